This design comes from an exercise in tuning for small area on the open sky130 flow, not from production work. The RTL was checked by simulation tests, not by an equivalence proof against the original design. Order is by start time. A run may have started before the one above it ended, and the first run may already hold edits. The series may have gaps, and a smaller design here may also do less where the tests do not look. No activity file was given, so power comes from the tool's default toggle rates.

**config.mk**
```make
export PLATFORM = sky130hd
export DESIGN_NAME = M65C02A_Core
export DESIGN_NICKNAME = M65C02A_Core
export VERILOG_FILES = /design/flow/design.v
export SDC_FILE = /design/flow/constraint.sdc
export NUM_CORES = 4
export LEC_CHECK = 0
export CAP_MARGIN = 20
export CORE_MARGIN = 2
export CORE_UTILIZATION = 40
export SLEW_MARGIN = 20
export SYNTH_MEMORY_MAX_BITS = 32768
```
**constraint.sdc**
```tcl
create_clock -name core_clock -period 20.0 [get_ports {Clk}]
set_input_delay 4.0000 -clock core_clock [delete_from_list [all_inputs] [get_ports {Clk}]]
set_output_delay 4.0000 -clock core_clock [all_outputs]
set_load 0.01 [all_outputs]
```
**design.v**
```verilog
`timescale 1ns / 1ps
module M65C02A_Core #(
    parameter pSIZ          = 1'b0,  
    parameter pAddrWidth    = 8'd9,  
    parameter pMPC_Stk      = 8'd0,  
    parameter pRst_Addrs    = 8'd0,  
    parameter pInt_Hndlr    = 9'd9,  
    parameter pM65C02A_uPgm = "M65C02A_uPgm_ROM.mem",
    parameter pM65C02A_IDec = "M65C02A_IDecode_ROM.mem",
    parameter pDef_Page     = 8'h01, 
    parameter pSk_Rst       = 8'h02, 
    parameter pSu_Rst       = 8'hFF  
)(
    input   Rst,             
    input   Clk,             
    output  IRQ_Msk,         
    output  LE_Int,          
    input   xIRQ,            
    input   Int,             
    input   [15:0] Vector,   
    output  reg VP,          
    input   SO,              
    output  Clr_SO,          
    output  Kernel,          
    output  ADJ,             
    output  BRK,             
    output  COP,             
    output  FTH,             
    output  PFX,             
    output  SPC,             
    output  Done,            
    output  SC,              
    output  RMW,             
    input   Wait,            
    output  reg Rdy,         
    output  [ 1:0] IO_Op,    
    output  [15:0] AO,       
    input   [ 7:0] DI,       
    output  [ 7:0] DO,       
    output  reg IND,         
    output  reg SIZ,         
    output  reg OAX,         
    output  reg OAY,         
    output  reg OSX,         
    output  COP_En,          
    input   COP_SIZ,         
    output  [ 2:0] COP_Sel,  
    output  [ 1:0] COP_RA,   
    output  COP_Dir,         
    output  [15:0] COP_DI,   
    input   [15:0] COP_DO,   
    input   COP_Busy,        
    input   COP_Done,        
    output  COP_Start,       
    output  COP_Clear,       
    output  COP_Pulse,       
    output  [15:0] X,        
    output  [15:0] Y,        
    output  [15:0] A,        
    output  [15:0] IP,       
    output  [15:0] W,        
    output  [ 7:0] P,        
    output  [15:0] S,        
    output  [15:0] M,        
    output  [ 7:0] IR        
);
localparam  pROM_AddrWidth = 8'd9;
localparam  pROM_Width     = 8'd36;
localparam  pROM_Depth     = (2**pROM_AddrWidth);
localparam  pDEC_AddrWidth = 8'd8;
localparam  pDEC_Width     = 8'd36;
localparam  pDEC_Depth     = (2**pDEC_AddrWidth);
localparam  pBA_Fill = (pROM_AddrWidth - pDEC_AddrWidth);
localparam  pBRV1    = 2'b01;            
localparam  pBRV2    = 2'b10;            
localparam  pBRV3    = 2'b11;            
localparam  pFTCH    = 4'b0010;          
localparam  pBMW     = 4'b0011;          
localparam  pBMW0    = 4'b1100;          
localparam  pBMW1    = 4'b1101;          
localparam  pBMW2    = 4'b1110;          
localparam  pBMW3    = 4'b1111;          
localparam  pIO_WR   = 2'b01;            
localparam  pIO_RD   = 2'b10;            
localparam  pIO_IF   = 2'b11;            
localparam  pDO_ALU  = 2'b00;            
localparam  pDO_MDH  = 2'b01;            
localparam  pDO_MDL  = 2'b10;            
localparam  pDO_PSW  = 2'b11;            
localparam  pDI_Mem  = 2'b00;            
localparam  pDI_OP2  = 2'b01;            
localparam  pDI_OP1  = 2'b10;            
localparam  pDI_IR   = 2'b11;            
localparam  pNOP     = 8'hEA;            
localparam  pSTP     = 8'hDB;            
localparam  pMode    = 5;                
localparam  pIntMsk  = 2;                
localparam  pMd_WAI  = 7;                
localparam  pMd_PFX  = 6;                
localparam  pMd_SPC1 = 5;                
localparam  pMd_FTH  = 4;                
localparam  pMd_BRK  = 3;                
localparam  pMd_COP  = 2;                
localparam  pMd_SPC2 = 1;                
localparam  pMd_VAL  = 0;                
wire    [2:0] Mode;                      
wire    SPC1;                            
wire    SPC2;                            
wire    PSH;                             
wire    PHR;                             
wire    MOV;                             
wire    RTI;                             
wire    DUP;                             
wire    SWP;                             
wire    ROT;                             
wire    WRD;                             
wire    VEN;                             
wire    CEN;                             
wire    PHI;                             
wire    PLI;                             
wire    RSPX;                            
wire    iOSX;                            
wire    iOAY;                            
wire    iOAX;                            
wire    iSIZ;                            
wire    iIND;                            
wire    BRV1;                            
wire    BRV2;                            
wire    BRV3;                            
reg     [(pROM_Width - 1):0] uP_ROM [(pROM_Depth - 1):0];  
wire    [3:0] I;                         
wire    [3:0] T;                         
reg     [2:0] MW;                        
reg     [(pROM_AddrWidth - 1):0] BA;     
wire    [(pROM_AddrWidth - 1):0] MA;     
wire    [1:0] Via;                       
reg     [(pROM_Width - 1)    :0] uPL;    
wire    [(pROM_AddrWidth - 2):0] uP_BA;  
wire    [3:0] uPCntl;                    
wire    [8:0] NA_Op;                     
wire    [2:0] DI_Op;                     
wire    [3:0] DO_Op;                     
wire    Reg_WE;                          
wire    [2:0] uMCntl;                    
wire    Prv;                             
wire    TSiz;                            
wire    Mod;                             
wire    En;                              
wire    CE_IR, CE_OP2, CE_OP1;           
reg     [7:0] rIR, OP2, OP1;             
wire    [1:0] Stk_Op;                    
reg     [(pDEC_Width - 1):0] ID_ROM [(pDEC_Depth - 1):0];  
reg     [(pDEC_Width - 1):0] IDEC;       
wire    [7:0] IDEC_A;                    
wire    [5:0] FU_Sel;                    
wire    [1:0] Op;                        
wire    [1:0] QSel;                      
wire    [1:0] RSel;                      
wire    [1:0] CSel;                      
wire    [2:0] WSel;                      
wire    [2:0] OSel;                      
wire    [3:0] CCSel;                     
wire    [7:0] Opcode;                    
wire    [15:0] MAR;                      
wire    [15:0] PC;                       
wire    SelS;                            
wire    [15:0] ALU_DO;                   
wire    Valid;                           
wire    CC;                              
wire    ALU_Z;                           
reg     dTSZ;                            
wire    [15:0] VM;                       
wor     [15:0] MuxDat;                   
wor     [ 7:0] OutMux;                   
reg     rBRV2;                           
assign Done = Via[0];            
assign SC   = (&Via);            
always @(*)
begin
    case({Done, (FU_Sel[5] & Reg_WE), Valid, ~Wait})
        4'b0000 : Rdy <= 0;
        4'b0001 : Rdy <= 1;      
        4'b0010 : Rdy <= 0;
        4'b0011 : Rdy <= 1;      
        4'b0100 : Rdy <= 0;
        4'b0101 : Rdy <= 1;      
        4'b0110 : Rdy <= 0;
        4'b0111 : Rdy <= 1;      
        4'b1000 : Rdy <= 0;
        4'b1001 : Rdy <= 1;      
        4'b1010 : Rdy <= 0;
        4'b1011 : Rdy <= 1;      
        4'b1100 : Rdy <= 0;      
        4'b1101 : Rdy <= 0;      
        4'b1110 : Rdy <= 0;      
        4'b1111 : Rdy <= 1;      
    endcase
end
assign BRV1 = (Via == pBRV1);
assign BRV2 = (Via == pBRV2);
assign BRV3 = (Via == pBRV3);
always @(*)
begin
    if(&I[3:2])  
        case(I[1:0])
            2'b00 : MW <= {1'b0,  SIZ, 1'b0};    
            2'b01 : MW <= {1'b0, ~IND, ~SIZ};    
            2'b10 : MW <= {1'b0, ~IND, 1'b0};    
            2'b11 : MW <= {1'b0, 1'b0, ~IND};    
        endcase
    else         
        MW <= {2'b00, Int};
end
always @(*) BA <= ((Done) ? ((Int & SC) ? pInt_Hndlr
                                        : {{pBA_Fill{1'b1}}, DI[3:0], DI[7:4]})
                          : {{pBA_Fill{1'b0}}, uP_BA});
assign T = {xIRQ, Int, ALU_Z, CC};
assign TSZ = SIZ & TSiz;     
M65C02A_MPC     #(
                    .pAddrWidth(pAddrWidth),
                    .pMPC_Stk(pMPC_Stk),
                    .pRst_Addrs(pRst_Addrs)
                ) MPC (
                    .Rst(Rst), 
                    .Clk(Clk),
                    .Rdy(Rdy),               
                    .I(((TSZ & ~PSH) ? pFTCH : I)),  
                    .T(T),                   
                    .MW(MW),                 
                    .BA(BA),                 
                    .Via(Via),               
                    .MA(MA)                  
                );
initial
    $readmemb("M65C02A_uPgm_ROM.mem", uP_ROM, 0, (pROM_Depth - 1));
always @(posedge Clk)
begin
    if(Rdy | Rst)
        uPL <= uP_ROM[MA];
end
assign I      = uPL[35:32];      
assign uP_BA  = uPL[31:24];      
assign uPCntl = uPL[23:20];      
assign NA_Op  = uPL[19:11];      
assign IO_Op  = uPL[10: 9];      
assign DI_Op  = uPL[ 7: 5];      
assign DO_Op  = uPL[ 8: 5];      
assign Reg_WE = uPL[    4];      
assign ISR    = uPL[    3];      
assign uMCntl = uPL[ 2: 0];      
assign Mod    = uPCntl[0];       
assign TSiz   = uPCntl[1];       
assign Prv    = uPCntl[2];       
assign SPR    = uPCntl[3];       
assign Stk_Op = {NA_Op[6] & ~NA_Op[1], NA_Op[0]};    
assign Ld_OP1 = IO_Op[1] & DI_Op[2];
assign Ld_OP2 = IO_Op[1] & DI_Op[1];
assign SignDI = DI_Op[0];
assign CE_OP1 = Ld_OP1 & Rdy & ~CE_IR;
always @(posedge Clk)
begin
    if(Rst | BRV2)
        OP1 <= Vector[7:0];
    else if(CE_OP1)
        OP1 <= DI;      
end
assign CE_OP2 = Ld_OP2 & Rdy & ~CE_IR;
always @(posedge Clk)
begin
    if(Rst | BRV2)
        OP2 <= Vector[15:8];
    else if(CE_OP2)
        OP2 <= ((Ld_OP1) ? ((SignDI) ? {8{DI[7]}} : {8{1'b0}}) : DI);
end
assign CE_IR  = (BRV1 | (BRV3 & ~Int)) & Rdy;
assign IDEC_A = {DI[3:0], DI[7:4]}; 
always @(posedge Clk)
begin
    if(Rst | BRV2)
        rIR <= pNOP;
    else if(CE_IR)    
        rIR <= DI;
end
assign IR = rIR;
initial
    $readmemb("M65C02A_IDecode_ROM.mem", ID_ROM, 0, (pDEC_Depth - 1));
always @(posedge Clk)
begin
    if(Rst)
        IDEC <= 0;
    else if(CE_IR)
        IDEC <= ID_ROM[IDEC_A];  
end
assign  Mode   = IDEC[35:33];        
assign  RMW    = IDEC[32];           
assign  FU_Sel = IDEC[31:26];        
assign  Op     = IDEC[25:24];        
assign  QSel   = IDEC[23:22];        
assign  RSel   = IDEC[21:20];        
assign  CSel   = IDEC[19:18];        
assign  WSel   = IDEC[17:15];        
assign  OSel   = IDEC[14:12];        
assign  CCSel  = IDEC[11: 8];        
assign  Opcode = IDEC[ 7: 0];        
assign PFX  = (Mode == pMd_PFX);     
assign iOSX = (PFX) & Opcode[4];     
assign iOAY = (PFX) & Opcode[3];     
assign iOAX = (PFX) & Opcode[2];     
assign iSIZ = (PFX) & Opcode[1];     
assign iIND = (PFX) & Opcode[0];     
assign SPC1 = (Mode == pMd_SPC1);    
assign PSH  = (SPC1) & Opcode[7];    
assign PHR  = (SPC1) & Opcode[6];    
assign MOV  = (SPC1) & Opcode[5];    
assign RTI  = (SPC1) & Opcode[4];    
assign DUP  = (SPC1) & Opcode[3];    
assign SWP  = (SPC1) & Opcode[2];    
assign ROT  = (SPC1) & Opcode[1];    
assign WRD  = (SPC1) & Opcode[0] | (COP_En & COP_SIZ);   
assign SPC2 = (Mode == pMd_SPC2);    
assign ADJ  = (SPC2) & Opcode[7];                
assign LSCX = (SPC2) & Opcode[6];                
assign VEN  = (SPC2) & Opcode[1] & BRV3 & IND;   
assign CEN  = (SPC2) & Opcode[0] & BRV3 & IND;   
assign SPC  = SPC1 | SPC2;
assign FTH  = (Mode == pMd_FTH);     
assign PHI  = (FTH) & Opcode[5];     
assign PLI  = (FTH) & Opcode[4];     
assign RSPX = (FTH) & Opcode[3];     
assign BRK  = (Mode == pMd_BRK);     
assign COP  = (Mode == pMd_COP);     
always @(posedge Clk)
begin
    if(Rst | BRV1)
        rBRV2 <= 0;
    else if(BRV2)
        rBRV2 <= 1;
end
assign Kernel = (P[pMode] | ((BRV2 | rBRV2 | RTI) & ~Done));
always @(posedge Clk)
begin
    if(Rst) begin
        OSX <= 0;                   
        IND <= 0;
        SIZ <= pSIZ;
        OAX <= 0;
        OAY <= 0;
    end else if(CE_IR) begin
        OSX <= ((PFX) ? iOSX | OSX & ~iOAX         : 0);     
        IND <= ((PFX) ? iIND | IND                 : 0);     
        SIZ <= ((PFX) ? ((pSIZ ^ iSIZ) | SIZ)      : pSIZ);  
        OAX <= ((PFX) ? iOAX | OAX & ~iOSX & ~iOAY : 0);
        OAY <= ((PFX) ? iOAY | OAY &         ~iOAX : 0);
    end
end
M65C02A_AddrGen     #(
                        .pDef_Page(pDef_Page),
                        .pSk_Rst(pSk_Rst),
                        .pSu_Rst(pSu_Rst)
                    ) AddrGen (
                        .Rst(Rst),           
                        .Clk(Clk),           
                        .Kernel(Kernel),     
                        .Vector(Vector),     
                        .NA_Op(NA_Op),       
                        .IND(IND),           
                        .SIZ(SIZ),         
                        .OAX(OAX),
                        .OAY(OAY),
                        .OSX(OSX ^ RSPX),    
                        .SPR(SPR & ~LSCX),   
                        .Mod(Mod),           
                        .Prv(Prv),           
                        .CC(CC),             
                        .BRV3(BRV3),         
                        .Int(Int),           
                        .Rdy(Rdy),           
                        .Valid(Valid),       
                        .M(M),               
                        .IP(VM),             
                        .X(X),               
                        .Y(Y),               
                        .A(A),               
                        .AO(AO),             
                        .SelS(SelS),         
                        .Stk_Op(Stk_Op),     
                        .SDI(ALU_DO),        
                        .SDO(S),             
                        .MAR(MAR),           
                        .PC(PC)              
                    );
always @(posedge Clk)
begin
    if(Rst)
        VP <= 0;
    else if(ISR)
        VP <= Mod;
end
assign COP_En    = COP & Reg_WE;
assign COP_Sel   = COP & OP2[7:5];
assign COP_RA    = COP & OP2[2:1];
assign COP_Dir   = COP & OP2[0];
assign COP_DI    = COP & ALU_DO;
assign COP_Start = COP & (OP2[4:3] == 2'b01) & (OP2[2:1] == 2'b00);
assign COP_Clear = COP & (OP2[4:3] == 2'b10) & (OP2[2:1] == 2'b00);
assign COP_Pulse = COP & (OP2[4:3] == 2'b11) & (OP2[2:1] == 2'b00);
M65C02A_ForthVM FVM (
                    .Rst(Rst), 
                    .Clk(Clk),
                    .En(FTH | NA_Op[5]),
                    .Rdy(Rdy), 
                    .IND(IND), 
                    .PHI(PHI), 
                    .PLI(PLI),
                    .DUP(DUP),
                    .VMCntl(uMCntl), 
                    .A(A),
                    .M(M), 
                    .T(VM), 
                    .IP(IP), 
                    .W(W)
                );
assign En = Reg_WE;
assign M  = ((COP_En) ? COP_DO : {OP2, OP1});
M65C02A_ALUv2   ALUv2 (
                    .Rst(Rst),           
                    .Clk(Clk),           
                    .Rdy(Rdy),           
                    .En(En),             
                    .Reg_WE(Reg_WE),     
                    .ISR(ISR),           
                    .SO(SO),             
                    .Clr_SO(Clr_SO),     
                    .COP_SO(1'b0),       
                    .MOV(MOV),           
                    .uMCntl(uMCntl),     
                    .SrcMode(OP2[1:0]),  
                    .DstMode(OP2[3:2]),  
                    .IND(IND),           
                    .SIZ(SIZ | WRD | FTH | ADJ),     
                    .OAX(OAX),           
                    .OAY(OAY),           
                    .OSX(OSX ^ RSPX),    
                    .DUP(DUP),           
                    .SWP(SWP),           
                    .ROT(ROT),           
                    .SelS(SelS),         
                    .S(S),               
                    .Mod(Mod),           
                    .Stk_Op(Stk_Op),     
                    .ADJ(ADJ),           
                    .VEN(VEN),           
                    .CEN(CEN),           
                    .FU_Sel(FU_Sel[4:0]),    
                    .Op(Op),             
                    .QSel(QSel),         
                    .RSel(RSel),         
                    .CSel(CSel),         
                    .WSel(WSel),         
                    .OSel(OSel),         
                    .CCSel(CCSel),       
                    .K(((SPC2) ? 8'b0 : Opcode)),    
                    .T(VM),              
                    .M(M),               
                    .DO(ALU_DO),         
                    .Val(Valid),         
                    .CC_Out(CC),         
                    .ALU_C(),            
                    .ALU_Z(ALU_Z),       
                    .ALU_V(),            
                    .ALU_N(),            
                    .X(X),               
                    .Y(Y),               
                    .A(A),               
                    .P(P)                
                );
assign IRQ_Msk = P[pIntMsk];             
always @(posedge Clk)
begin
    if(Rst)
        dTSZ <= 0;
    else
        dTSZ <= TSZ;
end
reg     Sel_P, Sel_DL, Sel_DH;
assign HB = ((SIZ) ?  (^{dTSZ, PSH}) : 1'b0);
assign LB = ((SIZ) ? ~(^{dTSZ, PSH}) : 1'b1);
always @(*)
begin
    case(DO_Op)
        4'b0000 : {Sel_P, Sel_DL, Sel_DH} <= {1'b0, 1'b0, 1'b0};     
        4'b0001 : {Sel_P, Sel_DL, Sel_DH} <= {1'b0, LB,   HB  };     
        4'b0010 : {Sel_P, Sel_DL, Sel_DH} <= {1'b0, 1'b0, 1'b1};     
        4'b0011 : {Sel_P, Sel_DL, Sel_DH} <= {1'b0, 1'b0, 1'b1};     
        4'b0100 : {Sel_P, Sel_DL, Sel_DH} <= {1'b0, 1'b1, 1'b0};     
        4'b0101 : {Sel_P, Sel_DL, Sel_DH} <= {1'b0, 1'b1, 1'b0};     
        4'b0110 : {Sel_P, Sel_DL, Sel_DH} <= {1'b0, 1'b0, 1'b0};     
        4'b0111 : {Sel_P, Sel_DL, Sel_DH} <= {1'b0, 1'b0, 1'b0};     
        4'b1000 : {Sel_P, Sel_DL, Sel_DH} <= {1'b1, 1'b0, 1'b0};     
        4'b1001 : {Sel_P, Sel_DL, Sel_DH} <= {1'b0, 1'b0, 1'b0};     
        4'b1010 : {Sel_P, Sel_DL, Sel_DH} <= {1'b0, 1'b0, 1'b0};     
        4'b1011 : {Sel_P, Sel_DL, Sel_DH} <= {1'b0, 1'b0, 1'b0};     
        4'b1100 : {Sel_P, Sel_DL, Sel_DH} <= {1'b0, 1'b0, 1'b0};     
        4'b1101 : {Sel_P, Sel_DL, Sel_DH} <= {1'b0, 1'b0, 1'b0};     
        4'b1110 : {Sel_P, Sel_DL, Sel_DH} <= {1'b0, 1'b0, 1'b0};     
        4'b1111 : {Sel_P, Sel_DL, Sel_DH} <= {1'b0, 1'b0, 1'b0};     
    endcase
end
assign MuxDat = ((DO_Op[0]) ? ALU_DO : ((PHR) ? MAR : PC));
assign OutMux = ((Sel_DH) ? MuxDat[15:8] : 0);
assign OutMux = ((Sel_DL) ? MuxDat[ 7:0] : 0);
assign OutMux = ((Sel_P ) ? P            : 0);
assign DO = OutMux;
assign LE_Int = BRV2;
endmodule
`timescale 1ns / 1ps
module M65C02A_MPC #(
    parameter pAddrWidth = 10,           
    parameter pMPC_Stk   = 1'b0,         
    parameter pRst_Addrs = 0             
)(
    input   Rst,                         
    input   Clk,                         
    input   Rdy,                         
    input   [3:0] I,                     
    input   [3:0] T,                     
    input   [2:0] MW,                    
    input   [(pAddrWidth-1):0] BA,       
    output  [1:0] Via,                   
    output  [(pAddrWidth-1):0] MA        
);
localparam pRTS  =  0;   
localparam pBSR  =  1;   
localparam pFTCH =  2;   
localparam pBMW  =  3;   
localparam pBRV0 =  4;   
localparam pBRV1 =  5;   
localparam pBRV2 =  6;   
localparam pBRV3 =  7;   
localparam pBTH0 =  8;   
localparam pBTH1 =  9;   
localparam pBTH2 = 10;   
localparam pBTH3 = 11;   
localparam pBMW0 = 12;   
localparam pBMW1 = 13;   
localparam pBMW2 = 14;   
localparam pBMW3 = 15;   
reg     dRst;                              
wire    MPC_Rst;                           
wire    [(pAddrWidth - 1):0] Next;         
wire    [(pAddrWidth - 1):0] MWA;          
reg     [(pAddrWidth - 1):0] PC_In;        
reg     [(pAddrWidth - 1):0] PC;           
always @(posedge Clk)
begin
    if(Rst)
        dRst <= 1;
    else
        dRst <= 0;
end
assign MPC_Rst = (Rst | dRst);
reg [(pAddrWidth - 1):0] A;      
generate
    if(pMPC_Stk) begin                           
        reg [(pAddrWidth - 1):0] B, C, D;        
        always @(posedge Clk)
        begin
            if(MPC_Rst)
                {A, B, C, D} <= 0;
            else if(Rdy)
                if(I == pBSR)
                    {A, B, C, D} <= {Next, A, B, C};
                else if(I == pRTS)
                    {A, B, C, D} <= {B, C, D, {pAddrWidth{1'b0}}};
        end
    end else begin                               
        always @(posedge Clk)
        begin
            if(MPC_Rst)
                A <= 0;
            else if(Rdy)
                if(I == pBSR)
                    A <= Next;
                else if(I == pRTS)
                    A <= {pAddrWidth{1'b0}};
        end
    end
endgenerate
assign Next = PC + 1;
assign MWA = BA + MW;
assign Via = ((I[3:2] == 2'b01) ? I[1:0] : 0);
always @(*)
begin
    if(MPC_Rst)
        PC_In <= pRst_Addrs;
    else
        case(I)
            4'b0000 : PC_In <= A;                            
            4'b0001 : PC_In <= BA;                           
            4'b0010 : PC_In <= Next;                         
            4'b0011 : PC_In <= MWA;                          
            4'b0100 : PC_In <= BA;                           
            4'b0101 : PC_In <= BA;                           
            4'b0110 : PC_In <= BA;                           
            4'b0111 : PC_In <= BA;                           
            4'b1000 : PC_In <= (T[0] ? BA : Next);           
            4'b1001 : PC_In <= (T[1] ? BA : Next);           
            4'b1010 : PC_In <= (T[2] ? BA : Next);           
            4'b1011 : PC_In <= (T[3] ? BA : Next);           
            4'b1100 : PC_In <= MWA;                          
            4'b1101 : PC_In <= MWA;                          
            4'b1110 : PC_In <= MWA;                          
            4'b1111 : PC_In <= MWA;                          
        endcase
end
always @(posedge Clk)
begin
    if(MPC_Rst)
        PC <= pRst_Addrs;
    else if(Rdy)
        PC <= PC_In;
end
assign MA = PC_In;
endmodule
`timescale 1ns / 1ps
module M65C02A_AddrGen #(
    parameter pDef_Page = 1,         
    parameter pSk_Rst   = 2,         
    parameter pSu_Rst   = 255        
)(
    input   Rst,                     
    input   Clk,                     
    input   Kernel,                  
    input   [15:0] Vector,           
    input   [ 8:0] NA_Op,            
    input   IND,                     
    input   SIZ,                     
    input   OAX,                     
    input   OAY,                     
    input   OSX,                     
    input   SPR,                     
    input   Mod,                     
    input   Prv,                     
    input   CC,                      
    input   BRV3,                    
    input   Int,                     
    input   Rdy,                     
    input   Valid,                   
    input   [15:0] M,                
    input   [15:0] IP,               
    input   [15:0] X,                
    input   [15:0] Y,                
    input   [15:0] A,                
    output  reg [15:0] AO,           
    input   SelS,                    
    input   [ 1:0] Stk_Op,           
    input   [15:0] SDI,              
    output  [15:0] SDO,              
    output  reg [15:0] MAR,          
    output  reg [15:0] PC            
);
wire    [15:0] S;                    
wire    [15:0] Abs;                  
wor     [15:0] AL, AR;               
wire    [15:0] NA;                   
wire    CE_MAR;                      
wire    CE_PC;                       
assign Ld_PC   = NA_Op[8];
assign Sel_PC  = NA_Op[7];           
assign Sel_SP  = ((OSX) ? NA_Op[3] |  SPR : NA_Op[6]);    
assign Sel_IP  = NA_Op[5];           
assign Sel_MAR = NA_Op[4];           
assign Sel_X   = ((OSX) ? NA_Op[6]        : NA_Op[3]);    
assign Sel_Y   = NA_Op[2];
assign Sel_Abs = NA_Op[1];
assign Ci      = NA_Op[0];
assign Ld_MAR  = ~(NA_Op[6] & ~Sel_Abs);
assign Abs = ((CC | ~Ld_PC) ? M : 0);
assign AL = ((Sel_PC ) ? PC  : 0);
assign AL = ((Sel_SP ) ? S   : 0);
assign AL = ((Sel_IP ) ? IP  : 0);
assign AL = ((Sel_X  ) ? ((OAX) ? A : X) : 0);   
assign AL = ((Sel_Y  ) ? ((OAY) ? A : Y) : 0);   
assign AL = ((Sel_MAR) ? MAR : 0);
assign AR = ((Sel_Abs) ? Abs : 0);
assign NA = (AL + ((Prv) ? ~AR : AR) + Ci);
always @(*)
begin
    if(Rst)
        AO <= Vector;
    else
        AO <= ((Mod & ~|AL[15:9]) ? {AL[15:8], NA[7:0]} : NA);
end
assign CE_MAR = Rdy & Ld_MAR;
always @(posedge Clk)
begin
    if(Rst)
        MAR <= 0;
    else if(CE_MAR)
        MAR <= AO;
end
assign CE_PC = Rdy & ((BRV3) ? (Ld_PC & ~Int) : Ld_PC);
always @(posedge Clk)
begin
    if(Rst)
        PC <= 0;
    else if(CE_PC)
        PC <= AO;
end
M65C02A_StkPtrV2    #(
                        .pDef_Page(pDef_Page),
                        .pSk_Rst(pSk_Rst),
                        .pSu_Rst(pSu_Rst)
                    ) SysStk (
                        .Rst(Rst), 
                        .Clk(Clk),
                        .Mode(Kernel),
                        .Ind(IND),
                        .Size(SIZ),
                        .Mod(Mod & ~|S[15:9]),
                        .Rdy(Rdy), 
                        .Valid(Valid),
                        .Sel(SelS), 
                        .Stk_Op(((OSX) ? 2'b0 : Stk_Op)), 
                        .SDI(SDI),
                        .SDO(SDO),
                        .S(S)
                    );
endmodule
`timescale 1ns / 1ps
module M65C02A_StkPtrV2 #(
    parameter pDef_Page = 8'd1,
    parameter pSk_Rst   = 8'd2,
    parameter pSu_Rst   = 8'd255
)(
    input   Rst,
    input   Clk,
    input   Mode,                
    input   Ind,                 
    input   Size,                
    input   Mod,                 
    input   Rdy,
    input   Valid,
    input   Sel,                 
    input   [ 1:0] Stk_Op,       
    input   [15:0] SDI,          
    output  [15:0] SDO,          
    output  [15:0] S             
);
wire    [15:0] Sum, StkIn;
reg     [15:0] Sk, Su;
assign Sum   = S + ((Stk_Op[0]) ? ( 1) : (~0));      
assign StkIn = ((Mod) ? {S[15:8], Sum[7:0]} : Sum);  
assign Ld_Sk = (Mode & ~Ind) & Rdy & (Sel & Valid);
assign CE_Sk =  Mode         & Rdy & Stk_Op[1];
always @(posedge Clk)
begin
    if(Rst)
        Sk <= {pDef_Page, pSk_Rst};
    else if(Ld_Sk)
        Sk <= ((Size) ? SDI : {pDef_Page, SDI[7:0]});
    else if(CE_Sk)
        Sk <= StkIn;    
end
assign Ld_Su = (~Mode | Mode & Ind) & Rdy & (Sel & Valid);
assign CE_Su =  ~Mode               & Rdy & Stk_Op[1];
always @(posedge Clk)
begin
    if(Rst)
        Su <= {pDef_Page, pSu_Rst};
    else if(Ld_Su)
        Su <= ((Size) ? SDI : {pDef_Page, SDI[7:0]});
    else if(CE_Su)
        Su <= StkIn;    
end
assign S   = (( Mode)              ? Sk : Su);  
assign SDO = ((~Mode | Mode & Ind) ? Su : Sk);  
endmodule
`timescale 1ns / 1ps
module M65C02A_ForthVM (
    input   Rst,
    input   Clk,
    input   En,
    input   Rdy,
    input   IND,                 
    input   PHI,                 
    input   PLI,                 
    input   DUP,                 
    input   [ 2:0] VMCntl, 
    input   [15:0] A,
    input   [15:0] M,
    output  [15:0] T,
    output  reg [15:0] IP,
    output  reg [15:0] W
);
localparam pSTW = 3'b001;    
localparam pIP1 = 3'b010;    
localparam pWP2 = 3'b011;    
localparam pM2W = 3'b100;    
localparam pM2I = 3'b101;    
localparam pA2I = 3'b110;    
localparam pW2I = 3'b111;    
wire    [15:0] X, Y, S;
wor     [15:0] iIP, iW;
assign X =(((VMCntl == pWP2) | ((VMCntl == pIP1) &  IND)) ? W : IP);
assign Y = ((VMCntl == pWP2) ? 16'h2 : 16'h1);
assign S = X + Y;
assign SelI_S = ((VMCntl == pIP1) & ~IND        );
assign SelI_M = ((VMCntl == pM2I) & ~(PLI & IND));
assign SelI_A = ((VMCntl == pA2I) |  (IND & DUP));
assign SelI_W = ((VMCntl == pW2I)               );
assign SelW_S = ((VMCntl == pWP2) | (VMCntl == pIP1) &  IND       );
assign SelW_M = ((VMCntl == pM2W) | (VMCntl == pM2I) & (IND & PLI));
assign iIP = ((SelI_S) ? S : 0);
assign iIP = ((SelI_M) ? M : 0);
assign iIP = ((SelI_A) ? A : 0);
assign iIP = ((SelI_W) ? W : 0);
assign iW  = ((SelW_S) ? S : 0);
assign iW  = ((SelW_M) ? M : 0);
always @(posedge Clk)
begin
    if(Rst)
        {IP, W} <= 0;
    else if(En & Rdy) begin
        IP <= ((SelI_S | SelI_M | SelI_W) ? iIP : IP);
        W  <= ((SelW_S | SelW_M         ) ? iW  : W );
    end
end
assign T = (((VMCntl == pSTW) | (PHI & IND)) ? W : IP);
endmodule
`timescale 1ns / 1ps
module M65C02A_ALUv2 (
    input   Rst,             
    input   Clk,             
    input   Rdy,             
    input   En,              
    input   Reg_WE,          
    input   ISR,             
    input   SO,              
    output  Clr_SO,          
    input   COP_SO,          
    input   MOV,             
    input   [2:0] uMCntl,    
    input   [1:0] SrcMode,   
    input   [1:0] DstMode,   
    input   IND,             
    input   SIZ,             
    input   OAX,             
    input   OAY,             
    input   OSX,             
    input   DUP,             
    input   SWP,             
    input   ROT,             
    output  SelS,            
    input   [15:0] S,        
    input   Mod,             
    input   [1:0] Stk_Op,    
    input   ADJ,             
    input   VEN,             
    input   CEN,             
    input   [4:0] FU_Sel,    
    input   [1:0] Op,        
    input   [1:0] QSel,      
    input   [1:0] RSel,      
    input   [1:0] CSel,      
    input   [2:0] WSel,      
    input   [2:0] OSel,      
    input   [3:0] CCSel,     
    input   [ 7:0] K,        
    input   [15:0] T,        
    input   [15:0] M,        
    output  [15:0] DO,       
    output  Val,             
    output  CC_Out,          
    output  ALU_C,           
    output  ALU_Z,           
    output  ALU_V,           
    output  ALU_N,           
    output  [15:0] X,        
    output  [15:0] Y,        
    output  [15:0] A,        
    output  [ 7:0] P         
);
localparam pLST  = 5'd16;    
localparam pIDC  = 5'd01;    
localparam pINC  = 2'd0;     
localparam pDEC  = 2'd1;     
localparam pQ_M  = 2'd0;     
localparam pQ_A  = 2'd3;     
localparam pR_M  = 2'd0;     
localparam pR_K  = 2'd1;     
localparam pCi_C = 2'd0;     
localparam pCi_0 = 2'd1;     
localparam pWS_0 = 3'd0;     
localparam pWS_A = 3'd3;     
localparam pOS_A = 3'd3;     
localparam pOS_M = 3'd7;     
localparam pNE   = 4'd10;    
localparam pNZ   = 4'd5;     
localparam pNZC  = 4'd6;     
localparam pNVZC = 4'd7;     
wire    CMP;
wire    iSIZ;
wire    [7:0] iK;
wire    [4:0] iFU_Sel;
wire    [1:0] iOp;
wire    [1:0] iQSel, iRSel, iCSel;
wire    [2:0] iWSel, iOSel;
wire    [3:0] iCCSel;
wire    [1:0] Stk_OpX, Stk_OpY;
wire    iCC_Out;
assign CMP = Op[1] & FU_Sel[0];
assign Stk_OpY = ((MOV) ? ((uMCntl[2]) ? DstMode : 0)
                        :                          0 );
assign Stk_OpX = ((MOV) ? ((uMCntl[1]) ? SrcMode : 0) 
                        : ((OSX)       ? Stk_Op  : 0));
assign iSIZ    = ((MOV) ? 1 : SIZ);
assign iK      = ((MOV) ? 0 : K  );
assign iFU_Sel = ((MOV) ? ((uMCntl[0])       ? pIDC  : pLST)  : FU_Sel        );
assign iOp     = ((MOV) ? ((uMCntl[0])       ? pDEC  : pINC)  : Op            );
assign iQSel   = ((MOV) ? ((uMCntl[0])       ? pQ_A  : pQ_M)  : QSel          );
assign iRSel   = ((MOV) ? ((uMCntl[0])       ? pR_K  : pR_M)  : RSel          );
assign iCSel   = ((MOV) ? ((uMCntl[0])       ? pCi_0 : pCi_C) : CSel          );
assign iWSel   = ((MOV) ? ((uMCntl[0])       ? pWS_A : pWS_0) : WSel          );
assign iOSel   = ((MOV) ? ((uMCntl[0])       ? pOS_A : pOS_M) : OSel          );
assign iCCSel  = ((MOV) ? ((uMCntl[0])       ? pNZ   : pNE                   )
                        : ((SIZ & CMP | VEN) ? pNVZC : ((CEN) ? pNZC : CCSel)));         
M65C02A_ALU    ALU (
                    .Rst(Rst),           
                    .Clk(Clk),           
                    .Rdy(Rdy),           
                    .En(En),             
                    .Reg_WE(Reg_WE),     
                    .ISR(ISR),           
                    .SO(SO),             
                    .Clr_SO(Clr_SO),     
                    .COP_SO(COP_SO),     
                    .IND(IND),           
                    .SIZ(iSIZ),          
                    .OAX(OAX),           
                    .OAY(OAY),           
                    .OSX(OSX),           
                    .DUP(DUP),           
                    .SWP(SWP),           
                    .ROT(ROT),           
                    .SelS(SelS),         
                    .S(S),               
                    .Mod(Mod),           
                    .Stk_OpX(Stk_OpX),   
                    .Stk_OpY(Stk_OpY),   
                    .ADJ(ADJ),           
                    .FU_Sel(iFU_Sel),    
                    .Op(iOp),            
                    .QSel(iQSel),        
                    .RSel(iRSel),        
                    .CSel(iCSel),        
                    .WSel(iWSel),        
                    .OSel(iOSel),        
                    .CCSel(iCCSel),      
                    .K(iK),              
                    .T(T),               
                    .M(M),               
                    .DO(DO),             
                    .Val(Val),           
                    .CC_Out(iCC_Out),    
                    .ALU_C(ALU_C),       
                    .ALU_Z(ALU_Z),       
                    .ALU_V(ALU_V),       
                    .ALU_N(ALU_N),       
                    .X(X),               
                    .Y(Y),               
                    .A(A),               
                    .P(P)                
                );
assign CC_Out = ((MOV) ? ((M[15]) ? 0 : ~P[1]) : iCC_Out);
endmodule
`timescale 1ns / 1ps
module M65C02A_ALU (
    input   Rst,             
    input   Clk,             
    input   Rdy,             
    input   En,              
    input   Reg_WE,          
    input   ISR,             
    input   SO,              
    output  Clr_SO,          
    input   COP_SO,          
    input   IND,             
    input   SIZ,             
    input   OAX,             
    input   OAY,             
    input   OSX,             
    input   DUP,             
    input   SWP,             
    input   ROT,             
    output  SelS,            
    input   [15:0] S,        
    input   Mod,             
    input   [1:0] Stk_OpX,   
    input   [1:0] Stk_OpY,   
    input   ADJ,             
    input   [4:0] FU_Sel,    
    input   [1:0] Op,        
    input   [1:0] QSel,      
    input   [1:0] RSel,      
    input   [1:0] CSel,      
    input   [2:0] WSel,      
    input   [2:0] OSel,      
    input   [3:0] CCSel,     
    input   [ 7:0] K,        
    input   [15:0] T,        
    input   [15:0] M,        
    output  [15:0] DO,       
    output  Val,             
    output  reg CC_Out,      
    output  ALU_C,           
    output  ALU_Z,           
    output  ALU_V,           
    output  ALU_N,           
    output  [15:0] X,        
    output  [15:0] Y,        
    output  [15:0] A,        
    output  [ 7:0] P         
);
localparam pTRUE = 4'd0;     
localparam pCC   = 4'd8;     
localparam pCS   = 4'd9;     
localparam pNE   = 4'd10;    
localparam pEQ   = 4'd11;    
localparam pVC   = 4'd12;    
localparam pVS   = 4'd13;    
localparam pPL   = 4'd14;    
localparam pMI   = 4'd15;    
localparam pPSW  = 4'd0;     
localparam pBRK  = 4'd1;     
localparam pZ    = 4'd2;     
localparam pNVZ  = 4'd3;     
localparam pPHP  = 4'd4;     
localparam pNZ   = 4'd5;     
localparam pNZC  = 4'd6;     
localparam pNVZC = 4'd7;     
wire    En_LST;                  
wire    En_LU;                   
wire    En_SU;                   
wire    En_AU;                   
wire    En_DU;                   
wire    [15:0] B;                
wire    [15:0] J;                
wire    [15:0] G, H, L;          
wire    [15:0] W, U, Q;          
wire    [15:0] E, F, R;          
reg     Ci;                      
wire    [16:0] Out;              
wire    OV;                      
wire    Valid;                   
wire    [16:0] LST_Out, LU_Out, SU_Out, AU_Out;  
wire    SU_OV, AU_OV;                            
wire    LST_Val, LU_Val, SU_Val, AU_Val;         
wire    LU_Z;                    
wire    SelA, SelX, SelY, SelP;  
wire    N, V, D, Z, C;           
assign En_LST = En & FU_Sel[4];      
assign En_LU  = En & FU_Sel[3];      
assign En_SU  = En & FU_Sel[2];                        
assign En_AU  = En & ((FU_Sel[1] & ~D) | FU_Sel[0]);   
assign En_DU  = En &  (FU_Sel[1] &  D);                
assign Valid = (~|FU_Sel) | LST_Val | LU_Val | SU_Val | AU_Val;
assign Out   = LST_Out | LU_Out | SU_Out | AU_Out;
assign OV    = SU_OV | AU_OV;
assign B = ((OAX) ? X : ((OAY) ? Y : A));
assign J = ((ADJ) ? ((OSX) ? X : S) : ((OSX) ? S : X));
assign G = ((QSel[0]) ? K : M);      
assign H = ((QSel[0]) ? B : P);      
assign L = ((QSel[1]) ? H : G);
assign W = ((QSel[0]) ? J : M);      
assign U = ((QSel[0]) ? B : Y);      
assign Q = ((QSel[1]) ? U : W);
assign E = ((RSel[0]) ? K : M);      
assign F = ((RSel[0]) ? B : P);      
assign R = ((RSel[1]) ? F : E);
always @(*)
begin
    case(CSel)
        2'b00 : Ci <= C;             
        2'b01 : Ci <= 0;             
        2'b10 : Ci <= 1;             
        2'b11 : Ci <= N;             
    endcase
end
M65C02A_LST LST (
                .En(En_LST), 
                .OAX(OAX),           
                .OAY(OAY),           
                .OSX(OSX),           
                .OSel(OSel),
                .X(X),
                .Y(Y),
                .A(A),
                .T(T),
                .S(S), 
                .P({8'b0, P}), 
                .M(M), 
                .Out(LST_Out), 
                .Val(LST_Val)
            );
M65C02A_LU  LU (
                .En(En_LU),
                .SIZ(SIZ),
                .Op(Op),
                .L(L),
                .M(R),
                .Out(LU_Out),
                .Z(LU_Z),
                .Val(LU_Val)
            );
assign En_ASR = Op[0] & IND & (SelX | SelY | SelA);
M65C02A_SU  SU (
                .En(En_SU),
                .SIZ(SIZ),
                .Op(Op[0]),
                .SU(Q),
                .Ci((En_ASR) ? (V ^ ((SIZ) ? Q[15] : Q[7])) : Ci),
                .Out(SU_Out),
                .OV(SU_OV),
                .Val(SU_Val)
            );
M65C02A_Add AU (
                .Rst(Rst), 
                .Clk(Clk),
                .SIZ(SIZ),
                .En_AU(En_AU), 
                .En_DU(En_DU), 
                .Op(Op[0]), 
                .Q(Q), 
                .R(R), 
                .Ci(Ci), 
                .Out(AU_Out),
                .OV(AU_OV),
                .Val(AU_Val)
            );
assign DO    = ((SIZ) ? Out : {8'h00, Out[7:0]});
assign ALU_C = Out[16];
assign ALU_Z = ~|DO;
assign ALU_V = OV;
assign ALU_N = ((SIZ) ? Out[15] : Out[7]);
assign Val   = Valid;
always @(posedge Clk)
begin
    if(Rst)
        CC_Out <= 1;
    else
        case(CCSel)
            pCC     : CC_Out <= ~C;
            pCS     : CC_Out <= C;
            pNE     : CC_Out <= ((SIZ) ? ~(C | Z) : ((En_LU) ? ~LU_Z : ~Z));
            pEQ     : CC_Out <= ((SIZ) ?  (C | Z) : ((En_LU) ?  LU_Z :  Z));
            pVC     : CC_Out <= ((SIZ) ? ~((N ^ V)    ) : ~V);
            pVS     : CC_Out <= ((SIZ) ?  ((N ^ V)    ) :  V);
            pPL     : CC_Out <= ((SIZ) ? ~((N ^ V) | Z) : ~N);
            pMI     : CC_Out <= ((SIZ) ?  ((N ^ V) | Z) :  N);
            default : CC_Out <= 1;
        endcase 
end
M65C02A_WrSel   WrSel (
                    .Rst(Rst),
                    .Clk(Clk),
                    .OAX(OAX),
                    .OAY(OAY),
                    .OSX(OSX),
                    .WE(Reg_WE), 
                    .WSel(WSel),
                    .SelA(SelA), 
                    .SelX(SelX), 
                    .SelY(SelY), 
                    .SelP(SelP),
                    .SelS(SelS) 
                );
M65C02A_RegStkV2    RegX (
                        .Rst(Rst),
                        .Clk(Clk),
                        .Rdy(Rdy),
                        .Valid(Valid),
                        .Sel(SelX),
                        .DUP((OAX ? DUP : 1'b0)),
                        .SWP((OAX ? SWP : 1'b0)),
                        .ROT((OAX ? ROT : 1'b0)),
                        .D(DO),
                        .Q(X),
                        .Page(1'b0),
                        .Size(SIZ),
                        .Mod(Mod),
                        .Stk_Op(Stk_OpX),
                        .TOS(),
                        .NOS(),
                        .BOS()
                    );
M65C02A_RegStkV2    RegY (
                        .Rst(Rst),
                        .Clk(Clk),
                        .Rdy(Rdy),
                        .Valid(Valid),
                        .Sel(SelY),
                        .DUP((OAY ? DUP : 1'b0)),
                        .SWP((OAY ? SWP : 1'b0)),
                        .ROT((OAY ? ROT : 1'b0)),
                        .D(DO),
                        .Q(Y),
                        .Page(1'b0),
                        .Size(1'b1),
                        .Mod(1'b0),
                        .Stk_Op(Stk_OpY),
                        .TOS(),
                        .NOS(),
                        .BOS()
                    );
M65C02A_RegStk  RegA (
                    .Rst(Rst),
                    .Clk(Clk),
                    .Rdy(Rdy),
                    .Valid(Valid),
                    .Sel(SelA),
                    .IND(IND),
                    .SIZ(SIZ),
                    .DUP((~(OAX | OAY) ? DUP : 1'b0)),
                    .SWP((~(OAX | OAY) ? SWP : 1'b0)),
                    .ROT((~(OAX | OAY) ? ROT : 1'b0)),
                    .D(DO),
                    .T(T),
                    .Q(A),
                    .TOS(),
                    .NOS(),
                    .BOS()
                );
wire    iD;      
M65C02A_PSW     PSW (
                    .Rst(Rst),
                    .Clk(Clk),
                    .SO(SO), 
                    .Clr_SO(Clr_SO),
                    .COP_SO(COP_SO),
                    .SelP(SelP), 
                    .Valid(Valid), 
                    .Rdy(Rdy),
                    .ISR(ISR), 
                    .CCSel(CCSel), 
                    .ALU_C(ALU_C), 
                    .ALU_Z(ALU_Z),
                    .ALU_V(ALU_V),
                    .ALU_N(ALU_N),
                    .LU_Z(LU_Z),
                    .M(((SIZ) ? M[15:14] : M[7:6])),
                    .DO(DO),
                    .P(P),
                    .N(N),
                    .V(V),
                    .K(),
                    .B(),
                    .D(iD),
                    .I(),
                    .Z(Z),
                    .C(C)
                );
assign D = iD & ~SIZ;    
endmodule
`timescale 1ns / 1ps
module M65C02A_LST(
    input   En,
    input   OAX,             
    input   OAY,             
    input   OSX,             
    input   [2:0] OSel,
    input   [15:0] X,
    input   [15:0] Y,
    input   [15:0] A,
    input   [15:0] T,
    input   [15:0] S,
    input   [15:0] P,
    input   [15:0] M,
    output  [16:0] Out,
    output  Val
);
wor     [16:0] Mux;
wire    [ 7:1] Sel;
assign Sel[1] = En & (  ((OSel == 3) &  OAX)             
                      | ((OSel == 5) &  OSX)
                      | ((OSel == 1) & ~(OAX | OSX)));
assign Sel[2] = En & (  ((OSel == 3) &  OAY)             
                      | ((OSel == 2) & ~OAY));
assign Sel[3] = En & (  ((OSel == 1) &  OAX)             
                      | ((OSel == 2) &  OAY)
                      | ((OSel == 3) & ~(OAX | OAY)));
assign Sel[4] = En & (OSel == 4);                        
assign Sel[5] = En & (  ((OSel == 1) &  OSX)             
                      | ((OSel == 5) & ~OSX));
assign Sel[6] = En & (OSel == 6);                        
assign Sel[7] = En & (OSel == 7);                        
assign Mux = ((Sel[1]) ? {1'b0, X}   : 0);       
assign Mux = ((Sel[2]) ? {1'b0, Y}   : 0);       
assign Mux = ((Sel[3]) ? {1'b0, A}   : 0);       
assign Mux = ((Sel[4]) ? {1'b0, T}   : 0);       
assign Mux = ((Sel[5]) ? {1'b0, S}   : 0);       
assign Mux = ((Sel[6]) ? {1'b0, P}   : 0);       
assign Mux = ((Sel[7]) ? {1'b0, M}   : 0);       
assign Out = Mux;
assign Val = En;
endmodule
`timescale 1ns / 1ps
module M65C02A_LU(
    input   En,
    input   SIZ,
    input   [ 1:0] Op,
    input   [15:0] L,
    input   [15:0] M,
    output  [16:0] Out,
    output  Z,
    output  Val
);
reg     [15:0] DO;
always @(*)
begin
    if(En)
        case(Op)
            2'b00 : DO <= (~L & M);     
            2'b01 : DO <= ( L & M);     
            2'b10 : DO <= ( L | M);     
            2'b11 : DO <= ( L ^ M);     
        endcase
    else
        DO <= 0;
end
assign Out = ((En) ? ((SIZ) ? {1'b0, DO} : {9'h00, DO[7:0]}   ) : 0);
assign Z   = ((En) ? ((SIZ) ? ~|(L & M)  : ~|((L & M) & 8'hFF)) : 0);
assign Val = En;
endmodule
`timescale 1ns / 1ps
module M65C02A_SU (
    input   En,
    input   SIZ,
    input   Op,
    input   [15:0] SU,
    input   Ci,
    output  reg [16:0] Out,
    output  reg OV,
    output  Val
);
always @(*)
begin
    if(En)
        if(SIZ)
            {OV, Out} <= ((Op) ? {^SU[15:14],                    
                                 { SU[ 0],                       
                                 { Ci, SU[15:1]}}}               
                               : {^SU[15:14],                    
                                 { SU[15],                       
                                 { SU[14:0], Ci}}});             
        else
            {OV, Out} <= ((Op) ? {^SU[ 7: 6],                    
                                 { SU[ 0],                       
                                 { 8'h00, {Ci, SU[7:1]}}}}       
                               : {^SU[ 7: 6],                    
                                 { SU[ 7],                       
                                 { 8'h00, {SU[6:0], Ci}}}});     
    else
        {OV, Out} <= 0;
end
assign Val = En;
endmodule
`timescale 1ns / 1ps
module M65C02A_Add (
    input   Rst,                 
    input   Clk,                 
    input   SIZ,                 
    input   En_AU,               
    input   En_DU,               
    input   Op,                  
    input   [15:0] Q,            
    input   [15:0] R,            
    input   Ci,                  
    output  [16:0] Out,
    output  OV,
    output  Val
);
wire    [15:0] M;                
reg     rEn_DU;                  
reg     rOp;
wire    [15:0] S;                
wire    C15, C14, C7, C6, C3;    
wire    [15:0] AU_Sum;           
wire    AU_OV, AU_Co;            
reg     [ 7:0] rS;               
reg     rC7, rC3;                
reg     MSN_GT9, MSN_GT8, LSN_GT9;   
reg     [1:0] DA;                
reg     [7:0] Adj;               
reg     [7:0] BCD;               
reg     BCD_Co, BCD_OV, BCD_Val;
wor     [16:0] Sum;
wor     V;
wor     Valid;
assign Rst_Add = (Rst | (~(En_AU ^ En_DU))); 
always @(*)
begin
    if(Rst_Add)
        {rEn_DU, rOp} = 0;
    else
        {rEn_DU, rOp} = {En_DU, Op};
end        
assign M = ((Op) ? ~R : R);
assign {C3,  S[ 3:0]} = Q[ 3:0] + M[ 3:0] + Ci;
assign {C6,  S[ 6:4]} = Q[ 6:4] + M[ 6:4] + C3;
assign {C7,  S[ 7]  } = Q[ 7]   + M[ 7]   + C6;
assign {C14, S[14:8]} = Q[14:8] + M[14:8] + C7;
assign {C15, S[15]  } = Q[15]   + M[15]   + C14;
assign AU_OV  = ((SIZ) ? C15 ^ C14 : C7 ^ C6        );
assign AU_Co  = ((SIZ) ? C15       : C7             );
assign AU_Sum = ((SIZ) ? S         : {8'h00, S[7:0]}); 
assign {Valid, V, Sum} = ((En_AU) ? {En_AU, AU_OV, {AU_Co, AU_Sum}} : 0);
always @(*)
begin
    if(Rst_Add)
        {rC7, rC3, rS} = 0;
    else
        {rC7, rC3, rS} = {C7, C3, S[7:0]};
end
always @(*)
begin
    case(rS[7:4])
        4'b0000 : {MSN_GT9, MSN_GT8} <= 2'b00;
        4'b0001 : {MSN_GT9, MSN_GT8} <= 2'b00;
        4'b0010 : {MSN_GT9, MSN_GT8} <= 2'b00;
        4'b0011 : {MSN_GT9, MSN_GT8} <= 2'b00;
        4'b0100 : {MSN_GT9, MSN_GT8} <= 2'b00;
        4'b0101 : {MSN_GT9, MSN_GT8} <= 2'b00;
        4'b0110 : {MSN_GT9, MSN_GT8} <= 2'b00;
        4'b0111 : {MSN_GT9, MSN_GT8} <= 2'b00;
        4'b1000 : {MSN_GT9, MSN_GT8} <= 2'b00;
        4'b1001 : {MSN_GT9, MSN_GT8} <= 2'b01;
        4'b1010 : {MSN_GT9, MSN_GT8} <= 2'b11;
        4'b1011 : {MSN_GT9, MSN_GT8} <= 2'b11;
        4'b1100 : {MSN_GT9, MSN_GT8} <= 2'b11;
        4'b1101 : {MSN_GT9, MSN_GT8} <= 2'b11;
        4'b1110 : {MSN_GT9, MSN_GT8} <= 2'b11;
        4'b1111 : {MSN_GT9, MSN_GT8} <= 2'b11;
    endcase
end
always @(*)
begin
    case(rS[3:0])
        4'b0000 : LSN_GT9 <= 0;
        4'b0001 : LSN_GT9 <= 0;
        4'b0010 : LSN_GT9 <= 0;
        4'b0011 : LSN_GT9 <= 0;
        4'b0100 : LSN_GT9 <= 0;
        4'b0101 : LSN_GT9 <= 0;
        4'b0110 : LSN_GT9 <= 0;
        4'b0111 : LSN_GT9 <= 0;
        4'b1000 : LSN_GT9 <= 0;
        4'b1001 : LSN_GT9 <= 0;
        4'b1010 : LSN_GT9 <= 1;
        4'b1011 : LSN_GT9 <= 1;
        4'b1100 : LSN_GT9 <= 1;
        4'b1101 : LSN_GT9 <= 1;
        4'b1110 : LSN_GT9 <= 1;
        4'b1111 : LSN_GT9 <= 1;
    endcase
end
always @(*)
begin
    if(rEn_DU)   
        if(rOp) begin    
            DA[1] <= ~rC7 | (~rC3 & MSN_GT9);
            DA[0] <= ~rC3;
        end else begin   
            DA[1] <= (rC7 | MSN_GT9 | (MSN_GT8 & ~rC3 & LSN_GT9));
            DA[0] <=  rC3 | LSN_GT9;
        end
    else
        DA <= 0;
end
always @(*)
begin
     case({rOp, DA})
        3'b000 : Adj <= 8'h00;   
        3'b001 : Adj <= 8'h06;   
        3'b010 : Adj <= 8'h60;   
        3'b011 : Adj <= 8'h66;   
        3'b100 : Adj <= 8'h00;   
        3'b101 : Adj <= 8'hFA;   
        3'b110 : Adj <= 8'hA0;   
        3'b111 : Adj <= 8'h9A;   
    endcase
end
always @(*)
begin
    {BCD, BCD_Val, BCD_OV, BCD_Co} <= {(rS[7:0] + Adj),
                                       rEn_DU,
                                       DA[1],
                                       (rOp ^ DA[1])    };
end
assign {Valid, V, Sum} = ((BCD_Val) ? {BCD_Val, BCD_OV, {BCD_Co, {8'b0, BCD}}}
                                    : 0);
assign Out = Sum;
assign OV  = V;
assign Val = Valid;
endmodule
`timescale 1ns / 1ps
module M65C02A_WrSel(
    input   Rst,
    input   Clk,
    input   OAX,             
    input   OAY,             
    input   OSX,             
    input   WE,
    input   [2:0] WSel,
    output  reg SelA,
    output  reg SelX,
    output  reg SelY,
    output  reg SelP,
    output  reg SelS
);
reg     iD_A, iD_X, iD_Y, iD_P, iD_S;
always @(*)
begin
    casex({WE, WSel})
        4'b0xxx : {iD_X, iD_Y, iD_A, iD_P, iD_S} <= 5'b000_0_0;
        4'b1000 : {iD_X, iD_Y, iD_A, iD_P, iD_S} <= 5'b000_0_0;
        4'b1001 : {iD_X, iD_Y, iD_A, iD_P, iD_S} <= 5'b100_1_0;
        4'b1010 : {iD_X, iD_Y, iD_A, iD_P, iD_S} <= 5'b010_1_0;
        4'b1011 : {iD_X, iD_Y, iD_A, iD_P, iD_S} <= 5'b001_1_0;
        4'b1100 : {iD_X, iD_Y, iD_A, iD_P, iD_S} <= 5'b000_0_0;
        4'b1101 : {iD_X, iD_Y, iD_A, iD_P, iD_S} <= 5'b000_0_1;
        4'b1110 : {iD_X, iD_Y, iD_A, iD_P, iD_S} <= 5'b000_1_0;
        4'b1111 : {iD_X, iD_Y, iD_A, iD_P, iD_S} <= 5'b000_1_0;
    endcase
end
always @(*)
begin
    if(Rst)
        {SelX, SelY, SelA, SelP, SelS} = 0;
    else begin
        SelX = (  (iD_A &  OAX)
                    | (iD_S &  OSX)
                    | (iD_X & ~(OAX | OSX)));
        SelY = (  (iD_A &  OAY)
                    | (iD_Y & ~OAY));
        SelA = (  (iD_X &   OAX)
                    | (iD_Y &   OAY)
                    | (iD_A & ~(OAX | OAY)));
        SelP = (iD_P);
        SelS = (  (iD_X &  OSX)
                    | (iD_S & ~OSX));
    end
end
endmodule
`timescale 1ns / 1ps
module M65C02A_RegStkV2 #(
    parameter pWidth = 16,
    parameter pTOS   = 16'h0000,
    parameter pNOS   = 16'h0000,
    parameter pBOS   = 16'h0000
)(
    input   Rst,
    input   Clk,
    input   Rdy,
    input   Valid,
    input   Sel,
    input   DUP,
    input   SWP,
    input   ROT,
    input   [(pWidth - 1):0] D,
    output  [(pWidth - 1):0] Q,
    input   Page,
    input   Size,
    input   Mod,
    input   [1:0] Stk_Op,
    output      [(pWidth - 1):0] TOS,
    output  reg [(pWidth - 1):0] NOS,
    output  reg [(pWidth - 1):0] BOS
);
reg    [15:0] iTOS, iNOS, iBOS;
always @(*)
begin
    if(Rst)
        {iTOS, iNOS, iBOS} <= {pTOS, pNOS, pBOS};
    else if(Rdy & Valid)
        case({Sel, DUP, SWP, ROT})   
            4'b1000 : {iTOS, iNOS, iBOS} <= {D,   NOS, BOS};     
            4'b0100 : {iTOS, iNOS, iBOS} <= {TOS, TOS, NOS};     
            4'b0010 : {iTOS, iNOS, iBOS} <= {NOS, TOS, BOS};     
            4'b0001 : {iTOS, iNOS, iBOS} <= {NOS, BOS, TOS};     
            default : {iTOS, iNOS, iBOS} <= {TOS, NOS, BOS};     
        endcase
    else
        {iTOS, iNOS, iBOS} <= {TOS, NOS, BOS};
end
always @(posedge Clk)
begin
    if(Rst)
        {NOS, BOS} <= {pNOS, pBOS};
    else
        {NOS, BOS} <= {iNOS, iBOS};
end
M65C02A_StkPtr  #(
                    .pStkPtr_Rst(0)
                ) AuxStk (
                    .Rst(Rst), 
                    .Clk(Clk),
                    .Rdy(Rdy), 
                    .Valid(Valid),
                    .Sel(Sel | DUP | SWP | ROT), 
                    .Page(Page),
                    .Size(Size),
                    .Mod(Mod),
                    .Stk_Op(Stk_Op), 
                    .D(iTOS),
                    .Q(TOS)
                );
assign Q = TOS;
endmodule
`timescale 1ns / 1ps
module M65C02A_RegStk #(
    parameter pWidth = 16,
    parameter pTOS   = 16'h0000,
    parameter pNOS   = 16'h0000,
    parameter pBOS   = 16'h0000
)(
    input   Rst,
    input   Clk,
    input   Rdy,
    input   Valid,
    input   Sel,
    input   IND,
    input   SIZ,
    input   DUP,
    input   SWP,
    input   ROT,
    input   [(pWidth - 1):0] D,
    input   [(pWidth - 1):0] T,
    output  [(pWidth - 1):0] Q,
    output  reg [(pWidth - 1):0] TOS,
    output  reg [(pWidth - 1):0] NOS,
    output  reg [(pWidth - 1):0] BOS
);
wire    [15:0] BSW;
assign BSW = {TOS[7:0], TOS[15:8]};
wire    [15:0] Rev;
assign Rev = {TOS[ 0], TOS[ 1], TOS[ 2], TOS[ 3],
              TOS[ 4], TOS[ 5], TOS[ 6], TOS[ 7],
              TOS[ 8], TOS[ 9], TOS[10], TOS[11],
              TOS[12], TOS[13], TOS[14], TOS[15]};
always @(posedge Clk)
begin
    if(Rst)
        {TOS, NOS, BOS} <= {pTOS, pNOS, pBOS};
    else
        if(Rdy & Valid)
            case({Sel, DUP, SWP, ROT})   
                4'b1000 : {TOS, NOS, BOS} <= {  D, NOS, BOS};     
                4'b0100 : {TOS, NOS, BOS} <= 
                            ((SIZ) ? {  T, NOS, BOS}                 
                                   : {TOS, TOS, NOS});               
                4'b0010 : {TOS, NOS, BOS} <= 
                            ((IND) ? {BSW, NOS, BOS}                 
                                   : {NOS, TOS, BOS});               
                4'b0001 : {TOS, NOS, BOS} <= 
                            ((IND) ? {Rev, NOS, BOS}                 
                                   : {NOS, BOS, TOS});               
                default : {TOS, NOS, BOS} <= {TOS, NOS, BOS};     
            endcase
end
assign Q = TOS;
endmodule
`timescale 1ns / 1ps
module M65C02A_StkPtr #(
    parameter pStkPtr_Rst = 0
)(
    input   Rst,
    input   Clk,
    input   Page,                
    input   Size,                
    input   Mod,                 
    input   Rdy,
    input   Valid,
    input   Sel,
    input   [ 1:0] Stk_Op,
    input   [15:0] D,
    output  reg [15:0] Q
);
wire    [15:0] Sum;
assign Ld = Rdy & (Sel & Valid);
assign CE = Rdy & Stk_Op[1];
assign Sum = Q + ((Stk_Op[0]) ? ( 1) : (~0));   
always @(posedge Clk)
begin
    if(Rst)
        Q <= {{7{1'b0}}, Page, pStkPtr_Rst};
    else if(Ld)
        Q <= ((Size) ? D : {{7{1'b0}}, Page, D[7:0]});
    else if(CE)
        Q <= ((Mod) ? {Q[15:8], Sum[7:0]} : Sum);    
end
endmodule
`timescale 1ns / 1ps
module M65C02A_PSW (
    input   Rst,
    input   Clk,
    input   SO,
    output  Clr_SO,
    input   COP_SO,
    input   SelP,
    input   Valid,
    input   Rdy,
    input   ISR,
    input   [3:0] CCSel,
    input   ALU_C,
    input   ALU_Z,
    input   ALU_V,
    input   ALU_N,
    input   LU_Z,
    input   [ 7:6] M,
    input   [15:0] DO,
    output  [ 7:0] P,
    output  N,
    output  V,
    output  K,
    output  B,
    output  D,
    output  I,
    output  Z,
    output  C
);
localparam pPSW  = 3'b000;   
localparam pBRK  = 3'b001;   
localparam pZ    = 3'b010;   
localparam pNVZ  = 3'b011;   
localparam pPHP  = 3'b100;   
localparam pNZ   = 3'b101;   
localparam pNZC  = 3'b110;   
localparam pNVZC = 3'b111;   
reg     [6:0] PSW;
wire    SV;
assign WE_P = ((SelP | SO | COP_SO) & Valid & Rdy);  
assign SV   = (        SO | COP_SO);                 
always @(posedge Clk)
begin
    if(Rst)
        PSW <= 7'b0010100;
    else if(ISR & Rdy)
        PSW <= {N, V, 1'b1, 1'b0, 1'b1, Z, C};
    else if(WE_P) 
        case(CCSel[2:0])
            pPSW  : PSW <= {DO[7], (DO[6] | SV), K    , DO[3:0]           };
            pBRK  : PSW <= {DO[7], (DO[6] | SV), DO[5], DO[3:0]           };
            pZ    : PSW <= {    N, (V     | SV), K    , D, I,  LU_Z,     C};
            pNVZ  : PSW <= { M[7], (M[6]  | SV), K    , D, I,  LU_Z,     C};
            pPHP  : PSW <= {DO[7], (V     | SV), K    , D, I, ALU_Z,     C};
            pNZ   : PSW <= {ALU_N, (V     | SV), K    , D, I, ALU_Z,     C};
            pNZC  : PSW <= {ALU_N, (V     | SV), K    , D, I, ALU_Z, ALU_C};
            pNVZC : PSW <= {ALU_N, (ALU_V | SV), K    , D, I, ALU_Z, ALU_C};
        endcase
end
assign BRK = ((CCSel[3]) ? 1'b0 : (CCSel[2:0] == pBRK));
assign PHP = ((CCSel[3]) ? 1'b0 : (CCSel[2:0] == pPHP));
assign N = PSW[6];   
assign V = PSW[5];   
assign K = PSW[4];   
assign B = (BRK | PHP);  
assign D = PSW[3];   
assign I = PSW[2];   
assign Z = PSW[1];   
assign C = PSW[0];   
assign P = {N, V, K, B, D, I, Z, C};
assign Clr_SO = SO & Valid & Rdy;
endmodule
```
**M65C02A_IDecode_ROM.mem**
```
011011000000000000000000000100000000
000011000000000000000000111000010000
000011000000000000000000000000100000
000011000000000000000000111100110000
101011000000000000110111000100010000
000011000000000000000000110001010000
000011000000000000000000000001100000
000011000000000000000000110101110000
000011000000000000000000000010000000
000011000000000000000000100010010000
000011000000000000010111010110100000
000011000000000000000000100110110000
000010000111100010110000011011000000
000011000000000000000000101011010000
001010000111010010110000011001000000
000011000000000000000000101111110000
000010100010110000011000010100000001
000010100010110000011000010100010001
000010100001110000011000010100100001
000010100001110000011000010100110001
000010100011110000011000010101000001
000010100011110000011000010101010001
000010001000110000011000011101100001
000010001000110000011000011101110001
000011000000000000000011000010000001
000011000000000000000011000010010001
000011000000000000011111010110100001
000011000000000000011111010110110001
000010000111110010110000011011000001
000010000111110010110000011011010001
000010001001110000011000011111100001
000010001001110000011000011111110001
010011000000000000000111000000000010
000010100010110000011000010100010010
000000000000000000000000000000100010
000010100001110000011000010100110010
000000000000000000000000000001000010
000010100011110000011000010101010010
000000000000000000000000000001100010
000010001000110000011000011101110010
000000000000000000000000000010000010
000011000000000000000011000010010010
001011000000000000001111010101000000
000011000000000000011111010110110010
001010001000010001101000000010000000
000010000111110010110000011011010010
101011000000000000000111000010000000
000010001001110000011000011111110010
000010100010110000011000010100000011
000110010000000001110000011000010011
000010100001110000011000010100100011
000110010000000000110000011000110011
000010100011110000011000010101000011
000110010001000001110000011001010011
000010001000110001011000011101100011
000110010001000000110000011001110011
000011000000000000000011000010000011
000110100010110000110000001010010011
000011000000000000011111010110100011
000110100000110000110000001010110011
000010000111110010110000011011000011
000110000101000101110000010100000000
000010001001110010011000011111100011
000110000100000110110000010100000000
000110100010110000110000001000000100
000110100000110000110000001000010100
000010100001110000110000001100100100
000010100001110000110000001100110100
000011000000110000000011000001000100
101000000000000000000000000000100000
000011000000000000000000000001100100
000011000000000000000000000001110100
000011000000000000000010000010000100
000011000000000000000010000010010100
000011000000000000010111010110100100
000011000000000000010111010110110100
000010000111100010110000011011000100
101011000000000000000111000010000000
001010000111010010110000011001000000
101011000000000000000111010100000000
000010100010110000011000010100000101
000010100010110000011000010100010101
000010100001110000011000010100100101
000010100001110000011000010100110101
000010100011110000011000010101000101
000010100011110000011000010101010101
000010001000110000011000011101100101
000010001000110000011000011101110101
000011000000000000000011000010000101
000011000000000000000011000010010101
000011000000000000011111010110100101
000011000000000000011111010110110101
000010000111110010110000011011000101
000010000111110010110000011011010101
000010001001110000011000011111100101
000010001001110000011000011111110101
000110010000000001110000011000000110
000110010000000001110000011000010110
000110010000000000110000011000100110
000110010000000000110000011000110110
000110010001000001110000011001000110
000110010001000001110000011001010110
000110010001000000110000011001100110
000110010001000000110000011001110110
001011000000000000000001000001000000
001011000000000000000001000001000000
001011000000000000001111010101000000
001011000000000000001111010101000000
000110000101000101110000010100000000
000110000101000101110000010100000000
000110000100000110110000010100000000
000110000100000110110000010100000000
000110100000010000000000000000000001
000110100000010000000000000000000010
000110100000010000000000000000000100
000110100000010000000000000000001000
000110100000010000000000000000010000
000110100000010000000000000000100000
000110100000010000000000000001000000
000110100000010000000000000010000000
000110100010010000000000000000000001
000110100010010000000000000000000010
000110100010010000000000000000000100
000110100010010000000000000000001000
000110100010010000000000000000010000
000110100010010000000000000000100000
000110100010010000000000000001000000
000110100010010000000000000010000000
000011000000000000000110010000001000
000010100000011000110000000000000001
000011000000000000110111000000101000
000010100010011000110000000000000001
101011000000000000000011000010000000
000010100000011000110000000000000100
000011000000000000011111010101101000
000010100010011000110000000000000100
000010000101100101010000010100000000
000011000000110000011010010110011000
000011000000110000010011010110101000
000010100000011000110000000001000000
000010000100100110010000010100000000
000010100000011000110000000000001000
000010000100010110001000010100000000
000010100010011000110000000000001000
000010100010110000011000010100001001
000010100010110000011000010100011001
000010100001110000011000010100101001
000010100001110000011000010100111001
000010100011110000011000010101001001
000010100011110000011000010101011001
000010001000110000011000011101101001
000010001000110000011000011101111001
000010100001110000110000001010001001
000011000000110000000011000010011001
000011000000110000011111010110101001
000011000000110000011111010110111001
000010000111110010110000011011001001
000010000111110010110000011011011001
000010001001110000011000011111101001
000010001001110000011000011111111001
001010010000110001011000011000001010
001010000100110110011000010100000000
001010010000110000011000011000101010
001010000101110101011000010100000000
001010010001110001011000011000000100
101011000000000000000010000010000000
000010010001110000011000011001101010
000011000000000000010111010101111010
000011000000000000011001010110001010
000011000000000000101001000010011010
000011000000000000001011010110101010
000011000000000000001101010110111010
000010000101010101001000010100000000
101011000000000000000001000010000000
000000000000000000000000000011101010
000011000000000000001111010111111010
101000000000000000000000000000001000
101000000000000000000000000000000100
101000000000000000000000000000000010
100000000000000000000000000010000000
100011000000000000000100000000101000
100000000000000000000000000000000001
100000000000000000000000000000011000
100011000000000000000100000001001000
110000000000000000000000000000010000
110000000000000000000000000000000001
110000000000000000000000000000000010
110000000000000000000000000000000011
110000000000000000000000000000010010
110000000000000000000000000000010011
110000000000000000000000000000000100
110000000000000000000000000000001000
000110100010110000110000001000001100
000110100000110000110000001000011100
000010100001110000110000001100101100
000010100001110000110000001100111100
000000000000000000000000000001001100
101000000000000000000000000001000000
000000000000000000000000000001101100
000000000000000000000000000001111100
000011000000000000000010000010001100
000011000000000000000000000010011100
000011000000000000010111010110101100
000011000000000000010111010110111100
000010000111100010110000011011001100
101011000000000000000111000010000000
001010000111010010110000011001000000
101011000000000000000111010100000000
000010100010110000011000010100001101
000010100010110000011000010100011101
000010100001110000011000010100101101
000010100001110000011000010100111101
000010100011110000011000010101001101
000010100011110000011000010101011101
000010001000110000011000011101101101
000010001000110000011000011101111101
000011000000000000000011000010001101
000011000000000000000011000010011101
000011000000000000011111010110101101
000011000000000000011111010110111101
000010000111110010110000011011001101
000010000111110010110000011011011101
000010001001110000011000011111101101
000010001001110000011000011111111101
000110010000000001110000011000001110
000110010000000001110000011000011110
000110010000000000110000011000101110
000110010000000000110000011000111110
000110010001000001110000011001001110
000110010001000001110000011001011110
000110010001000000110000011001101110
000110010001000000110000011001111110
001011000000000000000001000001000000
000011000000000000000000000010011110
001011000000000000001111010101000000
001011000000000000001111010101000000
000110000101000101110000010100000000
000110000101000101110000010100000000
000110000100000110110000010100000000
000110000100000110110000010100000000
000010100001010000000000101100000001
000010100001010000000000101100000010
000010100001010000000000101100000100
000010100001010000000000101100001000
000010100001010000000000101100010000
000010100001010000000000101100100000
000010100001010000000000101101000000
000010100001010000000000101110000000
000010100001010000000000101000000001
000010100001010000000000101000000010
000010100001010000000000101000000100
000010100001010000000000101000001000
000010100001010000000000101000010000
000010100001010000000000101000100000
000010100001010000000000101001000000
000010100001010000000000101010000000
```
**M65C02A_uPgm_ROM.mem**
```
011000000001000000000000000000000000
001000000001000100100000001001010000
001000000010000100100000001010010000
001000000011000100100000001100011000
001000000100000000000001010011000000
001000000101000000001000110001001000
010100000110000010000001010100000000
000000000000000000000000000000000000
010100001000000011000000110100010000
011000001011000100100000001001010000
011000001011000100100000001001010000
001000001011000100100000001010010000
001000001100000100100000001100011000
001000001101000010000001010011000000
001000001110000000001000110001001000
010100001111000010000001010100000000
001000010000000011000000110001000000
010100010001000011000001110100000000
001000010010000011000000110001000000
001000010011000100100000001001000000
111000010101000100100000001010000000
001000010101000000000001010011000000
001000010110000000001000110001000000
010100010111000010000001010100000000
001000011000000100100000110011010000
001000011001000100100000110001000000
010100011010000010000001110100000000
111000011100000011000000110001000000
001000011100000000000101010011000000
010000100100000000001000110001000000
001000011110000000000101010011000000
001000100110000000001000110001000000
111000100100000000001000110001000000
111000100010000011000000110001000000
001000100010000000000001010011000000
001000100011000000001000110001000000
001000100100000000000001010011000000
001000100101000000001000110001000000
010100100110000010000001010100000000
010100001000000011000000110100010000
011000001011000100100000001001010000
001100100111000011000000110001000000
010100001000000011000000110100010000
011000001011000100100000001001010000
001100101010000100100000110001000000
010100001000000011000000110100010000
011000001011000100100000001001010000
001100101101000100100000001000110000
001000110000100100000001010011000000
010001010101000100001000110001000000
001000110010100100000001010011000000
010001010111000100001000110001000000
001100001000101100000001010011000000
001100001000000100001000110001000000
001000110110000100000101010011000000
010001010101000100001000110001000000
001000111000000100000101010011000000
010001010111000100001000110001000000
001100001000001100000101010011000000
001100001000000100001000110001000000
001000111100100100000001010011000000
010001011111000100001000110001000000
001000111110100100000001010011000000
010001100001000100001000110001000000
001100001000001100000011010011000000
001100001000000100001000110001000000
001001000010100100000001010011000000
010001100100000100001000110001000000
001001000100100100000001010011000000
010001100110000100001000110001000000
001100001000101100000001001000110000
001100001000000100001000101000110000
001001001000000100000101010011000000
010001100100000100001000110001000000
001001001010000100000101010011000000
010001100110000100001000110001000000
001100001000001100000101001000110000
001100001000000100001000101000110000
001001001110100100000001010011000000
010001101110000100001000110001000000
001001010000100100000001010011000000
010001110000000100001000110001000000
001100001000001100000011001000110000
001100001000000100001000101000110000
111001010101000011000000110001000000
001001010101100000000001010011000000
001001010110000000001000110001000000
001100001000101000000001010011000000
001100001000000000001000110001000000
111001011010000011000000110001000000
001001011010000000000101010011000000
010001010111000000001000110001000000
001100001000001000000101010011000000
001100001000000000001000110001000000
111001011111000011000000110001000000
001001011111100000000001010011000000
001001100000000000001000110001000000
001100001000001000000011010011000000
001100001000000000001000110001000000
111001100100000011000000110001000000
001001100100100000000001010011000000
001001100101000000001000110001000000
001100001000101000000001001000110000
001100001000000000001000101000110000
111001101001000011000000110001000000
001001101001000000000101010011000000
010001100110000000001000110001000000
001100001000001000000101001000110000
001100001000000000001000101000110000
111001101110000011000000110001000000
001001101110100000000001010011000000
001001101111000000001000110001000000
001100001000001000000011001000110000
001100001000000000001000101000110000
010101110010000011000000110100000000
011000001010000100100000001001000000
110101110110100100000101010011000000
110101110110100100000001010011000000
010010000010000100001000110001000000
010010000110000100001000110001000000
010010000100000100001000110001000000
001101110010000000001000001000110000
001001111010000011000000110001000000
110101111110000000000101010011000000
001001111100000011000000110001000000
110101111110100000000001010011000000
010010000010000000001000110001000000
010010000110000000001000110001000000
010010000100000000001000110001000000
001101110010000000001000001000110000
001010000010000000000001010011000000
001010000011000000001000110001000000
001010000100011000001000001000110000
001101110010000000001000101000110000
001010000110000000000001010011000000
001101110010000000001000001000110000
111010001001100100000001010011000000
001010001001000100001000110001000000
001010001010000000000001010011000000
001101110010000000001000001000110000
111010001101100100000001010011000000
001010001101000100001000110001000000
001010001110000000000001010011000000
001010001111000011000000110011110000
010110010000000011000001110100000000
010010010001000011000000000000000000
101100001000000011000000000000000000
101000001001000011000000000000000000
001110010010000011000000000000000000
001010010101000011000000110001000000
010010011010000001000001100000000000
001010010111000100100000001001010000
001010011000000100100000001010010000
010110011001000011000001110100000000
001010011010000100100000001001010000
001100001000000100100000001010010000
001010011100000011000000110001000000
001010011101000100100000001001110000
001100001000000100100000001010110000
110110100010000100000001010011000000
001010100000000011000000110001000000
110110100010000000000001010011000000
010010100111000100001000110001000000
010010100110000100001000110001000000
010010101001000100001000110001000000
001100001000000100100000001010110000
010010100101000000000001010011000000
001010100111000000000001010011000000
001010101000000000001000110001000000
010010100101000100100000001001110000
001010101010000100000001010011000000
010010110000000100001000110001000000
110010110001000100000001000000000000
111010101110000011000000110001000000
001010101110000000000001010011000000
110010110001000000001000110001000000
110010110001000000000001000000000000
001010110001000100100000110011000000
001100001000000000001000001010110000
001010110011000100100000110011000000
001010110100000100100000110001000000
001010110101000000001000001010110000
001100001000000000001000101001110000
001010110111001100100000001010110111
001010111000000000010000010011000010
111010111010000000010000010001000010
001010111010000000000001010011000100
010010111101000000001000110001000000
010110111100000010000001010100000100
010110111101000010000001010100000000
001100001000000100100000001010110000
001111000000000100100000110001000000
010111000000000000001000110100000101
011000001011000100100000001001010101
001011000010000000010000010011000010
010001010111000000010000010001000010
001100001000001000010000010011000010
001100001000000000010000010001000010
001011000110000000010000010011000010
010001100110000000010000010001000010
001100001000001000010000001000110010
001100001000000000010000001000110010
110111001011000100010000010011000010
010010000010000100001000110001000010
010010000110000100001000110001000010
010010000100000100001000110001000010
001101110010000000001000001000110000
001011001111000000000100010010010001
100011001111000000000010001000110110
010111010001000011000000110100000000
110111010011000100000101010011000000
010011010111000100001000110001000000
010011011011000100001000110001000000
010011011001000100001000110001000000
001100001000000000001000001000110000
001011010111000000000001010011000000
001011011000000000001000110001000000
010011011001011000001000001000110000
001100001000000000001000101000110000
001011011011000000000001010011000000
001100001000000000001000001000110000
000000000000000000000000000000000000
000000000000000000000000000000000000
000000000000000000000000000000000000
000000000000000000000000000000000000
000000000000000000000000000000000000
000000000000000000000000000000000000
000000000000000000000000000000000000
000000000000000000000000000000000000
000000000000000000000000000000000000
000000000000000000000000000000000000
000000000000000000000000000000000000
000000000000000000000000000000000000
000000000000000000000000000000000000
000000000000000000000000000000000000
000000000000000000000000000000000000
000000000000000000000000000000000000
000000000000000000000000000000000000
000000000000000000000000000000000000
000000000000000000000000000000000000
000000000000000000000000000000000000
000000000000000000000000000000000000
000000000000000000000000000000000000
000000000000000000000000000000000000
000000000000000000000000000000000000
000000000000000000000000000000000000
000000000000000000000000000000000000
000000000000000000000000000000000000
000000000000000000000000000000000000
000000000000000000000000000000000000
000000000000000000000000000000000000
000000000000000000000000000000000000
000000000000000000000000000000000000
000000000000000000000000000000000000
000000000000000000000000000000000000
000000000000000000000000000000000000
010000001010000011000000110011000000
111100010000000011000000110011100000
010000010010000011000000110011000000
111100010000000011000000110011100000
010000011000000100100000110011000000
111100010000000011000000110011100000
010000011001000100100000110011000000
111100010000000011000000110011100000
111100010000000011000000110011100000
111100010000000011000000110011100000
110000100111000011000000110011000000
111100010000000011000000110011100000
110000100111000011000000110011000000
111100010000000011000000110011100000
110000100111000011000000110011000000
111100010000000011000000110011100000
111000110110000011000000110011100000
111000111100000011000000110011000000
111000110110000011000000110011100000
111000111100000011000000110011000000
111000110110000011000000110011100000
111000111100000011000000110011000000
111000110110000011000000110011100000
111000111100000011000000110011000000
111001001000000011000000110011100000
111001001110000011000000110011000000
111000110110000011000000110011100000
111000111100000011000000110011000000
111000110110000011000000110011100000
111000111100000011000000110011000000
111000110110000011000000110011100000
111000111100000011000000110011000000
001100001000000011000000110001000000
111000110000000011000000110011000000
011100100010000011000000110100000000
111000110000000011000000110011000000
011100100100000011000000110100000000
111000110000000011000000110011000000
011100100110000011000000110100000000
111000110000000011000000110011000000
011100101000000011000000110100000000
010001000100000011000000110011000000
110000100111000011000000110011000000
111000110000000011000000110011000000
110000100111000011000000110011100000
111000110000000011000000110011000000
110010011100000011000000110011000000
111000110000000011000000110011000000
111011000010000011000000110011100000
010011001010000011000000110011100000
111011000010000011000000110011100000
010011001010000011000000110011100000
111011000010000011000000110011100000
010011001010000011000000110011100000
111011000010000011000000110011100000
010011001010000011000000110011100000
111011000110000011000000110011100000
010011001010000011000000110011100000
111011000010000011000000110011100000
010011001010000011000000110011100000
111011000010000011000000110011100000
010011001010000011000000110011100000
111011000010000011000000110011100000
010011001010000011000000110011100000
010001110101000011000000110011000000
010001110101000011000000110011000000
111000110010000011000000110011000000
111000111000000011000000110011100000
010011010010000011000000110011100000
010011001111000011000000110001000000
111001000100000011000000110011000000
111001001010000011000000110011100000
111001000100000011000000110011000000
111001001010000011000000110011100000
111000110010000011000000110011000000
111000111000000011000000110011100000
111000110010000011000000110011000000
111010011111000011000000110011000000
111000110010000011000000110011000000
111010101100000011000000110011000000
111000110010000011000000110011000000
111000111000000011000000110011100000
111000110010000011000000110011000000
111000111000000011000000110011100000
111000110010000011000000110011000000
111000111000000011000000110011100000
111000110010000011000000110011000000
111000111000000011000000110011100000
111001000100000011000000110011000000
111001001010000011000000110011100000
111000110010000011000000110011000000
111000111000000011000000110011100000
111000110010000011000000110011000000
111000111000000011000000110011100000
111000110010000011000000110011000000
111000111000000011000000110011100000
010001110101000011000000110011000000
010001110100000011000000110011100000
010001110101000011000000110011000000
010001110100000011000000110011100000
010001110101000011000000110011000000
010001110100000011000000110011100000
010001110101000011000000110011000000
010001110100000011000000110011100000
111001000100000011000000110011000000
111001010000000011000000110011000000
111000110010000011000000110011000000
111000111110000011000000110011000000
010001110101000011000000110011000000
010001110100000011000000110011100000
010001110101000011000000110011000000
010001110100000011000000110011100000
010010001000000011000000110011000000
010010001000000011000000110011000000
010010001000000011000000110011000000
010010001000000011000000110011000000
010010001000000011000000110011000000
010010001000000011000000110011000000
010010001000000011000000110011000000
010010001000000011000000110011000000
010010001000000011000000110011000000
010010001000000011000000110011000000
010010001000000011000000110011000000
010010001000000011000000110011000000
010010001000000011000000110011000000
010010001000000011000000110011000000
010010001000000011000000110011000000
010010001000000011000000110011000000
001100001000000100100000001000110000
011110000001000011000000110100010000
001100001000000100100000110011000000
011110000011000011000000110100010000
110000101101001100100000001000110000
010110000101000011000000110100010000
110000101010000100100000110011000000
010110000111000011000000110100010000
011110001000000011000000110100010000
011110001001000011000000110100010000
011110001010000011000000110100010000
011110001011000011000000110100010000
011110001100000011000000110100010000
011110001101000011000000110100010000
011110001110000011000000110100010000
011110001111000011000000110100010000
110000100111000011000000110011000000
010001011110000011000000110011000000
110000100111000011000000110011000000
010001011110000011000000110011000000
110000100111000011000000110011000000
010001011110000011000000110011000000
110000100111000011000000110011000000
010001011110000011000000110011000000
110000100111000011000000110011000000
010001101101000011000000110011000000
110000100111000011000000110011000000
010001011110000011000000110011000000
110000100111000011000000110011000000
010001011110000011000000110011000000
110000100111000011000000110011000000
010001011110000011000000110011000000
011110100000000011000000110100010000
011110100001000011000000110100010000
011110100010000011000000110100010000
011110100011000011000000110100010000
011110100100000011000000110100010000
110000101101001100100000001000110000
011110100110000011000000110100010000
110000101010000100100000110011000000
011110101000000011000000110100010000
011110101001000011000000110100010000
011110101010000011000000110100010000
011110101011000011000000110100010000
011110101100000011000000110100010000
110000101101001100100000001000110000
011110101110000011000000110100000000
110000101010000100100000110011000000
011110110000000011000000110100010000
011110110001000011000000110100010000
011110110010000011000000110100010000
010010111001000000010000010011000010
010010111110000100100000001001110000
011110110101000011000000110100000010
010010111111000100100000110011000000
010010110111001100100000001001110011
010110111000000011000000110100000000
010110111001000011000000110100000000
010110111010000011000000110100000000
010110111011000011000000110100000000
010110111100000011000000110100000000
010110111101000011000000110100000000
010110111110000011000000110100000000
010110111111000011000000110100000000
010001111100000011000000110011000000
010001111100000011000000110011000000
010001010100000011000000110011000000
010001011001000011000000110011000000
010000100000000011000000110011000000
111010010101000011000000110011000000
010000100001000011000000110011000000
010000011011000011000000110011000000
010001100011000011000000110011000000
010001100011000011000000110011000000
010001010100000011000000110011000000
010001011001000011000000110011000000
010001010100000011000000110011000000
010010100000000011000000110011000000
010001010100000011000000110011000000
010010101101000011000000110011000000
010001010100000011000000110011000000
010001011001000011000000110011000000
010001010100000011000000110011000000
010001011001000011000000110011000000
010001010100000011000000110011000000
010001011001000011000000110011000000
010001010100000011000000110011000000
010001011001000011000000110011000000
010001100011000011000000110011000000
010001101000000011000000110011000000
010001010100000011000000110011000000
010001011001000011000000110011000000
010001010100000011000000110011000000
010001011001000011000000110011000000
010001010100000011000000110011000000
010001011001000011000000110011000000
010001111100000011000000110011000000
010001111010000011000000110011000000
010001111100000011000000110011000000
010001111010000011000000110011000000
010001111100000011000000110011000000
010001111010000011000000110011000000
010001111100000011000000110011000000
010001111010000011000000110011000000
010001100011000011000000110011000000
010001101000000011000000110011000000
010001010100000011000000110011000000
010001011110000011000000110011000000
010001111100000011000000110011000000
010001111010000011000000110011000000
010001111100000011000000110011000000
010001111010000011000000110011000000
010010001100000011000000110011000000
010010001100000011000000110011000000
010010001100000011000000110011000000
010010001100000011000000110011000000
010010001100000011000000110011000000
010010001100000011000000110011000000
010010001100000011000000110011000000
010010001100000011000000110011000000
010010001100000011000000110011000000
010010001100000011000000110011000000
010010001100000011000000110011000000
010010001100000011000000110011000000
010010001100000011000000110011000000
010010001100000011000000110011000000
010010001100000011000000110011000000
010010001100000011000000110011000000
```
**run.sh**
```bash
#!/bin/bash
# synth_recipe.tcl (not shown) runs the flow's synth.tcl, then flattens the netlist and writes it again
# the make line also repeats each setting of config.mk as NAME=value (left out here)
make -C /OpenROAD-flow-scripts/flow DESIGN_CONFIG=/design/flow/config.mk WORK_HOME=/design/flow/orfs CLKGATE_MAP_FILE= SYNTH_SCRIPT=/design/flow/synth_recipe.tcl finish
```
==> implementation parameters, run 1 <==
Parameter                              Value

Status
  Status  timing/DRC/antenna clean

Detailed routing
  Wire length per cell after detailed routing    36.3 um
  Number of detailed-routing iterations run before antenna repair    14
  Post-route DRC violation count    0
  Vias after detailed routing    51755
  Antenna Violating Nets Remaining    0
  Detailed Route WL    259 mm
  Initial drt markers    9726
  Vias/cell    7.27

Final layout
  Count of placed standard cells in the final layout, fillers left out    approximately 7100
  Area growth from synthesis to final layout    13.9%
  Biggest regs    IDEC x36, uPL x36
  Ratio of cells with drive above 1 in the final layout    9.57%
  Fillers    10228
  Number of nets in the layout    6017
  Area of all placed cells without fillers    0.0454 mm^2

Logic synthesis
  Area leader, netlist    dfxtp_1
  Number of warnings printed during yosys synthesis    50
  Post-synthesis adder-cell area fraction    6.08%
  Synth cell types    117
  Mean instance size in the synthesized netlist    slightly below 7 um^2
  Most used flip-flop cell after synthesis    dfxtp_1
  Ys async rst share    0%
  Seq cells post-synth    371
  Post-synthesis cell count    5753
  Area share of the largest cell type after synthesis    16.0%
  Share of the yosys chip area belonging to registers    20.0%
  Dominant combinational cell family by area after synthesis    compound AO/OA/AOI/OAI gates
  Simple-gate area share of the yosys netlist    23.1%
  Area fraction in compound gates after synthesis    36.1%
  Synthesized area    0.0398 mm^2
  Top post-synthesis cells by area    dfxtp_1, nor2_1, a21oi_1
  Multiplexer fraction of the synthesized cell area    4.58%
  Cell with the most instances after synthesis    nor2_1
  Number of synthesized flops with an enable pin    52
  Synthesized-area fraction occupied by xor and xnor cells    between 2 and 3%
  Commonest cells in the netlist    nor2_1, nand2_1, a21oi_1

Global routing
  Overflow left after global routing    0
  First-pass GRT wire length    358 mm
  Global-route usage over all layers    48.2%
  Number of global-route vias before repair    46470
  Number of antenna violations at the first check in global routing    13
  Maximum number of pins on one net before global-route repair    104

STA
  Final setup violation count    0
  Final critical path time including I/O delays and setup    around 17000 ps
  Worst Max-Slew Pin Slew    1300 ps
  Worst-case clock skew    60.0 ps
  Normalized max-slew margin    12.3%
  Final Hold Violating Endpoints    0
  Final worst path period share    87.0%
  Total negative setup slack    0 ps
  Final hold slack    454 ps
  Final slew viol count    0
  RSZ-0062 raised after global routing    no
  Highest clock frequency the design can meet    0.0575 GHz

Setup path
  Largest fanout of any net on the critical path    15
  Worst endpoint required time    20290 ps
  Worst Path Class, Setup    in2reg
  Cell occurring most often along the worst timing path    fa_1
  Data arrival time of the critical path    around 18000 ps
  Max stage delay on crit path    1100 ps
  Worst path slowest cell    a41oi_1
  CP endpoint kind    register
  Startpoint Class    primary input

CTS
  Clock latency at the later pin of the worst-skew pair    a little under 700 ps
  Number of CTS-inserted buffers    47
  Clock Pin Slew Worst Setup and Hold Paths    approximately 70 ps
  Sinks on Clock Net    371
  CTS tree    built
  Number of buffers between clock root and the deepest sink    3
  Hold buffer count at cts    0
  Setup Fix Bufs, Post-CTS    0
  Clk root buf    clkbuf_16
  Depth of the CTS H-tree    2
  Count of instances resized after the clock tree is built    0

Floorplanning
  Overall die area    about 0.1 mm^2
  Core Box Area    0.0986 mm^2
  Number of I/O pins    249
  Initial Utilization    around two fifths
  Y dimension of the die    about 320 um
  Row Count    approximately 120
  DIE WIDTH    approximately 320 um

Placement
  Post-placement cell count    7021
  Detailed Place HPWL    between 150 and 200 mm
  Placed cell area    0.0437 mm^2
  Port Buf Inserts    228
  Final weighted congestion in routability-driven placement    roughly 1.1

Hold path
  Path type of the worst min-delay path    reg2reg

Power and ir drop
  Pwr Total    5400 uW
  Leak pwr    0.0161 uW
  Worst voltage drop across the vdd grid    just over 0.08 mV
  Power density cells    119 mW/mm^2

Run
  Max Cap Violations    0
-- layer usage --
layer / up-vias / wire [um] / track usage (%)
met4: 18 / 23900 / 34.9
met5: - / 122 / 0
met1: 24482 / 95600 / 60.7
met2: 4485 / 102000 / 68.2
li1: 21550 / - / -
met3: 1220 / 36600 / 16.3
-- placed cells by master, fill, tap and decap left out, types with 43 or more instances in the layout --
| master | instances |
|---|---|
| buf_4 | 268 |
| clkdlybuf4s50_1 | 221 |
| xnor2_1 | 96 |
| mux2_2 | 69 |
| ha_1 | 166 |
| inv_1 | 159 |
| nand2_1 | 619 |
| mux2i_1 | 82 |
| edfxtp_1 | 52 |
| a221oi_1 | 59 |
| nor3_1 | 156 |
| dfxtp_1 | 317 |
| a22oi_1 | 185 |
| o21ai_0 | 373 |
| clkbuf_16 | 49 |
| a31oi_1 | 86 |
| nor2_1 | 756 |
| nand3_1 | 157 |
| o22ai_1 | 65 |
| nor4_1 | 43 |
| a222oi_1 | 67 |
| a211oi_1 | 174 |
| o211ai_1 | 88 |
| a21oi_1 | 543 |
-- worst max-delay path, delay by kind of cell --
| family | cells | cell delay, ps |
|---|---|---|
| AND/OR/NAND/NOR | 7 | 2480 |
| adder cells (fa/ha/maj) | 7 | 3670 |
| buffers and inverters | 5 | 1380 |
| AO/OA/AOI/OAI | 13 | 4980 |
| multiplexers | 2 | 820 |
| XOR/XNOR | 2 | 320 |
-- cells by family (layout without fill, tap and decap cells) --
group	Yosys count	in the layout
flip-flops	371	371
buffers and inverters	703	756
XOR/XNOR	125	125
other	1	25
adder cells (fa/ha/maj)	184	184
AND/OR/NAND/NOR	2054	2054
multiplexers	166	166
AO/OA/AOI/OAI	2149	2149
-- power by group --
group	total [uW]	internal (uW)	switching (uW)	leakage [uW]
Clock	910	521	389	0.000788
Sequential	976	854	122	0.00313
Combinational	3520	1010	2510	0.0122
Total	5400	2380	3020	0.0161
-- worst paths after layout --
path | from | to | slack, ps | cells past startpoint
max | COP_DO[0] | uPL[26]$_DFFE_PP_ | 2610 | 36
min | rIR[0]$_SDFFE_PN0P_ | rIR[0]$_SDFFE_PN0P_ | 450 | 2
max reg2reg | IDEC[34]$_SDFFE_PP0P_ | uPL[26]$_DFFE_PP_ | 4870 | 36
min reg2reg | rIR[0]$_SDFFE_PN0P_ | rIR[0]$_SDFFE_PN0P_ | 450 | 2
-- layout make-up --
class                   count  area, um^2  area share [%]
clock inverters            14         150           0.331
repair buffers            500        4340            9.56
flip-flops and latches    371        7950            17.5
multi-input cells        4696       29200            64.4
well taps                1287        1610            3.55
diodes                      7        17.5          0.0386
clock buffers              74        1470            3.24
inverters                 168         633            1.40
-- through the flow --
stage	worst slack, ps	util (%)
global route	2490	46.0
finish	2610	46.0
detailed placement	3120	44.3
CTS	3090	46.0
floorplan	5770	-
global placement	3100	44.3
==> run 2: too many edits to list; what changed since run 1 <==
design.v: 1774 -> 4937 lines; modules unchanged: 5
  M65C02A_Core: edited, 514 -> 514 lines
  M65C02A_IDec_Logic: new, 746 lines, not shown
  M65C02A_MPC: edited, 108 -> 45 lines
  M65C02A_uPgm_Logic: new, 2412 lines, shown in part
  M65C02A_AddrGen: edited, 104 -> 106 lines
  M65C02A_StkPtrV2: edited, 48 -> 47 lines
  M65C02A_ForthVM: edited, 51 -> 61 lines
  M65C02A_ALU: edited, 287 -> 295 lines
  M65C02A_LU: edited, 27 -> 19 lines
  M65C02A_Add: edited, 137 -> 142 lines
  M65C02A_IncDec: new, 20 lines
  M65C02A_RAdd: new, 18 lines
  M65C02A_RegStkV2: edited, 64 -> 60 lines
  M65C02A_RegStk: edited, 52 -> 70 lines
  M65C02A_StkPtr: edited, 29 -> 29 lines
==> module M65C02A_Core, changes in run 2 <==
@@ -126,12 +126,14 @@
 wire    BRV1;                            
 wire    BRV2;                            
 wire    BRV3;                            
-reg     [(pROM_Width - 1):0] uP_ROM [(pROM_Depth - 1):0];  
 wire    [3:0] I;                         
 wire    [3:0] T;                         
 reg     [2:0] MW;                        
 reg     [(pROM_AddrWidth - 1):0] BA;     
 wire    [(pROM_AddrWidth - 1):0] MA;     
+wire    [(pROM_AddrWidth - 1):0] uPC;    
+wire    [(pROM_Width - 1):0] uPL_w;     
+wire    [(pDEC_Width - 1):0] IDEC_w;    
 wire    [1:0] Via;                       
 reg     [(pROM_Width - 1)    :0] uPL;    
 wire    [(pROM_AddrWidth - 2):0] uP_BA;  
@@ -147,8 +149,8 @@
 wire    En;                              
 wire    CE_IR, CE_OP2, CE_OP1;           
 reg     [7:0] rIR, OP2, OP1;             
+reg     [7:0] dIR;                       
 wire    [1:0] Stk_Op;                    
-reg     [(pDEC_Width - 1):0] ID_ROM [(pDEC_Depth - 1):0];  
 reg     [(pDEC_Width - 1):0] IDEC;       
 wire    [7:0] IDEC_A;                    
 wire    [5:0] FU_Sel;                    
@@ -228,15 +230,11 @@
                     .MW(MW),                 
                     .BA(BA),                 
                     .Via(Via),               
-                    .MA(MA)                  
+                    .MA(MA),                 
+                    .uPC(uPC)                
                 );
-initial
-    $readmemb("M65C02A_uPgm_ROM.mem", uP_ROM, 0, (pROM_Depth - 1));
-always @(posedge Clk)
-begin
-    if(Rdy | Rst)
-        uPL <= uP_ROM[MA];
-end
+M65C02A_uPgm_Logic uPgm_ROM (.a(uPC), .d(uPL_w));
+always @(*) uPL = uPL_w;
 assign I      = uPL[35:32];      
 assign uP_BA  = uPL[31:24];      
 assign uPCntl = uPL[23:20];      
@@ -273,23 +271,25 @@
 end
 assign CE_IR  = (BRV1 | (BRV3 & ~Int)) & Rdy;
 assign IDEC_A = {DI[3:0], DI[7:4]}; 
+reg     IR_NOP;
 always @(posedge Clk)
 begin
     if(Rst | BRV2)
-        rIR <= pNOP;
-    else if(CE_IR)    
-        rIR <= DI;
+        IR_NOP <= 1;
+    else if(CE_IR)
+        IR_NOP <= 0;
 end
+always @(*) rIR = ((IR_NOP) ? pNOP : dIR);
 assign IR = rIR;
-initial
-    $readmemb("M65C02A_IDecode_ROM.mem", ID_ROM, 0, (pDEC_Depth - 1));
 always @(posedge Clk)
 begin
     if(Rst)
-        IDEC <= 0;
+        dIR <= pNOP;
     else if(CE_IR)
-        IDEC <= ID_ROM[IDEC_A];  
+        dIR <= DI;
 end
+M65C02A_IDec_Logic IDec_ROM (.a({dIR[3:0], dIR[7:4]}), .d(IDEC_w));
+always @(*) IDEC = IDEC_w;
 assign  Mode   = IDEC[35:33];        
 assign  RMW    = IDEC[32];           
 assign  FU_Sel = IDEC[31:26];        
==> module M65C02A_MPC as of run 2 <==
module M65C02A_MPC #(
    parameter pAddrWidth = 10,           
    parameter pMPC_Stk   = 1'b0,         
    parameter pRst_Addrs = 0             
)(
    input   Rst,                         
    input   Clk,                         
    input   Rdy,                         
    input   [3:0] I,                     
    input   [3:0] T,                     
    input   [2:0] MW,                    
    input   [(pAddrWidth-1):0] BA,       
    output  [1:0] Via,                   
    output  [(pAddrWidth-1):0] MA,       
    output  [(pAddrWidth-1):0] uPC       
);
reg     dRst;                            
wire    MPC_Rst;                         
wire    [(pAddrWidth - 1):0] Next;       
wire    [(pAddrWidth - 1):0] MWA;        
wire    [pAddrWidth:0] MWA_C;
wire    [(pAddrWidth - 1):0] PC_In;      
reg     [(pAddrWidth - 1):0] PC;         
always @(posedge Clk) dRst <= Rst;
assign MPC_Rst = (Rst | dRst);
M65C02A_IncDec #(.pW(pAddrWidth), .pCut(pAddrWidth)) PCInc (
                    .a(PC), .dec(1'b0), .cut(1'b0), .y(Next));
M65C02A_RAdd #(.pW(pAddrWidth)) MWAdd (
                    .a(BA), .b({{(pAddrWidth - 3){1'b0}}, MW}), .ci(1'b0),
                    .y(MWA), .c(MWA_C));
assign Via = ((I[3:2] == 2'b01) ? I[1:0] : 0);
wire    Sel_MWA = (I[3] & I[2]) | (~I[3] & ~I[2] & I[1] & I[0]);
wire    Sel_BA  = (~I[3] & I[2]) | (I[3] & ~I[2] & T[0]);
assign PC_In = ((MPC_Rst) ? pRst_Addrs
                          : ((Sel_MWA) ? MWA : ((Sel_BA) ? BA : Next)));
always @(posedge Clk)
begin
    if(MPC_Rst)
        PC <= pRst_Addrs;
    else if(Rdy)
        PC <= PC_In;
end
assign MA  = PC_In;
assign uPC = PC;
endmodule
==> module M65C02A_uPgm_Logic as of run 2, first 118 of 2412 lines <==
module M65C02A_uPgm_Logic(a, d);
  input [8:0] a;
  wire [8:0] a;
  output [35:0] d;
  wire [35:0] d;
  wire _0000_;
  wire _0001_;
  wire _0002_;
  wire _0003_;
  wire _0004_;
  wire _0005_;
  wire _0006_;
  wire _0007_;
  wire _0008_;
  wire _0009_;
  wire _0010_;
  wire _0011_;
  wire _0012_;
  wire _0013_;
  wire _0014_;
  wire _0015_;
  wire _0016_;
  wire _0017_;
  wire _0018_;
  wire _0019_;
  wire _0020_;
  wire _0021_;
  wire _0022_;
  wire _0023_;
  wire _0024_;
  wire _0025_;
  wire _0026_;
  wire _0027_;
  wire _0028_;
  wire _0029_;
  wire _0030_;
  wire _0031_;
  wire _0032_;
  wire _0033_;
  wire _0034_;
  wire _0035_;
  wire _0036_;
  wire _0037_;
  wire _0038_;
  wire _0039_;
  wire _0040_;
  wire _0041_;
  wire _0042_;
  wire _0043_;
  wire _0044_;
  wire _0045_;
  wire _0046_;
  wire _0047_;
  wire _0048_;
  wire _0049_;
  wire _0050_;
  wire _0051_;
  wire _0052_;
  wire _0053_;
  wire _0054_;
  wire _0055_;
  wire _0056_;
  wire _0057_;
  wire _0058_;
  wire _0059_;
  wire _0060_;
  wire _0061_;
  wire _0062_;
  wire _0063_;
  wire _0064_;
  wire _0065_;
  wire _0066_;
  wire _0067_;
  wire _0068_;
  wire _0069_;
  wire _0070_;
  wire _0071_;
  wire _0072_;
  wire _0073_;
  wire _0074_;
  wire _0075_;
  wire _0076_;
  wire _0077_;
  wire _0078_;
  wire _0079_;
  wire _0080_;
  wire _0081_;
  wire _0082_;
  wire _0083_;
  wire _0084_;
  wire _0085_;
  wire _0086_;
  wire _0087_;
  wire _0088_;
  wire _0089_;
  wire _0090_;
  wire _0091_;
  wire _0092_;
  wire _0093_;
  wire _0094_;
  wire _0095_;
  wire _0096_;
  wire _0097_;
  wire _0098_;
  wire _0099_;
  wire _0100_;
  wire _0101_;
  wire _0102_;
  wire _0103_;
  wire _0104_;
  wire _0105_;
  wire _0106_;
  wire _0107_;
  wire _0108_;
  wire _0109_;
  wire _0110_;
  wire _0111_;
  wire _0112_;
==> module M65C02A_AddrGen, changes in run 2 <==
@@ -54,11 +54,13 @@
 assign AL = ((Sel_PC ) ? PC  : 0);
 assign AL = ((Sel_SP ) ? S   : 0);
 assign AL = ((Sel_IP ) ? IP  : 0);
-assign AL = ((Sel_X  ) ? ((OAX) ? A : X) : 0);   
-assign AL = ((Sel_Y  ) ? ((OAY) ? A : Y) : 0);   
+assign AL = ((Sel_X & ~OAX) ? X : 0);
+assign AL = ((Sel_Y & ~OAY) ? Y : 0);
+assign AL = (((Sel_X & OAX) | (Sel_Y & OAY)) ? A : 0);   
 assign AL = ((Sel_MAR) ? MAR : 0);
 assign AR = ((Sel_Abs) ? Abs : 0);
-assign NA = (AL + ((Prv) ? ~AR : AR) + Ci);
+wire    [16:0] NA_C;
+M65C02A_RAdd #(.pW(16)) NAAdd (.a(AL), .b(((Prv) ? ~AR : AR)), .ci(Ci), .y(NA), .c(NA_C));
 always @(*)
 begin
     if(Rst)
==> module M65C02A_StkPtrV2, changes in run 2 <==
@@ -19,8 +19,7 @@
 );
 wire    [15:0] Sum, StkIn;
 reg     [15:0] Sk, Su;
-assign Sum   = S + ((Stk_Op[0]) ? ( 1) : (~0));      
-assign StkIn = ((Mod) ? {S[15:8], Sum[7:0]} : Sum);  
+M65C02A_IncDec #(.pW(16), .pCut(8)) SAdd (.a(S), .dec(~Stk_Op[0]), .cut(Mod), .y(StkIn));
 assign Ld_Sk = (Mode & ~Ind) & Rdy & (Sel & Valid);
 assign CE_Sk =  Mode         & Rdy & Stk_Op[1];
 always @(posedge Clk)
==> module M65C02A_ForthVM, changes in run 2 <==
@@ -25,7 +25,17 @@
 wor     [15:0] iIP, iW;
 assign X =(((VMCntl == pWP2) | ((VMCntl == pIP1) &  IND)) ? W : IP);
 assign Y = ((VMCntl == pWP2) ? 16'h2 : 16'h1);
-assign S = X + Y;
+wire    WP2 = (VMCntl == pWP2);
+wire    [16:1] SC;
+assign S[0]  = X[0] ^ ~WP2;
+assign SC[1] = (X[0] & ~WP2) | WP2;
+genvar i;
+generate
+    for(i = 1; i < 16; i = i + 1) begin : gInc
+        assign S[i]      = X[i] ^ SC[i];
+        assign SC[i + 1] = X[i] & SC[i];
+    end
+endgenerate
 assign SelI_S = ((VMCntl == pIP1) & ~IND        );
 assign SelI_M = ((VMCntl == pM2I) & ~(PLI & IND));
 assign SelI_A = ((VMCntl == pA2I) |  (IND & DUP));
==> module M65C02A_ALU, changes in run 2 <==
@@ -92,15 +92,23 @@
 assign OV    = SU_OV | AU_OV;
 assign B = ((OAX) ? X : ((OAY) ? Y : A));
 assign J = ((ADJ) ? ((OSX) ? X : S) : ((OSX) ? S : X));
-assign G = ((QSel[0]) ? K : M);      
-assign H = ((QSel[0]) ? B : P);      
-assign L = ((QSel[1]) ? H : G);
-assign W = ((QSel[0]) ? J : M);      
-assign U = ((QSel[0]) ? B : Y);      
-assign Q = ((QSel[1]) ? U : W);
-assign E = ((RSel[0]) ? K : M);      
-assign F = ((RSel[0]) ? B : P);      
-assign R = ((RSel[1]) ? F : E);
+wire    BX = OAX;                    
+wire    BY = ~OAX &  OAY;            
+wire    BA = ~OAX & ~OAY;            
+wire    JX = (ADJ == OSX);           
+wire    [3:0] QD = {( QSel[1] &  QSel[0]), ( QSel[1] & ~QSel[0]),
+                    (~QSel[1] &  QSel[0]), (~QSel[1] & ~QSel[0])};
+wire    [3:0] RD = {( RSel[1] &  RSel[0]), ( RSel[1] & ~RSel[0]),
+                    (~RSel[1] &  RSel[0]), (~RSel[1] & ~RSel[0])};
+assign L = ({16{QD[0]}} & M) | ({16{QD[1]}} & {8'b0, K}) | ({16{QD[2]}} & {8'b0, P})
+         | ({16{QD[3] & BX}} & X) | ({16{QD[3] & BY}} & Y) | ({16{QD[3] & BA}} & A);
+assign Q = ({16{QD[0]}} & M)
+         | ({16{(QD[1] & JX) | (QD[3] & BX)}} & X)
+         | ({16{QD[1] & ~JX}} & S)
+         | ({16{QD[2] | (QD[3] & BY)}} & Y)
+         | ({16{QD[3] & BA}} & A);
+assign R = ({16{RD[0]}} & M) | ({16{RD[1]}} & {8'b0, K}) | ({16{RD[2]}} & {8'b0, P})
+         | ({16{RD[3] & BX}} & X) | ({16{RD[3] & BY}} & Y) | ({16{RD[3] & BA}} & A);
 always @(*)
 begin
     case(CSel)
==> module M65C02A_LU as of run 2 <==
module M65C02A_LU(
    input   En,
    input   SIZ,
    input   [ 1:0] Op,
    input   [15:0] L,
    input   [15:0] M,
    output  [16:0] Out,
    output  Z,
    output  Val
);
wire    [15:0] LaM  = L & M;
wire    [15:0] LoM  = L | M;
wire    [15:0] DO   = ((Op[1]) ? (LoM & ~({16{Op[0]}} & LaM))
                               : (M & ~(L ^ {16{Op[0]}})));
wire    [15:0] Mask = {{8{SIZ}}, 8'hFF};
assign Out = {1'b0, DO & Mask & {16{En}}};
assign Z   = En & ~|(LaM & Mask);
assign Val = En;
endmodule
==> module M65C02A_Add, changes in run 2 <==
@@ -26,6 +26,9 @@
 reg     [7:0] Adj;               
 reg     [7:0] BCD;               
 reg     BCD_Co, BCD_OV, BCD_Val;
+wire    [7:0] BCD_Sum;
+wire    [8:0] BCD_C;
+M65C02A_RAdd #(.pW(8)) BCDAdd (.a(rS), .b(Adj), .ci(1'b0), .y(BCD_Sum), .c(BCD_C));
 wor     [16:0] Sum;
 wor     V;
 wor     Valid;
@@ -38,11 +41,13 @@
         {rEn_DU, rOp} = {En_DU, Op};
 end        
 assign M = ((Op) ? ~R : R);
-assign {C3,  S[ 3:0]} = Q[ 3:0] + M[ 3:0] + Ci;
-assign {C6,  S[ 6:4]} = Q[ 6:4] + M[ 6:4] + C3;
-assign {C7,  S[ 7]  } = Q[ 7]   + M[ 7]   + C6;
-assign {C14, S[14:8]} = Q[14:8] + M[14:8] + C7;
-assign {C15, S[15]  } = Q[15]   + M[15]   + C14;
+wire    [16:0] AC;
+M65C02A_RAdd #(.pW(16)) BinAdd (.a(Q), .b(M), .ci(Ci), .y(S), .c(AC));
+assign C3  = AC[4];
+assign C6  = AC[7];
+assign C7  = AC[8];
+assign C14 = AC[15];
+assign C15 = AC[16];
 assign AU_OV  = ((SIZ) ? C15 ^ C14 : C7 ^ C6        );
 assign AU_Co  = ((SIZ) ? C15       : C7             );
 assign AU_Sum = ((SIZ) ? S         : {8'h00, S[7:0]}); 
@@ -124,7 +129,7 @@
 end
 always @(*)
 begin
-    {BCD, BCD_Val, BCD_OV, BCD_Co} <= {(rS[7:0] + Adj),
+    {BCD, BCD_Val, BCD_OV, BCD_Co} <= {BCD_Sum,
                                        rEn_DU,
                                        DA[1],
                                        (rOp ^ DA[1])    };
==> module M65C02A_IncDec as of run 2 <==
module M65C02A_IncDec #(
    parameter pW   = 16,
    parameter pCut = 8
)(
    input   [(pW - 1):0] a,
    input   dec,
    input   cut,
    output  [(pW - 1):0] y
);
wire    [pW:0] c;
assign c[0] = 1'b1;
genvar i;
generate
    for(i = 0; i < pW; i = i + 1) begin : gBit
        wire ci = ((i == pCut) ? c[i] & ~cut : c[i]);
        assign y[i]     = a[i] ^ ci;
        assign c[i + 1] = ci & (a[i] ^ dec);
    end
endgenerate
endmodule
==> module M65C02A_RAdd as of run 2 <==
module M65C02A_RAdd #(
    parameter pW = 16
)(
    input   [(pW - 1):0] a,
    input   [(pW - 1):0] b,
    input   ci,
    output  [(pW - 1):0] y,
    output  [pW:0] c
);
assign c[0] = ci;
genvar i;
generate
    for(i = 0; i < pW; i = i + 1) begin : gBit
        assign y[i]     = a[i] ^ b[i] ^ c[i];
        assign c[i + 1] = (a[i] & b[i]) | (a[i] & c[i]) | (b[i] & c[i]);
    end
endgenerate
endmodule
==> module M65C02A_RegStkV2 as of run 2 <==
module M65C02A_RegStkV2 #(
    parameter pWidth = 16,
    parameter pTOS   = 16'h0000,
    parameter pNOS   = 16'h0000,
    parameter pBOS   = 16'h0000
)(
    input   Rst,
    input   Clk,
    input   Rdy,
    input   Valid,
    input   Sel,
    input   DUP,
    input   SWP,
    input   ROT,
    input   [(pWidth - 1):0] D,
    output  [(pWidth - 1):0] Q,
    input   Page,
    input   Size,
    input   Mod,
    input   [1:0] Stk_Op,
    output  reg [(pWidth - 1):0] TOS,
    output  reg [(pWidth - 1):0] NOS,
    output  reg [(pWidth - 1):0] BOS
);
wire    WE  = Rdy & Valid;
wire    Ld  = WE &  Sel & ~DUP & ~SWP & ~ROT;
wire    Dup = WE & ~Sel &  DUP & ~SWP & ~ROT;
wire    Swp = WE & ~Sel & ~DUP &  SWP & ~ROT;
wire    Rot = WE & ~Sel & ~DUP & ~SWP &  ROT;
wire    Ld_TOS = WE & (Sel | DUP | SWP | ROT);
wire    CE_TOS = Rdy & Stk_Op[1];
wire    [15:0] TSrc = ((Ld) ? D : ((Swp | Rot) ? NOS : TOS));
wire    [15:0] TVal = ((Size) ? TSrc : {7'b0, Page, TSrc[7:0]});
wire    [15:0] Sum;
M65C02A_IncDec #(.pW(16), .pCut(8)) QAdd (.a(TOS), .dec(~Stk_Op[0]), .cut(Mod), .y(Sum));
always @(posedge Clk)
begin
    if(Rst)
        TOS <= pTOS;
    else if(Ld_TOS)
        TOS <= TVal;
    else if(CE_TOS)
        TOS <= Sum;
end
always @(posedge Clk)
begin
    if(Rst)
        NOS <= pNOS;
    else if(Dup | Swp | Rot)
        NOS <= ((Rot) ? BOS : TOS);
end
always @(posedge Clk)
begin
    if(Rst)
        BOS <= pBOS;
    else if(Dup | Rot)
        BOS <= ((Rot) ? TOS : NOS);
end
assign Q = TOS;
endmodule
==> module M65C02A_RegStk as of run 2 <==
module M65C02A_RegStk #(
    parameter pWidth = 16,
    parameter pTOS   = 16'h0000,
    parameter pNOS   = 16'h0000,
    parameter pBOS   = 16'h0000
)(
    input   Rst,
    input   Clk,
    input   Rdy,
    input   Valid,
    input   Sel,
    input   IND,
    input   SIZ,
    input   DUP,
    input   SWP,
    input   ROT,
    input   [(pWidth - 1):0] D,
    input   [(pWidth - 1):0] T,
    output  [(pWidth - 1):0] Q,
    output  reg [(pWidth - 1):0] TOS,
    output  reg [(pWidth - 1):0] NOS,
    output  reg [(pWidth - 1):0] BOS
);
wire    [15:0] BSW = {TOS[7:0], TOS[15:8]};
wire    [15:0] Rev;
genvar i;
generate
    for(i = 0; i < 16; i = i + 1) begin : gRev
        assign Rev[i] = TOS[15 - i];
    end
endgenerate
wire    WE   = Rdy & Valid;
wire    Ld   = WE &  Sel & ~DUP & ~SWP & ~ROT;
wire    Dup  = WE & ~Sel &  DUP & ~SWP & ~ROT;
wire    Swp  = WE & ~Sel & ~DUP &  SWP & ~ROT;
wire    Rot  = WE & ~Sel & ~DUP & ~SWP &  ROT;
wire    TIA  = Dup &  SIZ;           
wire    SDup = Dup & ~SIZ;           
wire    BSwp = Swp &  IND;           
wire    SSwp = Swp & ~IND;           
wire    RRev = Rot &  IND;           
wire    SRot = Rot & ~IND;           
wire    CE_TOS = Ld | TIA | BSwp | RRev | SSwp | SRot;
wire    CE_NOS = SDup | SSwp | SRot;
wire    CE_BOS = SDup | SRot;
always @(posedge Clk)
begin
    if(Rst)
        TOS <= pTOS;
    else if(CE_TOS)
        TOS <= ({16{Ld}}   & D)   | ({16{TIA}}  & T)
             | ({16{BSwp}} & BSW) | ({16{RRev}} & Rev)
             | ({16{SSwp | SRot}} & NOS);
end
always @(posedge Clk)
begin
    if(Rst)
        NOS <= pNOS;
    else if(CE_NOS)
        NOS <= ((SRot) ? BOS : TOS);
end
always @(posedge Clk)
begin
    if(Rst)
        BOS <= pBOS;
    else if(CE_BOS)
        BOS <= ((SRot) ? TOS : NOS);
end
assign Q = TOS;
endmodule
==> module M65C02A_StkPtr, changes in run 2 <==
@@ -16,7 +16,7 @@
 wire    [15:0] Sum;
 assign Ld = Rdy & (Sel & Valid);
 assign CE = Rdy & Stk_Op[1];
-assign Sum = Q + ((Stk_Op[0]) ? ( 1) : (~0));   
+M65C02A_IncDec #(.pW(16), .pCut(8)) QAdd (.a(Q), .dec(~Stk_Op[0]), .cut(Mod), .y(Sum));
 always @(posedge Clk)
 begin
     if(Rst)
@@ -24,6 +24,6 @@
     else if(Ld)
         Q <= ((Size) ? D : {{7{1'b0}}, Page, D[7:0]});
     else if(CE)
-        Q <= ((Mod) ? {Q[15:8], Sum[7:0]} : Sum);    
+        Q <= Sum;    
 end
 endmodule
removed: M65C02A_IDecode_ROM.mem
removed: M65C02A_uPgm_ROM.mem
removed: run.sh
==> flow/run.sh (new file) <==
#!/bin/bash
# The standard layout (standard.sh, unchanged synthesis), with two changes:
# port buffers use the smallest buffer cell, and CTS inserts no dummy loads.
# make's full output goes to flow_make.log; each ORFS step keeps its own log
# under orfs/logs.
set -euo pipefail
CTS="-sink_clustering_enable -repair_clock_nets -dont_use_dummy_load"
CTS="$CTS -buf_list sky130_fd_sc_hd__clkbuf_8"
CTS="$CTS -sink_clustering_size 12 -sink_clustering_max_diameter 60"
bash standard.sh \
    "BUFFER_PORTS_ARGS=-buffer_cell sky130_fd_sc_hd__buf_1" \
    "CTS_ARGS=$CTS" \
    finish > flow_make.log 2>&1
==> standard.sh (new file) <==
#!/bin/bash
# synth_recipe.tcl (not shown) runs the flow's synth.tcl, then flattens the netlist and writes it again
# the make line also repeats each setting of config.mk as NAME=value (left out here)
make -C /OpenROAD-flow-scripts/flow DESIGN_CONFIG=/design/flow/config.mk WORK_HOME=/design/flow/orfs CLKGATE_MAP_FILE= SYNTH_SCRIPT=/design/flow/synth_recipe.tcl "${@:-finish}"
--- a/config.mk
+++ b/config.mk
@@ -5,8 +5,12 @@
 export SDC_FILE = /design/flow/constraint.sdc
 export NUM_CORES = 4
 export LEC_CHECK = 0
-export CAP_MARGIN = 20
+export ABC_AREA = 1
+export CAP_MARGIN = 40
 export CORE_MARGIN = 2
-export CORE_UTILIZATION = 40
-export SLEW_MARGIN = 20
+export CORE_UTILIZATION = 50
+export CTS_BUF_LIST = sky130_fd_sc_hd__clkbuf_8
+export CTS_CLUSTER_DIAMETER = 60
+export CTS_CLUSTER_SIZE = 12
+export SLEW_MARGIN = 30
 export SYNTH_MEMORY_MAX_BITS = 32768
==> run 2 against run 1 <==
Register-to-register slack better by 330 ps. Still clean on timing, DRC and antenna. Cell count is 15% lower. Largest power group unchanged. Power down 33%. Wire length is 23% lower. Combinational power is 29% lower. Via count decreased by 16%. Area after synthesis shrank 24%.
==> implementation parameters, run 2 <==
Parameter                              Value

Detailed routing
  Detailed Route WL    198 mm (was 259 mm)
  Wire length per cell after detailed routing    32.7 um (was 36.3 um)
  Vias after detailed routing    43567 (was 51755)
  Number of detailed-routing iterations run before antenna repair    22 (was 14)
  Post-route DRC violation count    0 (unchanged)
  Initial drt markers    9953 (was 9726)
  Vias/cell    7.18 (was 7.27)
  Antenna Violating Nets Remaining    0 (unchanged)

CTS
  Clk root buf    clkbuf_8 (was clkbuf_16)
  Setup Fix Bufs, Post-CTS    0 (unchanged)
  CTS tree    built (unchanged)
  Number of CTS-inserted buffers    34 (was 47)
  Sinks on Clock Net    291 (was 371)
  Depth of the CTS H-tree    2 (unchanged)
  Hold buffer count at cts    0 (unchanged)
  Count of instances resized after the clock tree is built    0 (unchanged)
  Number of buffers between clock root and the deepest sink    3 (unchanged)
  Clock latency at the later pin of the worst-skew pair    670 ps (was 680 ps)
  Clock Pin Slew Worst Setup and Hold Paths    90 ps (was 70 ps)

Setup path
  Worst Path Class, Setup    reg2out (was in2reg)
  Reg2reg end    AddrGen.SysStk.Su[14]$_SDFFE_PP0P_ (was uPL[26]$_DFFE_PP_)
  Cell occurring most often along the worst timing path    fa_1 (unchanged)
  Count of cells along the worst register-to-register path    65 (was 36)
  Max stage delay on crit path    660 ps (was 1100 ps)
  Startpoint Class    register (was primary input)
  Worst path slowest cell    dfxtp_1 (was a41oi_1)
  Largest fanout of any net on the critical path    29 (was 15)
  CP endpoint kind    output port (was register)
  Register-to-Register Setup Slack    5200 ps (was 4870 ps)
  Data arrival time of the critical path    15160 ps (was 17680 ps)
  Worst endpoint required time    16000 ps (was 20290 ps)
  Reg2Reg Launch Point    dIR[5]$_SDFFE_PP1P_ (was IDEC[34]$_SDFFE_PP0P_)

Power and ir drop
  Design internal power    1400 uW (was 2380 uW)
  Clock share of power    10.8% (was 16.8%)
  Power density cells    111 mW/mm^2 (was 119 mW/mm^2)
  Pwr Total    3620 uW (was 5400 uW)
  Switching Share    61.4% (was 55.9%)
  Sequential fraction of design power    20.0% (was 18.1%)
  Worst voltage drop across the vdd grid    0.103 mV (was 0.0818 mV)
  Comb pwr share    69.1% (was 65.1%)
  Power spent charging and discharging nets    2220 uW (was 3020 uW)
  Leak pwr    0.0140 uW (was 0.0161 uW)

STA
  Normalized max-slew margin    23.6% (was 12.3%)
  Final slew viol count    0 (unchanged)
  Final Hold Violating Endpoints    0 (unchanged)
  Final setup violation count    0 (unchanged)
  Final critical path time including I/O delays and setup    19160 ps (was 17390 ps)
  Worst Max-Slew Pin Slew    1130 ps (was 1300 ps)
  Worst-case setup margin in the final layout    842 ps (was 2610 ps)
  Total negative setup slack    0 ps (unchanged)
  Final worst path period share    95.8% (was 87.0%)
  Worst-case clock skew    126 ps (was 60.0 ps)
  Highest clock frequency the design can meet    0.0522 GHz (was 0.0575 GHz)
  RSZ-0062 raised after global routing    no (unchanged)

Logic synthesis
  Share of the yosys chip area belonging to registers    19.8% (was 20.0%)
  Synthesized area    0.0302 mm^2 (was 0.0398 mm^2)
  Area leader, netlist    dfxtp_1 (unchanged)
  Most used flip-flop cell after synthesis    dfxtp_1 (unchanged)
  Cell with the most instances after synthesis    nand2_1 (was nor2_1)
  Post-synthesis cell count    5103 (was 5753)
  Area share of the largest cell type after synthesis    18.2% (was 16.0%)
  Ys async rst share    0% (unchanged)
  Mean instance size in the synthesized netlist    5.93 um^2 (was 6.92 um^2)
  Commonest cells in the netlist    nand2_1, inv_1, nor2_1 (was nor2_1, nand2_1, a21oi_1)
  Synth cell types    76 (was 117)
  Top post-synthesis cells by area    dfxtp_1, nand2_1, inv_1 (was dfxtp_1, nor2_1, a21oi_1)
  Number of synthesized flops with an enable pin    16 (was 52)
  Number of warnings printed during yosys synthesis    46 (was 50)
  Seq cells post-synth    291 (was 371)

Floorplanning
  Number of I/O pins    249 (unchanged)
  Overall die area    0.0625 mm^2 (was 0.102 mm^2)
  Initial Utilization    50.3% (was 40.4%)
  Row Count    90 (was 115)
  Core Box Area    0.0601 mm^2 (was 0.0986 mm^2)
  Y dimension of the die    250 um (was 320 um)
  DIE WIDTH    250 um (was 320 um)

Global routing
  First-pass GRT wire length    273 mm (was 358 mm)
  Number of global-route vias before repair    38375 (was 46470)
  Maximum number of pins on one net before global-route repair    78 (was 104)
  Overflow left after global routing    0 (unchanged)
  Number of antenna violations at the first check in global routing    36 (was 13)
  Global-route usage over all layers    60.1% (was 48.2%)

Run
  Max Cap Violations    0 (unchanged)

Final layout
  Count of placed standard cells in the final layout, fillers left out    6067 (was 7117)
  Area growth from synthesis to final layout    7.99% (was 13.9%)
  Leading cell types in the layout, fill and taps excluded    nand2_1, inv_1, nor2_1 (was nor2_1, nand2_1, a21oi_1)
  Utilization after layout    54.3% (was 46.0%)
  Ratio of cells with drive above 1 in the final layout    7.02% (was 9.57%)
  Number of nets in the layout    5409 (was 6017)
  Most common cell after layout, fill and taps aside    nand2_1 (was nor2_1)

Hold path
  Worst Hold Endpoint    ALUv2.ALU.RegY.BOS[10]$_SDFFE_PP0P_ (was rIR[0]$_SDFFE_PN0P_)
  Hold_sp    ALUv2.ALU.RegY.BOS[10]$_SDFFE_PP0P_ (was rIR[0]$_SDFFE_PN0P_)
  Path type of the worst min-delay path    reg2reg (unchanged)
  Worst hold path depth    2 (unchanged)

Status
  Status  timing/DRC/antenna clean (unchanged)

Placement
  Port Buf Inserts    227 (was 228)
  Post-place setup slack    2150 ps (was 3120 ps)
  Post-placement cell count    5987 (was 7021)
  Final weighted congestion in routability-driven placement    1.21 (was 1.11)
  Detailed Place HPWL    153 mm (was 185 mm)
[run 2: changes by cell type after synthesis, moves of 107 or more]
cell      previous run  this run
clkbuf_1           361       167
nand3_1            158       342
a211oi_1           174        67
a21oi_1            544       383
inv_1              159       634
a22oi_1            185        25
nand2_1            620      1128
nor2_1             766       534
[run 2: final cells by class]
class	count	area, um^2
Fill cell	6102	27500
Multi-Input combinational cell	3848	20500
Sequential cell	291	5990
Inverter	704	2650
Timing Repair Buffer	377	2030
Tap cell	782	978
Clock buffer	34	468
Antenna cell	31	77.6
[run 2: kinds of logic after synthesis]
kind of cell	count (synthesis)	share of synthesized area, %
AND/OR/NAND/NOR	2277	32.5
other	1	0.0124
buffers and inverters	981	13.0
multiplexers	1	0.0331
AO/OA/AOI/OAI	1377	27.3
XOR/XNOR	71	2.06
flip-flops	291	19.8
adder cells (fa/ha/maj)	104	5.22
[run 2: worst max-delay path by stage]
stage,startpoint,to,cells after the start
6_report,MPC.PC[3]$_SDFFE_PP0P_,AO[15],50
4_1_cts,dIR[5]$_SDFFE_PP1P_,DO[7],64
5_1_grt,dIR[5]$_SDFFE_PP1P_,DO[7],64
3_3_place_gp,dIR[5]$_SDFFE_PP1P_,DO[7],64
3_5_place_dp,dIR[5]$_SDFFE_PP1P_,DO[7],64
2_1_floorplan,COP_DO[15],AO[15],27
[run 2: metal layers]
| layer | track usage (%) | up-vias | share of wire [%] |
|---|---|---|---|
| li1 | - | 17512 | - |
| met1 | 70.9 | 19712 | 34 |
| met2 | 77.9 | 4866 | 36 |
| met3 | 38.4 | 1446 | 20 |
| met4 | 41.8 | 31 | 9.7 |
| met5 | 2.01 | - | 0.28 |
[run 2: power by group through the flow]
stage | clock network [uW] | logic, uW | registers [uW]
after floorplan | 0 | 1390 | 686
after global placement | 0 | 2210 | 725
after detailed placement | 0 | 2230 | 725
after CTS | 375 | 2250 | 713
after global routing | 395 | 2530 | 721
final | 392 | 2500 | 724
[run 2: metrics by stage]
stage | instance area [um^2] | hold WS, ps
final | 32700 | 470
after global routing | 32600 | 484
after CTS | 32500 | 468
after detailed placement | 32000 | 456
after global placement | 31900 | 451
after floorplan | 30300 | 434
[run 2: critical path, delay by kind of cell (launching register included)]
kind	cells	cell delay, ps
adder cells (fa/ha/maj)	16	6720
XOR/XNOR	3	530
AO/OA/AOI/OAI	9	2190
flip-flops	1	660
buffers and inverters	8	1910
AND/OR/NAND/NOR	14	2470

==> static timing again, ports no longer ideal <==
How much do the figures lean on ideal ports? The routed layouts below were timed once more, with nothing changed but the port constraints.
Step 1 assumes that a clkbuf_16 drives the clock port and a buf_2 every other input.
Step 2, shift: input delay + t, output delay - t, t = (earliest + latest rising clock arrival at the registers) / 2. This alone moves slack from input paths to output paths.
Slacks: ideal / step 1 / step 2; pairs: ideal / step 1.
| run | shift t [ns] | setup WS [ns] | hold WS [ns] |
|---|---|---|---|
| run 1 | 0.737 | 2.605 / 2.589 / 1.916 | 0.454 / 0.454 / 0.454 |
| run 2 | 0.676 | 0.842 / 0.778 / 1.454 | 0.470 / 0.470 / 0.470 |
After both steps setup and hold are still met in every run listed. For run 1, which loses most, drivers alone change the setup slack by -0.016 ns; drivers and shift together by -0.689 ns.
